What follows belongs to an exercise in optimizing a design on an open flow for small area and a short achievable clock period; a production flow would make more cautious choices.
Function was checked by simulation only, so behaviour that the tests miss may differ from the original.
Order is by start time. A run may have started before the one above it ended, and the first run may already hold edits.
Some runs may be left out. An edit can pass the tests and still lose a function that they never use.

[flow/run.sh]
#!/bin/bash
# synth_recipe.tcl (not shown) runs the flow's synth.tcl, then flattens the netlist and writes it again
# the make line also repeats each setting of config.mk as NAME=value (left out here)
make -C /OpenROAD-flow-scripts/flow DESIGN_CONFIG=/design/flow/config.mk WORK_HOME=/design/flow/orfs CLKGATE_MAP_FILE= SYNTH_SCRIPT=/design/flow/synth_recipe.tcl finish
[flow/config.mk]
export PLATFORM = sky130hd
export DESIGN_NAME = armCPU_Pipelined
export DESIGN_NICKNAME = armCPU_Pipelined
export VERILOG_FILES = /design/flow/design.v
export SDC_FILE = /design/flow/constraint.sdc
export NUM_CORES = 8
export LEC_CHECK = 0
export CAP_MARGIN = 30
export CORE_MARGIN = 2
export CORE_UTILIZATION = 40
export SETUP_SLACK_MARGIN = 0.5
export SLEW_MARGIN = 40
[flow/constraint.sdc]
create_clock -name core_clock -period 30.0 [get_ports {clk}]
set_input_delay 6.0000 -clock core_clock [delete_from_list [all_inputs] [get_ports {clk}]]
set_output_delay 6.0000 -clock core_clock [all_outputs]
set_load 0.01 [all_outputs]
[flow/design.v]
package structures;
	typedef struct packed { 
		logic	ALU_src;
		logic [1:0] ALU_op;
		logic setFlags;
	}  struct_EX;
	typedef struct packed {
		logic branch;
		logic	mem_write;
		logic	pc_src;
		logic mem_read;
		logic unconbr;
	}	struct_MEM;
	typedef struct packed {
		logic reg_write;
		logic mem_to_reg;
	}	struct_WB;
	 typedef struct packed {
	  logic D_type;      
	  logic I_type;      
	  logic B_type;      
	  logic CB_type;     
	  logic cbz_op;
	  logic blt_op;
	} format_type;
endpackage : structures
`timescale 1ps/1ps
module mux2_1(out, i0, i1, sel);
	output logic out;
	input logic i0, i1, sel;
	logic temp1;
	logic temp2;
	logic notsel;
	not notselect (notsel, sel);
	and firstAnd  (temp1, i1, sel);
	and secondAnd  (temp2, i0, notsel);
	or outOr  (out, temp1, temp2);
	endmodule
module mux4_1(out, i00, i01, i10, i11, sel0, sel1);
	output logic out;
	input logic i00, i01, i10, i11, sel0, sel1;
	logic v0, v1;
	mux2_1 m0(.out(v0), .i0(i00), .i1(i01), .sel(sel0));
	mux2_1 m1(.out(v1), .i0(i10), .i1(i11), .sel(sel0));
	mux2_1 m (.out(out), .i0(v0), .i1(v1), .sel(sel1));
	endmodule
module mux32_1(registers, ReadRegister, out);
	input logic [31:0] registers;
	input logic [4:0] ReadRegister;
	output logic out;
	logic [7:0] muxOut1;
	logic [1:0] muxOut2;
	genvar i;
		generate
			for(i = 0; i < 32; i = i + 4) begin: firstMuxs
				mux4_1 mux4_1_8(.out(muxOut1[i/4]), .i00(registers[i]), .i01(registers[i + 1]), .i10(registers[i + 2]),
									 .i11(registers[i + 3]), .sel0(ReadRegister[0]), .sel1(ReadRegister[1]));
			end
		endgenerate
	mux4_1 mux4_1_21(.out(muxOut2[0]), .i00(muxOut1[0]), .i01(muxOut1[1]), 
						 .i10(muxOut1[2]), .i11(muxOut1[3]), .sel0(ReadRegister[2]), .sel1(ReadRegister[3]));
	mux4_1 mux4_1_22(.out(muxOut2[1]), .i00(muxOut1[4]), .i01(muxOut1[5]), 
						 .i10(muxOut1[6]), .i11(muxOut1[7]), .sel0(ReadRegister[2]), .sel1(ReadRegister[3]));
	mux2_1 muxout(.out(out), .i0(muxOut2[0]), .i1(muxOut2[1]), .sel(ReadRegister[4]));
endmodule
module mux8to1(cntrl, results, out);
	input logic [2:0] cntrl;
	input logic [7:0] results;
	logic [1:0] muxOut4_1;
	output logic out;
	mux4_1 mux4_1_1(.out(muxOut4_1[0]), .i00(results[0]), .i01(results[1]), 
						 .i10(results[2]), .i11(results[3]), .sel0(cntrl[0]), .sel1(cntrl[1]));
	mux4_1 mux4_1_2(.out(muxOut4_1[1]), .i00(results[4]), .i01(results[5]), 
						 .i10(results[6]), .i11(results[7]), .sel0(cntrl[0]), .sel1(cntrl[1]));
	mux2_1 muxout(.out(out), .i0(muxOut4_1[0]), .i1(muxOut4_1[1]), .sel(cntrl[2]));
endmodule
module D_FF (q, d, reset, clk);
output reg q;
input d, reset, clk;
always_ff @(posedge clk)
	if (reset)
		q <= 0;  
	else
		q <= d;  
endmodule
module singleReg (enable, writeData, out, reset, clk);
	input logic enable;
	input logic reset;
	input logic writeData;
	input logic clk;
	output logic out;
	logic  muxOutput;
			mux2_1 mux2_1loop(.out(muxOutput), .i0(out), .i1(writeData), .sel(enable));
			D_FF d_ff (.q(out), .d(muxOutput), .reset(reset), .clk(clk));
endmodule
`timescale 1ps/1ps
module enDecoder3_8(enable, in, out);
    input logic enable;
    input logic [2:0] in;
    output logic [7:0] out;
    and de3to8_1 (out[0], ~in[2], ~in[1], ~in[0], enable);
    and de3to8_2 (out[1], ~in[2], ~in[1], in[0], enable);
    and de3to8_3 (out[2], ~in[2], in[1], ~in[0], enable);
    and de3to8_4 (out[3], ~in[2], in[1], in[0], enable);
    and de3to8_5 (out[4], in[2], ~in[1], ~in[0], enable);
    and de3to8_6 (out[5], in[2], ~in[1], in[0], enable);
    and de3to8_7 (out[6], in[2], in[1], ~in[0], enable);
    and de3to8_8 (out[7], in[2], in[1], in[0], enable);
endmodule
`timescale 1ps/1ps
module regfile (ReadData1, ReadData2, WriteData, ReadRegister1, ReadRegister2, WriteRegister, 
					RegWrite, clk, reset);
		input logic	[4:0]		ReadRegister1, ReadRegister2, WriteRegister;
		input logic [63:0]	WriteData;
		input logic				RegWrite, clk, reset;
		output logic [63:0]	ReadData1, ReadData2;
		logic [31:0] writeEnable;
		logic [15:0] secondDecoderOut;
		logic [3:0] out2to4; 
		logic [31:0][63:0] registers;
		and de2to4_1   (out2to4[0], ~WriteRegister[3], ~WriteRegister[4], RegWrite);
		and de2to4_2   (out2to4[1], WriteRegister[3], ~WriteRegister[4], RegWrite);
		and de2to4_3   (out2to4[2], ~WriteRegister[3], WriteRegister[4], RegWrite);
		and de2to4_4   (out2to4[3], WriteRegister[3], WriteRegister[4], RegWrite);
		enDecoder3_8 dec3_8_1 (.enable(out2to4[0]), .in({WriteRegister[2], WriteRegister[1], WriteRegister[0]}), 
									.out(writeEnable[7:0]));
		enDecoder3_8 dec3_8_2 (.enable(out2to4[1]), .in({WriteRegister[2], WriteRegister[1], WriteRegister[0]}), 
									  .out(writeEnable[15:8]));
		enDecoder3_8 dec3_8_3 (.enable(out2to4[2]), .in({WriteRegister[2], WriteRegister[1], WriteRegister[0]}), 
									  .out(writeEnable[23:16]));
		enDecoder3_8 dec3_8_4 (.enable(out2to4[3]), .in({WriteRegister[2], WriteRegister[1], WriteRegister[0]}), 
									  .out(writeEnable[31:24]));
		genvar n;
		genvar m;
			generate 
				for(m = 0; m < 31; m++) begin : regs		
						for(n = 0; n < 64; n++) begin : DFFs
							singleReg writetoregister(.enable(writeEnable[m]), .writeData(WriteData[n]), .reset(reset),
												  .clk(clk), .out(registers[m][n]));
							end					  
				end
		endgenerate
		genvar c;
			generate
				for (c = 0; c < 64; c++) begin : reg31
					singleReg writetoregister(.enable(writeEnable[31]), .writeData(1'b0), .reset(reset),
						.clk(clk), .out(registers[31][c]));
				end
		endgenerate 
		logic [63:0] reg_data_1, reg_data_2;
		genvar i;
			generate
				for(i=0; i < 64; i++) begin : eachReg
					logic [31:0] temp_bits;
					genvar j;
					for(j=0; j<32; j++) begin: storetemp
						assign temp_bits[j] = registers[j][i];
					end
					mux32_1 mux32_1_1(.registers(temp_bits), .ReadRegister(ReadRegister1),
											.out(reg_data_1[i]));
					mux32_1 mux32_1_2(.registers(temp_bits), .ReadRegister(ReadRegister2),
											.out(reg_data_2[i]));
				end
		endgenerate
	logic [4:0] 			match_addr_1, match_addr_2;
	logic 					hold_1, hold_2;					
	logic 					match_1, match_2;
	genvar q;
		generate
			for(q = 0; q < 5; q++) begin: check_addr
				xnor xnor1(match_addr_1[q], WriteRegister[q], ReadRegister1[q]);
				xnor xnor2(match_addr_2[q], WriteRegister[q], ReadRegister2[q]);
		end
	endgenerate
	and  and_1			(hold_1, match_addr_1[0], match_addr_1[1], match_addr_1[2]);
	and  and_1_2		(match_1, hold_1, match_addr_1[3], match_addr_1[4], RegWrite);				
	and  and_2			(hold_2, match_addr_2[0], match_addr_2[1], match_addr_2[2]);
	and  and_2_2		(match_2, hold_2, match_addr_2[3], match_addr_2[4], RegWrite);
	genvar p;
		generate
			for (p = 0; p < 64; p++) begin: match_write_read_addr 
				mux2_1 addr_1(
				.out	(ReadData1[p]),
				.i0	(reg_data_1[p]), 
				.i1	(WriteData[p]),
				.sel	(match_1)
				);
				mux2_1 addr_2(
				.out	(ReadData2[p]),
				.i0	(reg_data_2[p]), 
				.i1	(WriteData[p]),
				.sel	(match_2)
				);
		end
	endgenerate
endmodule
`timescale 1ps/1ps
module fa1Bit (sum, carryOut, A, B, carryIn);
	input logic A, B, carryIn;
	output logic sum, carryOut;
	logic axb, ab, cxab;
	xor x1 (axb, A, B);
	xor x2 (sum, axb, carryIn);
	and a1 (ab, A, B);
	and a2 (cxab, axb, carryIn);
	or  o1 (carryOut, ab, cxab);
endmodule
`timescale 1ps/1ps
module Adder (A, B, result);
	input logic [63:0] A, B;
	output logic [63:0] result;
	logic [64:0] carry;
	assign carry[0] = 1'b0;
	genvar i;
		generate
			for (i = 0; i < 64; i++) begin: add
				fa1Bit fa(.sum(result[i]), .carryOut(carry[i + 1]), .A(A[i]), .B(B[i]), .carryIn(carry[i]));
			end
		endgenerate
endmodule
`timescale 1ps/1ps
module checkZero (result, out);
	input logic [63:0] result;
	output logic out;
	logic [31:0] firstStage;
	logic [15:0] secondStage;
	logic [7:0] thirdStage;
	logic [3:0] fourthStage;
	logic [2:0] fifthStage;
	genvar n;
		generate
			for(n = 0; n < 64; n = n + 2) begin: first
				or compareFirst(firstStage[n / 2], result[n], result[n + 1]);
			end
		endgenerate
	genvar m;
		generate 
			for(m = 0; m < 32; m = m + 2) begin: second
				or compareSecond(secondStage[m / 2], firstStage[m], firstStage[m + 1]);
			end
		endgenerate
	genvar z;
		generate 
			for(z = 0; z < 16; z = z + 2) begin: third
				or compareThird(thirdStage[z / 2], secondStage[z], secondStage[z + 1]);
			end
		endgenerate
	genvar y;
		generate
			for(y = 0; y < 8; y = y + 2)  begin: fourth
				or compareFourth(fourthStage[y / 2], thirdStage[y], thirdStage[y + 1]);
			end
		endgenerate
	logic [1:0] lastTwo;
	or compareLast_5(lastTwo[0], fourthStage[0], fourthStage[1]);
	or compareLast_6(lastTwo[1], fourthStage[2], fourthStage[3]);
	logic notOut;
	or compareLast_7(notOut, lastTwo[0], lastTwo[1]);
	not (out, notOut);
	endmodule
`timescale 1ps/1ps
module outputB(B, negative, zero, overflow, carry_out, result);
	input logic [63:0] B;
	output logic negative, zero, overflow, carry_out;
	output logic [63:0] result;
	genvar i;
		generate
			for(i = 0; i < 64; i++) begin: write
				buf writeToResult (result[i], B[i]);
			end
		endgenerate
	buf writeNegative(negative, B[63]);
	checkZero checkZeroB(result, zero);
	buf writeOverflow(overflow, 1'b0);  
	buf writeCarry(carry_out, 1'b0);
	endmodule
`timescale 1ps/1ps
module outputAdd (A, B, negative, zero, overflow, carry_out, result);
	input logic [63:0] A, B;
	output logic negative, zero, overflow, carry_out;
	output logic [63:0] result;
	logic [63:0] carryIn;
	fa1Bit fa_1(.sum(result[0]), .carryOut(carryIn[1]), .A(A[0]), .B(B[0]), .carryIn(1'b0));
	genvar i;
		generate
			for(i = 1; i < 63; i++) begin: add
				fa1Bit fa_2(.sum(result[i]), .carryOut(carryIn[i + 1]), .A(A[i]), .B(B[i]), .carryIn(carryIn[i]));
			end
		endgenerate
	logic lastCarry_Out;
	fa1Bit fa_3(.sum(result[63]), .carryOut(lastCarry_Out), .A(A[63]), .B(B[63]), .carryIn(carryIn[62]));
	buf negativeWrite(negative, result[63]); 
	xor overflowWrite(overflow, carryIn[63], lastCarry_Out);
	buf carrOutWrite(carry_out, lastCarry_Out);
	checkZero checkZeroAdd(result, zero);
	endmodule
`timescale 1ps/1ps
module outputSub (A, B, negative, zero, overflow, carry_out, result);
	input logic [63:0] A, B;
	output logic negative, zero, overflow, carry_out;
	output logic [63:0] result;
	logic [63:0] invertB;
	logic [64:0] carryIn;
	genvar n;
		generate
			for(n = 0; n < 64; n++) begin: invert
				not notb(invertB[n], B[n]);
			end
		endgenerate
	fa1Bit fa_1(.sum(result[0]), .carryOut(carryIn[1]), .A(A[0]), .B(invertB[0]), .carryIn(1'b1));
	genvar i;
		generate
			for(i = 1; i < 64; i++) begin: add
				fa1Bit fa_2(.sum(result[i]), .carryOut(carryIn[i + 1]), .A(A[i]), .B(invertB[i]), .carryIn(carryIn[i]));
			end
		endgenerate
	buf negativeWrite(negative, result[63]);  
	xor overflowWrite(overflow, carryIn[63], carryIn[64]);
	buf carryWrite(carry_out, carryIn[64]);
	checkZero checkZeroAdd(result, zero);
	endmodule
`timescale 1ps/1ps
module outputAnd(A, B, negative, zero, overflow, carry_out, result);
	input logic [63:0] A, B;
	output logic negative, zero, overflow, carry_out;
	output logic [63:0] result;
	genvar i;
		generate
			for(i = 0; i < 64; i++) begin: write
				and writeToResult (result[i], A[i], B[i]);
			end
		endgenerate
	buf writeNegative(negative, result[63]);
	checkZero checkZeroB(result, zero);
	buf writeOverflow(overflow, 1'b0);  
	buf writeCarry(carry_out, 1'b0);
	endmodule
`timescale 1ps/1ps
module outputOr(A, B, negative, zero, overflow, carry_out, result);
	input logic [63:0] A, B;
	output logic negative, zero, overflow, carry_out;
	output logic [63:0] result;
	genvar i;
		generate
			for(i = 0; i < 64; i++) begin: write
				or writeToResult (result[i], A[i], B[i]);
			end
		endgenerate
	buf writeNegative(negative, result[63]);
	checkZero checkZeroB(result, zero);
	buf writeOverflow(overflow, 1'b0);  
	buf writeCarry(carry_out, 1'b0);
	endmodule
`timescale 1ps/1ps
module outputXor(A, B, negative, zero, overflow, carry_out, result);
	input logic [63:0] A, B;
	output logic negative, zero, overflow, carry_out;
	output logic [63:0] result;
	genvar i;
		generate
			for(i = 0; i < 64; i++) begin: write
				xor writeToResult (result[i], A[i], B[i]);
			end
		endgenerate
	buf writeNegative(negative, result[63]);
	checkZero checkZeroB(result, zero);
	buf writeOverflow(overflow, 1'b0);  
	buf writeCarry(carry_out, 1'b0);
	endmodule
module alu (A, B, cntrl, result, negative, zero, overflow, carry_out);
	input logic [63:0]	A, B;
	input logic [2:0]		cntrl;
	output logic [63:0]	result;
	output logic negative, zero, overflow, carry_out;
	logic [7:0] negativeAll, zeroAll, overflowAll, carry_outAll;
	assign negativeAll[1] = 1'b0;  assign negativeAll[7] = 1'b0;
	assign zeroAll[1] = 1'b0;      assign zeroAll[7] = 1'b0;
	assign overflowAll[1] = 1'b0;  assign overflowAll[7] = 1'b0;
	assign carry_outAll[1] = 1'b0; assign carry_outAll[7] = 1'b0;
	logic [5:0][63:0] allResults;
	outputB outputB(.B(B), .negative(negativeAll[0]), .zero(zeroAll[0]), 
							.overflow(overflowAll[0]), .carry_out(carry_outAll[0]), .result(allResults[0]));
	outputAdd outputAdd(.A(A), .B(B), .negative(negativeAll[2]), .zero(zeroAll[2]), 
						.overflow(overflowAll[2]), .carry_out(carry_outAll[2]), .result(allResults[1]));
	outputSub outputSub(.A(A), .B(B), .negative(negativeAll[3]), .zero(zeroAll[3]), 
						.overflow(overflowAll[3]), .carry_out(carry_outAll[3]), .result(allResults[2]));
	outputAnd outputAnd(.A(A), .B(B), .negative(negativeAll[4]), .zero(zeroAll[4]), 
						.overflow(overflowAll[4]), .carry_out(carry_outAll[4]), .result(allResults[3]));
	outputOr outputOr(.A(A), .B(B), .negative(negativeAll[5]), .zero(zeroAll[5]), 
						.overflow(overflowAll[5]), .carry_out(carry_outAll[5]), .result(allResults[4]));
	outputXor outputXor(.A(A), .B(B), .negative(negativeAll[6]), .zero(zeroAll[6]), 
						.overflow(overflowAll[6]), .carry_out(carry_outAll[6]), .result(allResults[5]));
	genvar i;
		generate
			for(i=0; i<64; i++) begin : resultLoop
				logic [7:0] temp_results;        
				assign temp_results[0] = allResults[0][i];
				assign temp_results[1] = 1'b0;
				assign temp_results[2] = allResults[1][i];
				assign temp_results[3] = allResults[2][i];
				assign temp_results[4] = allResults[3][i];
				assign temp_results[5] = allResults[4][i];
				assign temp_results[6] = allResults[5][i];
				assign temp_results[7] = 1'b0;
				mux8to1 mux8_1_1(.results(temp_results), .cntrl(cntrl),
											.out(result[i]));
			end
		endgenerate
		mux8to1 mux8_1_2(.results(negativeAll), .cntrl(cntrl),
							.out(negative));
		mux8to1 mux8_1_3(.results(zeroAll), .cntrl(cntrl),
							.out(zero));
		mux8to1 mux8_1_4(.results(overflowAll), .cntrl(cntrl),
							.out(overflow));
		mux8to1 mux8_1_5(.results(carry_outAll), .cntrl(cntrl),
							.out(carry_out));
	endmodule
module ALU_ctrl(
	ALU_ctrl,
	ALU_op,
	instruction_ALU_ctrl
	);
	input logic [1:0]  	 ALU_op;
	input logic [10:0]	 instruction_ALU_ctrl;
	output logic [2:0]	 ALU_ctrl;
    always_comb begin
        ALU_ctrl = 3'b111;              
        case (ALU_op)
				2'b00 : begin
					 ALU_ctrl = 3'b000;        
				end
				2'b01 : begin
					 ALU_ctrl = 3'b010;        
				end
				2'b10 : begin
					 ALU_ctrl = 3'b011;       
				end
				2'b11 : begin
					 ALU_ctrl = 3'b000;       
				end
			endcase
		end
endmodule
`timescale 1ps/1ps
import structures::*; 
module Control(
					clk,
					rst,
					instruction, 
					bubble_ctrl,
					Rd,
					EX, 
					MEM, 
					WB, 
					sel_se,
					linked_br,
					reg_br
				);
	input logic 			clk;
	input logic 			rst;
	input logic 			[10:0] instruction;
	input logic 			bubble_ctrl;
	input logic 			[4:0] Rd;
	output structures::format_type 	sel_se;					
	output structures::struct_EX 	EX; 	 
	output structures::struct_MEM	MEM; 	 
	output structures::struct_WB	WB; 	 
	output logic		linked_br;	
	output logic		reg_br;	
	always_comb begin
		EX  			= '0;
		MEM 			= '0;
		WB	 			= '0;
		sel_se		= '0;
		linked_br	= '0;
		reg_br		= '0;
		if (bubble_ctrl == '1) begin
			EX  			= '0;
			MEM 			= '0;
			WB	 			= '0;
			sel_se		= '0;
			linked_br	= '0;
			reg_br		= '0;
			end
		else if 		(instruction[10:1] == 11'b1001000100) begin		 
			EX.ALU_src 		= 1'b1;
			EX.ALU_op		= 2'b01;
			WB.reg_write 	= 1'b1;
			sel_se.I_type 	= 1'b1;
			end
		else if 	(instruction[10:0] == 11'b10101011000) begin		 
			EX.ALU_op		= 2'b01;
			WB.reg_write 	= 1'b1;
			EX.setFlags = 1'b1;
			end
		else if 	(instruction[10:0] == 11'b11101011000) begin		 
			EX.ALU_op		= 2'b10;
			WB.reg_write = 1'b1;
			EX.setFlags = 1'b1;
			end
		else if 	(instruction[10:5] == 6'b000101) begin				 
			EX.ALU_op		= 2'b00;
			MEM.branch 		= 1'b1;
			sel_se.B_type 	= 1'b1;
			end
		else if 	(instruction[10:5] == 6'b100101) begin				 
			EX.ALU_op		= 2'b00;
			EX.ALU_src 		= 1'b1;
			WB.reg_write 	= 1'b1;
			MEM.branch 		= 1'b1;
			sel_se.B_type 	= 1'b1;
			linked_br		= 1'b1;
			end
		else if 	(instruction[10:0] == 11'b11010110000) begin		 
			EX.ALU_op		= 2'b00;
			sel_se.B_type 	= 1'b1;
			reg_br		= 1'b1;
			MEM.branch = 1'b1;
			end
		else if 	(instruction[10:3] == 8'b10110100) begin			 
			EX.ALU_op		= 2'b00;
			MEM.branch = 1'b1;
			sel_se.CB_type 	= 1'b1;
			sel_se.cbz_op		= 1'b1;
			end
		else if 	(instruction[10:3] == 8'b01010100) begin			 
			EX.ALU_src 			= 1'b1;
			EX.ALU_op			= 2'b10;
			MEM.branch 			= 1'b1;
			sel_se.CB_type 	= 1'b1;
			sel_se.blt_op		= 1'b1;
			end
		else if 	(instruction[10:0] == 11'b11111000010) begin		 
			EX.ALU_op		= 2'b01;
			WB.reg_write  		= 1'b1;
			WB.mem_to_reg 		= 1'b1;
			MEM.mem_read  		= 1'b1;
			sel_se.D_type 		= 1'b1;
			EX.ALU_src 			= 1'b1;
			end
		else if 	(instruction[10:0] == 11'b11111000000) begin		 
			EX.ALU_op		= 2'b01;
			MEM.mem_write	= 1'b1;
			sel_se.D_type 	= 1'b1;
			EX.ALU_src 			= 1'b1;
		end
		if (Rd == 5'b11111) begin
			WB.reg_write  		= 1'b0;
		end
	end
endmodule
import structures::*;
`timescale 1ps/1ps 
module Sign_Extender(sel_se, se_data, instruction);
	input  logic 			[31:0] instruction;
	input  structures::format_type 	sel_se;
	output logic 			[63:0] se_data;
	logic [63:0] seImmData;
	logic [63:0] seLoadStore;
	logic [63:0] seBrAddr;
	logic [63:0] seCondBrAddr;	
	genvar i;
		generate 
			for (i = 0; i < 12; i++) begin: firstbits
				buf se (seImmData[i], instruction[i+10]);
			end
		endgenerate
	genvar j;
		generate 
			for (j = 12; j < 64; j++) begin: extendedbits
				buf se2 (seImmData[j], instruction[21]);
			end
		endgenerate
	genvar k;
		generate 
			for (k = 0; k < 9; k++) begin : seLS1
				buf se (seLoadStore[k], instruction[12+k]);
			end
	genvar p;
			for (p = 9; p < 64; p++) begin : seLS2
				buf se2 (seLoadStore[p], instruction[20]);   
			end
		endgenerate
	genvar a;
		generate 
			for (a = 0; a < 26; a++) begin: seBr1
				buf se (seBrAddr[a], instruction[a]);
			end
		endgenerate
	genvar b;
		generate 
			for (b = 26; b < 64; b++) begin: seBr2
				buf se2 (seBrAddr[b], instruction[25]);
			end
		endgenerate
	genvar c;
		generate 
			for (c = 0; c < 18; c++) begin: seCondBr1
				buf se (seCondBrAddr[c], instruction[c + 5]);
			end
		endgenerate
	genvar d;
		generate 
			for (d = 18; d < 64; d++) begin: seCondBr2
				buf se2 (seCondBrAddr[d], instruction[23]);
			end
		endgenerate
	logic sel0, sel1;
   or de4to2_1 (sel0, sel_se.D_type, sel_se.CB_type);
   or de4to2_2 (sel1, sel_se.B_type, sel_se.CB_type);
	genvar e;
		generate
			for (e = 0; e < 64; e++) begin: se_data_muxs
			mux4_1 se_muxs(
				.out(se_data[e]), 
				.i00(seImmData[e]), .i01(seLoadStore[e]), .i10(seBrAddr[e]), .i11(seCondBrAddr[e]), 
				.sel0(sel0), .sel1(sel1));
		end
	endgenerate
endmodule 
`timescale 1ps/1ps
import structures::*; 
module Conditonal_Branch_Check (
		read_data_1,
		read_data_2,
		instruction,
		branch,
		cbz_op,
		blt_op,
		flags,
		b_type,
		br_taken
	);
	input logic 	[63:0]		read_data_1, read_data_2;
	input logic 	[31:0]		instruction;
	input logic 					branch;
	input logic 					cbz_op;
	input logic 					blt_op;
	input logic 	[3:0]			flags;
	input logic						b_type;
	output logic					br_taken;
	logic 			neg_xor_overflow;
	logic 			not_zero_flag;
	logic 			pass_blt;
	xor (neg_xor_overflow, flags[0], flags[2]);
	not (not_zero_flag, flags[1]);
	and (pass_blt, not_zero_flag, neg_xor_overflow, blt_op);
	logic 			rd_not_zero;
	logic [63:0]	or_bits;
	logic 			pass_cbz;
	logic 			cbz_con_met;
	or (or_bits[0], 1'b0, read_data_2[0]);
	genvar x;
		generate
			for(x = 1; x < 64; x++) begin: cbz_or_loop
				or (or_bits[x], or_bits[x-1], read_data_2[x]);
		end
	endgenerate
	not (cbz_con_met, or_bits[63]);
	and (pass_cbz, cbz_con_met, cbz_op);
	or	 (br_taken, pass_cbz, pass_blt, b_type);
endmodule 
`timescale 1ps/1ps
import structures::*; 
module Hazard_Detection_Unit(
		id_reg_Rn,
		id_reg_Rm,
		ex_reg_Rm,
		ex_mem_read,
		clk,
		rst,
		if_flush,
		br_taken,
		bubble_ctrl,
		IF_ID_write,
		pc_write
	);
	input logic [4:0]			id_reg_Rn;
	input logic [4:0]			id_reg_Rm;
	input logic [4:0]			ex_reg_Rm;
	input logic 				ex_mem_read;
	input logic					br_taken;
	input logic					clk, rst;
	output logic				if_flush;
	output logic 				bubble_ctrl;
	output logic				IF_ID_write;
	output logic				pc_write;
	logic							br_taken_dff;
	logic							br_taken_dff_2;
	D_FF br_d_ff 	(.q(br_taken_dff), .d(br_taken), .reset(rst), .clk(clk));
	D_FF br_d_ff_2 (.q(br_taken_dff_2), .d(br_taken_dff), .reset(rst), .clk(clk));
	always_comb begin
		if_flush 	= 1'b0;
		bubble_ctrl = 1'b0;
		IF_ID_write = 1'b1;
		pc_write    = 1'b1;
		if (br_taken_dff) begin
			if_flush    = 1'b1;   
			bubble_ctrl = 1'b0;  
			IF_ID_write = 1'b0;  
			pc_write    = 1'b0;   
		end
		else if (br_taken_dff_2) begin
			if_flush    = 1'b0;   
			bubble_ctrl = 1'b1;  
			IF_ID_write = 1'b1;  
			pc_write    = 1'b1;   
		end
		else if (ex_mem_read &&
			(ex_reg_Rm == id_reg_Rn || 
			 ex_reg_Rm == id_reg_Rm)) begin
			if_flush 	= 1'b0;
			bubble_ctrl = 1'b1;
			IF_ID_write = 1'b0;
			pc_write		= 1'b0;
		end
	end
endmodule 
module Forwarding_Unit (
		clk,
		rst,
		ex_Rn,
		ex_Rm,
		mem_Rd,
		wb_Rd,
		ex_mem_reg_write,
		mem_wb_reg_write,
		instruction_ex,
		forward_A,
		forward_B,
		ALU_result,
		mem_ALU_result,
		wb_write_data,
		cbz_or_br,
		id_ex_reg_write,
		ex_Rd,
		forward_id_BR_data,
		forward_idB,
		id_Rd
	);
	input logic					clk, rst;
	input logic [4:0]	 		ex_Rn, ex_Rm;
	input logic [4:0] 		mem_Rd;
	input logic	[4:0]			wb_Rd;
	input logic 				ex_mem_reg_write;
	input logic 				mem_wb_reg_write;
	input logic	[31:0]		instruction_ex;
	output logic [1:0] 		forward_A;
	output logic [1:0] 		forward_B;
	input logic [63:0]		ALU_result;
	input logic [63:0]		mem_ALU_result;
	input logic [63:0]		wb_write_data;
	input logic 				cbz_or_br;
	input logic 				id_ex_reg_write;
	input logic [4:0]			ex_Rd;
	input logic	[4:0]			id_Rd;
	output logic [63:0]		forward_id_BR_data;
	output logic				forward_idB;
	logic [5:0] 				forward_rm;
	always_comb begin
		forward_A = '0;
		forward_B = '0;
		forward_idB = '0;
		forward_id_BR_data = '0;
		if (instruction_ex[31:21] == 11'b11111000000) begin  
			forward_rm = instruction_ex[4:0];   
		end
		else begin
			forward_rm = ex_Rm;
		end
		if ( cbz_or_br & id_ex_reg_write & (ex_Rd == id_Rd)) begin
				forward_idB = 1'b1;      				 
				forward_id_BR_data =	 ALU_result;
			end
		if ( cbz_or_br & ex_mem_reg_write & (mem_Rd == id_Rd)) begin
				forward_idB = 1'b1;      					 
				forward_id_BR_data = mem_ALU_result;
			end
		if ( cbz_or_br & mem_wb_reg_write & (wb_Rd == id_Rd)) begin
				forward_idB = 1'b1;      					 
				forward_id_BR_data = wb_write_data;
			end
		if (ex_mem_reg_write & (mem_Rd != 5'd31)) begin
			if  (mem_Rd == ex_Rn) begin
				forward_A = 2'b10;			
			end
			if (mem_Rd == forward_rm) begin
				forward_B = 2'b10;   
			end
		end
		if (mem_wb_reg_write & (wb_Rd != 5'd31)) begin
			if  (wb_Rd == ex_Rn) begin
				forward_A = 2'b01;
			end
			if (wb_Rd == ex_Rm) begin
				forward_B = 2'b01;
			end
		end
		end
endmodule 
`timescale 1ps/1ps 
import structures::*;
module IF_Stage (
			pc_src, 
			instruction, 
			pc_write, 
			pc_br,
			clk, 
			rst,
			pc,
			imem_rdata
		);
	input logic 					rst, clk;
	input logic 					pc_src;
	input logic 					pc_write;
	input logic 	[63:0] 		pc_br;	
	output logic 	[31:0] 		instruction;
	logic 			[63:0] 		pc_next;
	logic 			[63:0] 		pc_add4;
	output logic 	[63:0] 		pc;
	input logic 	[31:0] 		imem_rdata;
	genvar i;
		generate
			for(i = 0; i < 64; i++) begin: pc_src_muxs
				mux2_1 pc_src_mux(.out(pc_next[i]), .i0(pc_add4[i]), .i1(pc_br[i]), .sel(pc_src));
			end
		endgenerate
	genvar z;
		generate			
			for(z = 0; z < 64; z++) begin : pc_regs
				singleReg writetoregister(.enable(pc_write), .writeData(pc_next[z]), .reset(rst),
												  .clk(clk), .out(pc[z]));
			end	
	endgenerate	
	Adder PC_Add4(.A(pc), .B(64'h0000000000000004), .result(pc_add4));
	assign instruction = imem_rdata;
endmodule 
`timescale 1ps/1ps
import structures::*; 
module IF_ID_reg(	clk, rst, IF_ID_write, if_flush,
						instruction_in, pc_in, instruction_out, pc_out);
	input logic				 clk, rst;
	input logic				 IF_ID_write;
	input logic 	[31:0] instruction_in;
	input logic 	[63:0] pc_in;
	input logic				 if_flush;
	output logic 	[31:0] instruction_out;
	output logic 	[63:0] pc_out;
	logic						 rst_or_flush;
	or (rst_or_flush, rst, if_flush);
	genvar y;
		generate			
			for(y = 0; y < 64; y++) begin : pc_reg_loop
				singleReg pc_reg(.enable(IF_ID_write), .writeData(pc_in[y]), .reset(rst_or_flush),
												  .clk(clk), .out(pc_out[y]));
			end	
	endgenerate	
	genvar z;
		generate			
			for(z = 0; z < 32; z++) begin : instruct_reg_loop
				singleReg instruct_reg(.enable(IF_ID_write), .writeData(instruction_in[z]), .reset(rst_or_flush),
												  .clk(clk), .out(instruction_out[z]));
			end	
	endgenerate	
endmodule
`timescale 1ps/1ps
import structures::*; 
module ID_Stage (
			ex_reg_Rm,
			ex_mem_read,
			bubble_ctrl,
			IF_ID_write,
			pc_write,
			pc_id,
			instruction_id, 
			clk, 
			rst, 
			reg_to_loc, 
			write_data, 
			reg_write,  
			wr_reg_addr,
			flags,
			tempFlags,
			ex_setFlags,
			read_data_1,
			read_data_2, 
			se_data,
			id_EX, 
			id_MEM, 
			id_WB,
			if_flush,
			linked_or_Rd,
			pc_out,
			br_taken,
			cbz_or_br,
			forward_id_BR_data,
			forward_idB
			);
	input logic [4:0]			ex_reg_Rm;
	input logic 				ex_mem_read;
	output logic 				bubble_ctrl;	 
	output logic 				IF_ID_write;
	output logic				pc_write;
	input logic 				clk, rst;
	input logic [31:0] 		instruction_id;
	input logic [63:0] 		write_data;
	input logic [4:0] 		wr_reg_addr;
	input logic 				reg_to_loc;
	input logic					reg_write;
	input logic	[63:0]		pc_id;
	input logic [3:0]			flags, tempFlags;
	input logic 				ex_setFlags;
	output structures::struct_EX 			id_EX; 	
	output structures::struct_MEM			id_MEM; 	
	output structures::struct_WB			id_WB; 	
	output logic [63:0] 		se_data; 
	output logic [63:0] 		read_data_1, read_data_2;
	output logic [4:0]		linked_or_Rd;
	output logic [63:0]		pc_out;
	logic  [4:0] 				read_reg_2;	
	structures::format_type					sel_se;
	logic							linked_br;
	output logic				br_taken;
	logic 						reg_br;
	output logic				cbz_or_br;
	input  logic [63:0]		forward_id_BR_data;
	input  logic				forward_idB;
	output logic if_flush;
	Hazard_Detection_Unit hazard_detect(
			.id_reg_Rn					(instruction_id[9:5]),
			.id_reg_Rm					(instruction_id[4:0]),
			.ex_reg_Rm					(ex_reg_Rm),
			.ex_mem_read				(ex_mem_read),
			.if_flush					(if_flush),
			.br_taken					(br_taken),
			.clk							(clk),
			.rst							(rst),
			.bubble_ctrl				(bubble_ctrl),
			.IF_ID_write				(IF_ID_write),
			.pc_write					(pc_write)
		);
	logic	r2l_or_BR;
	or (r2l_or_BR, reg_to_loc, reg_br);
	genvar i;
		generate
			for (i = 0; i < 5; i++) begin: sel_reg2_loc  
				mux2_1 reg2logic(
				.out	(read_reg_2[i]),
				.i0	(instruction_id[i+16]), 
				.i1	(instruction_id[i]),
				.sel	(r2l_or_BR)
				);
		end
	endgenerate
	regfile regfilerun(
				.ReadData1			(read_data_1),
				.ReadData2			(read_data_2),
				.WriteData			(write_data),
				.ReadRegister1		(instruction_id[9:5]),
				.ReadRegister2		(read_reg_2),
				.WriteRegister		(wr_reg_addr),
				.RegWrite			(reg_write),
				.clk					(clk),
				.reset				(rst)
			);
	Control ctrl_unit(
					.clk				(clk),
					.rst				(rst),
					.instruction	(instruction_id[31:21]),	
					.bubble_ctrl	(bubble_ctrl),
					.Rd				(instruction_id[4:0]),
					.EX				(id_EX),
					.MEM				(id_MEM),
					.WB				(id_WB),
					.sel_se			(sel_se),
					.linked_br		(linked_br),
					.reg_br			(reg_br)
				); 
	logic [63:0] 					se_data_temp;
	Sign_Extender se (
			.sel_se					(sel_se),
			.se_data					(se_data_temp),
			.instruction			(instruction_id)
			);
	logic [63:0] 					br_shifted;
	logic [63:0]					br_link_data;
	buf (br_shifted[0], 1'b0);
	buf (br_shifted[1], 1'b0);
	genvar o;
		generate
			for (o = 2; o < 64; o++) begin: branchShift  
					buf (br_shifted[o], se_data_temp[o-2]);
		end
	endgenerate	
	Adder PC_Add4(.A(pc_id), .B(64'h0000000000000004), .result(br_link_data));
	genvar f;
		generate
			for (f = 0; f < 64; f++) begin: se_data_shift_mux
			mux2_1 se_shift_muxs(
				.out(se_data[f]), 
				.i0(se_data_temp[f]), .i1(br_link_data[f]),
				.sel(linked_br));
			end
		endgenerate
	logic [63:0]		br_add_pc;
	Adder addPCandBr(.A(pc_id), .B(br_shifted), .result(br_add_pc));
	logic [63:0] 					reg_br_data;
	genvar j;
		generate
			for (j = 0; j < 64; j++) begin: fwd_br_loop
			mux2_1 fwd_br_muxs(
				.out(reg_br_data[j]), 
				.i0(read_data_2[j]), .i1(forward_id_BR_data[j]),
				.sel(forward_idB));
			end
		endgenerate
	genvar h;
		generate
			for (h = 0; h < 64; h++) begin: reg_br_or_addPCandBr
			mux2_1 reg_br_or_addPCandBr_muxs(
				.out(pc_out[h]), 
				.i0(br_add_pc[h]), .i1(reg_br_data[h]),
				.sel(reg_br));
			end
		endgenerate
	logic [3:0]			flags_for_check;
	or (cbz_or_br, sel_se.cbz_op, reg_br);
	genvar k;
		generate
			for (k = 0; k < 4; k++) begin: flag_mux_loop
				mux2_1 flagMux (
					.out (flags_for_check[k]),
					.i0  (flags[k]),
					.i1  (tempFlags[k]),
					.sel (ex_setFlags)
					);
			end
		endgenerate
	 Conditonal_Branch_Check conBrCheck(
			.read_data_1					(read_data_1),
			.read_data_2					(reg_br_data),
			.instruction					(instruction_id),
			.branch							(id_MEM.branch),
			.cbz_op							(sel_se.cbz_op),
			.blt_op							(sel_se.blt_op),
			.b_type							(sel_se.B_type),
			.flags							(flags_for_check),
			.br_taken						(br_taken)
		);
	genvar t;
		generate
			for (t = 0; t < 4; t++) begin: wrRegMux 
				mux2_1 reg2logic_2(
				.out	(linked_or_Rd[t + 1]),
				.i0	(instruction_id[t + 1]),
				.i1	(1'b1),
				.sel	(linked_br)
				);	
		end
	endgenerate
	mux2_1 reg2logic(
				.out					(linked_or_Rd[0]),
				.i0					(instruction_id[0]),
				.i1					(1'b0),
				.sel					(linked_br)
			);	
endmodule 
import structures::*; 
module ID_EX_reg(
			read_data_1,						
			read_data_2,			
			pc_id,						
			instruction_id,			
			id_EX,						
			id_MEM,					
			id_WB,						
			se_data,					
			Rm_if_id,					
			Rn_if_id,					
			clk,
			rst,
			linked_or_Rd,
			pc_ex,						
			instruction_ALU_ctrl,		
			read_data_1_ex,			
			read_data_2_ex,			
			ex_Rm, ex_Rn,
			ex_Rd,
			ex_EX,						
			ex_MEM,						
			ex_WB,
			instruction_ex,
			se_data_ex
		);
	input logic [63:0] 	read_data_1, read_data_2, pc_id;
	input logic [31:0] 	instruction_id;
	input structures::struct_EX	 	id_EX;	
	input structures::struct_MEM	 	id_MEM;		
	input structures::struct_WB		id_WB;
	input logic [63:0]	se_data;
	input logic [4:0]		Rm_if_id;
	input logic [4:0]		Rn_if_id;
	input logic [4:0]		linked_or_Rd;
	input logic 			clk,rst;
	output logic [63:0] 	read_data_1_ex, read_data_2_ex, pc_ex, se_data_ex;
	output logic [10:0]	instruction_ALU_ctrl;
	output logic [31:0] 	instruction_ex;
	output structures::struct_EX	 	ex_EX;	
	output structures::struct_MEM	 	ex_MEM;		
	output structures::struct_WB		ex_WB;
	output logic [4:0]  ex_Rm, ex_Rn;
	output logic [4:0]  ex_Rd;
	genvar s;
		generate			
			for(s = 0; s < 11; s++) begin : alu_ctrl_loop
				singleReg alu_ctrl_reg(.enable(1'b1), .writeData(instruction_id[s+21]), .reset(rst),
												  .clk(clk), .out(instruction_ALU_ctrl[s]));
			end	
	endgenerate		
	genvar h;
		generate			
			for(h = 0; h < 5; h++) begin : rd_reg_loop
				singleReg rd_reg(.enable(1'b1), .writeData(linked_or_Rd[h]), .reset(rst),
												  .clk(clk), .out(ex_Rd[h]));
			end	
	endgenerate		
	genvar g;
		generate			
			for(g = 0; g < 5; g++) begin : rn_reg_loop
				singleReg rn_reg(.enable(1'b1), .writeData(Rn_if_id[g]), .reset(rst),
												  .clk(clk), .out(ex_Rn[g]));
			end	
	endgenerate		
	genvar f;
		generate			
			for(f = 0; f < 5; f++) begin : Rm_reg_loop
				singleReg Rm_reg(.enable(1'b1), .writeData(Rm_if_id[f]), .reset(rst),
												  .clk(clk), .out(ex_Rm[f]));
			end	
	endgenerate		
	genvar e;
		generate			
			for(e = 0; e < 32; e++) begin : instruction_reg_loop
				singleReg instruction_reg(.enable(1'b1), .writeData(instruction_id[e]), .reset(rst),
												  .clk(clk), .out(instruction_ex[e]));
			end	
	endgenerate	
	genvar d;
		generate			
			for(d = 0; d < 64; d++) begin : se_data_reg_loop
				singleReg read_data_1_reg(.enable(1'b1), .writeData(se_data[d]), .reset(rst),
												  .clk(clk), .out(se_data_ex[d]));
			end	
	endgenerate	
	genvar c;
		generate			
			for(c = 0; c < 2; c++) begin : wb_reg_loop
				singleReg wb_reg(.enable(1'b1), .writeData(id_WB[c]), .reset(rst),
												  .clk(clk), .out(ex_WB[c]));
			end	
	endgenerate	
	genvar b;
		generate			
			for(b = 0; b < 5; b++) begin : mem_reg_loop
				singleReg mem_reg(.enable(1'b1), .writeData(id_MEM[b]), .reset(rst),
												  .clk(clk), .out(ex_MEM[b]));
			end	
	endgenerate	
	genvar a;
		generate			
			for(a = 0; a < 4; a++) begin : ex_reg_loop
				singleReg ex_reg(.enable(1'b1), .writeData(id_EX[a]), .reset(rst),
												  .clk(clk), .out(ex_EX[a]));
			end	
	endgenerate	
	genvar y;
		generate			
			for(y = 0; y < 64; y++) begin : read_data_1_reg
				singleReg read_data_1_reg(.enable(1'b1), .writeData(read_data_1[y]), .reset(rst),
												  .clk(clk), .out(read_data_1_ex[y]));
			end	
	endgenerate	
	genvar x;
		generate			
			for(x = 0; x < 64; x++) begin : read_data_2_reg
				singleReg read_data_2_reg(.enable(1'b1), .writeData(read_data_2[x]), .reset(rst),
												  .clk(clk), .out(read_data_2_ex[x]));
			end	
	endgenerate	
	genvar u;
		generate			
			for(u = 0; u < 64; u++) begin : pc_reg_loop
				singleReg pc_reg(.enable(1'b1), .writeData(pc_id[u]), .reset(rst),
												  .clk(clk), .out(pc_ex[u]));
			end	
	endgenerate	
endmodule
import structures::*; 
`timescale 1ps/1ps 
module EX_Stage(
		instruction_ALU_ctrl,		
		read_data_1_ex,			
		read_data_2_ex,			
		ex_Rm,
		ex_Rn,
		ex_EX,						
		ex_MEM,						
		ex_WB,
		instruction_ex,
		se_data_ex,
		clk,
		rst,
		mem_Rd,
		wb_Rd,
		ex_mem_reg_write,
		mem_wb_reg_write,
		id_write_data,				
		mem_ALU_result,	
		ALU_result,
		ALU_B,
		flags,
		tempFlags,
		cbz_or_br,				
		forward_id_BR_data,	
		forward_idB,			
		id_Rd,					
		ex_Rd					
	);
	input logic [63:0] 		se_data_ex;
	input logic [63:0] 		read_data_1_ex, read_data_2_ex;
	input logic [10:0] 		instruction_ALU_ctrl;	
	input logic					clk, rst;
	input structures::struct_EX	 		ex_EX;	
	input structures::struct_MEM	 		ex_MEM;		
	input structures::struct_WB	 		ex_WB;
	input logic [63:0] 		id_write_data;
	input logic [63:0] 		mem_ALU_result;			
	output logic [3:0]		flags;
	output logic [63:0] 		ALU_result;
	input logic [4:0]	 		ex_Rn, ex_Rm, ex_Rd;
	input logic [4:0] 		mem_Rd;
	input logic	[4:0]			wb_Rd;
	input logic 				ex_mem_reg_write;
	input logic 				mem_wb_reg_write;
	logic [1:0] 				forward_A;
	logic [1:0] 				forward_B;
	input logic 				cbz_or_br;
	input logic	 [4:0]		id_Rd;
	output logic [63:0]		forward_id_BR_data;
	output logic				forward_idB;
	input logic [31:0]		instruction_ex;
	Forwarding_Unit ForwardUnit (
		.clk						(clk),
		.rst						(rst),
		.ex_Rn					(ex_Rn),
		.ex_Rm					(ex_Rm),
		.mem_Rd					(mem_Rd),
		.wb_Rd					(wb_Rd),
		.ex_mem_reg_write		(ex_mem_reg_write),			 
		.mem_wb_reg_write		(mem_wb_reg_write),
		.instruction_ex		(instruction_ex),
		.forward_A				(forward_A),
		.forward_B				(forward_B),
		.forward_id_BR_data	(forward_id_BR_data),
		.forward_idB			(forward_idB),
		.ALU_result				(ALU_result),
		.mem_ALU_result		(mem_ALU_result),
		.wb_write_data			(id_write_data),
		.cbz_or_br				(cbz_or_br),
		.id_ex_reg_write		(ex_WB.reg_write),
		.ex_Rd					(ex_Rd),
		.id_Rd					(id_Rd)
	);
	logic [2:0]	 ALU_ctrl;
	ALU_ctrl alu_control_unit(
		.instruction_ALU_ctrl			(instruction_ALU_ctrl), 
		.ALU_op								(ex_EX.ALU_op),
		.ALU_ctrl							(ALU_ctrl)
		);
	logic [63:0] 				ALU_A;
	output logic [63:0]		ALU_B;	 
	genvar z;
		generate 
			for (z = 0; z < 64; z++) begin: ALU_A_loop
				mux4_1 ALU_A_mux(
				.out(ALU_A[z]), 
				.i00(read_data_1_ex[z]), 
				.i01(id_write_data[z]),
				.i10(mem_ALU_result[z]),
				.i11(1'b0),
				.sel0(forward_A[0]),
				.sel1(forward_A[1])
				);
		end
	endgenerate
	genvar y;
		generate 
			for (y = 0; y < 64; y++) begin: ALU_B_loop
				mux4_1 ALU_B_mux(
				.out(ALU_B[y]), 
				.i00(read_data_2_ex[y]), 
				.i01(id_write_data[y]),
				.i10(mem_ALU_result[y]),
				.i11(1'b0),
				.sel0(forward_B[0]),
				.sel1(forward_B[1])
				);
		end
	endgenerate
	logic [63:0] se_or_B;
	genvar n;
		generate 
			for (n = 0; n < 64; n++) begin: SignE_readData2_muxs 
				mux2_1 se_or_read2_mux(
				.out(se_or_B[n]), 
				.i0(ALU_B[n]), 
				.i1(se_data_ex[n]), 
				.sel(ex_EX.ALU_src)
				);
		end
	endgenerate
	output logic  [3:0] tempFlags;				
	alu runALU(.A(ALU_A), .B(se_or_B), .cntrl(ALU_ctrl), .result(ALU_result),
			  .negative(tempFlags[0]), .zero(tempFlags[1]),
			  .overflow(tempFlags[2]), .carry_out(tempFlags[3]));
	singleReg negativeReg(.enable(ex_EX.setFlags), .writeData(tempFlags[0]), .reset(rst),
									.clk(clk), .out(flags[0]));
	singleReg zeroReg(.enable(ex_EX.setFlags), .writeData(tempFlags[1]), .reset(rst),
									.clk(clk), .out(flags[1]));
	singleReg overflowReg(.enable(ex_EX.setFlags), .writeData(tempFlags[2]), .reset(rst),
									.clk(clk), .out(flags[2]));
	singleReg carryReg(.enable(ex_EX.setFlags), .writeData(tempFlags[3]), .reset(rst),
									.clk(clk), .out(flags[3]));
endmodule 
import structures::*;
`timescale 1ps/1ps 
module EX_MEM_reg(
		ALU_result,
		flags,
		ex_MEM,
		ex_WB,
		ex_Rd,
		ALU_B,
		clk, rst,
		mem_MEM,
		mem_WB,
		mem_flags,
		mem_ALU_result,
		mem_ALU_B,
		mem_Rd
	);
	input logic [63:0] 		ALU_result; 
	input logic [3:0] 		flags; 
	input structures::struct_MEM			ex_MEM; 
	input structures::struct_WB			ex_WB;
	input logic [4:0]			ex_Rd; 
	input logic [63:0]		ALU_B; 
	input logic 				clk, rst;
	output logic [3:0]		mem_flags;
	output logic [63:0]		mem_ALU_result;
	output logic [63:0]		mem_ALU_B;
	output logic [4:0]		mem_Rd;
	output structures::struct_MEM			mem_MEM;
	output structures::struct_WB			mem_WB;
	genvar a;
		generate			
			for(a = 0; a < 5; a++) begin : mem_MEM_reg_loop
				singleReg ex_reg(.enable(1'b1), .writeData(ex_MEM[a]), .reset(rst),
												  .clk(clk), .out(mem_MEM[a]));
			end	
	endgenerate	
	genvar c;
		generate			
			for(c = 0; c < 2; c++) begin : mem_WB_reg_loop
				singleReg wb_reg(.enable(1'b1), .writeData(ex_WB[c]), .reset(rst),
												  .clk(clk), .out(mem_WB[c]));
			end	
	endgenerate	
	genvar y;
		generate			
			for(y = 0; y < 64; y++) begin : ALU_result_reg_loop
				singleReg ALU_result_reg(.enable(1'b1), .writeData(ALU_result[y]), .reset(rst),
												  .clk(clk), .out(mem_ALU_result[y]));
			end	
	endgenerate	
	genvar x;
		generate			
			for(x = 0; x < 64; x++) begin : mem_read_data_2_reg
				singleReg mem_read_data_2_reg(.enable(1'b1), .writeData(ALU_B[x]), .reset(rst),
												  .clk(clk), .out(mem_ALU_B[x]));
			end	
	endgenerate	
	genvar h;
		generate			
			for(h = 0; h < 5; h++) begin : mem_Rd_reg_loop
				singleReg mem_Rd_reg(.enable(1'b1), .writeData(ex_Rd[h]), .reset(rst),
												  .clk(clk), .out(mem_Rd[h]));
			end	
	endgenerate		
	genvar b;
		generate			
			for(b = 0; b < 4; b++) begin : flags_reg_loop
				singleReg flags_reg(.enable(1'b1), .writeData(flags[b]), .reset(rst),
												  .clk(clk), .out(mem_flags[b]));
			end	
	endgenerate	
endmodule 
import structures::*;
`timescale 1ps/1ps 
module MEM_Stage(
		mem_MEM,					
		mem_WB,					
		mem_flags,				
		mem_ALU_result,	
		mem_ALU_B,		
		mem_Rd,	
		clk,
		rst,
		mem_read_data,
		dmem_addr, dmem_we, dmem_re, dmem_wdata, dmem_rdata
	);
	input logic [3:0]			mem_flags;
	input logic [63:0]		mem_ALU_result;
	input logic [63:0]		mem_ALU_B;
	input logic [4:0]			mem_Rd;
	input logic 				clk, rst;
	input structures::struct_MEM			mem_MEM;
	input structures::struct_WB			mem_WB;
	output logic [63:0]		mem_read_data;
	output logic [63:0]		dmem_addr, dmem_wdata;
	output logic 				dmem_we, dmem_re;
	input logic [63:0]		dmem_rdata;
	assign dmem_addr      = mem_ALU_result;
	assign dmem_we        = mem_MEM.mem_write;
	assign dmem_re        = mem_MEM.mem_read;
	assign dmem_wdata     = mem_ALU_B;
	assign mem_read_data  = dmem_rdata;
endmodule 
import structures::*;
`timescale 1ps/1ps 
module MEM_WB_reg	(
		mem_read_data,		
		mem_ALU_result,		
		mem_WB,				
		mem_Rd,
		clk,
		rst,
		wb_read_data,			
		wb_ALU_result,		
		wb_Rd,					
		wb_WB					
	);
	input logic [63:0]		mem_read_data;
	input logic [63:0]		mem_ALU_result;
	input logic [4:0]			mem_Rd;
	input logic 				clk, rst;
	input structures::struct_WB 			mem_WB;
	output logic [63:0]		wb_read_data;
	output logic [63:0]		wb_ALU_result;
	output logic [4:0]		wb_Rd;
	output structures::struct_WB 			wb_WB;
	genvar x;
		generate			
			for(x = 0; x < 5; x++) begin : wb_mem_Rd_reg_loop
				singleReg wb_mem_Rd_reg(.enable(1'b1), .writeData(mem_Rd[x]), .reset(rst),
												  .clk(clk), .out(wb_Rd[x]));
			end	
	endgenerate	
	genvar a;
		generate			
			for(a = 0; a < 2; a++) begin : wb_WB_reg_loop
				singleReg wb_WB_reg(.enable(1'b1), .writeData(mem_WB[a]), .reset(rst),
												  .clk(clk), .out(wb_WB[a]));
			end	
	endgenerate	
	genvar c;
		generate			
			for(c = 0; c < 64; c++) begin : wb_read_data_reg_loop
				singleReg wb_read_data_reg_(.enable(1'b1), .writeData(mem_read_data[c]), .reset(rst),
												  .clk(clk), .out(wb_read_data[c]));
			end	
	endgenerate	
	genvar y;
		generate			
			for(y = 0; y < 64; y++) begin : wb_ALU_result_reg_loop
				singleReg wb_ALU_result_reg(.enable(1'b1), .writeData(mem_ALU_result[y]), .reset(rst),
												  .clk(clk), .out(wb_ALU_result[y]));
			end	
	endgenerate	
endmodule 
import structures::*;
`timescale 1ps/1ps 
module WB_Stage (
		wb_read_data,			
		wb_ALU_result,		
		wb_WB,
		wb_Rd,
		clk,
		rst,
		id_write_data,	 
		id_write_reg,			
		id_reg_write			
	);
	input logic [63:0]		wb_read_data;
	input logic [63:0]		wb_ALU_result;
	input logic [4:0]			wb_Rd;
	input logic 				clk, rst;
	input structures::struct_WB			wb_WB;
	output logic [63:0]		id_write_data;
	output logic [4:0]		id_write_reg;
	output logic 				id_reg_write;
	genvar n;
		generate 
			for (n = 0; n < 64; n++) begin: ALU_read_data_mux 
				mux2_1 ALU_B_mux(
				.out(id_write_data[n]), 
				.i0(wb_ALU_result[n]), 
				.i1(wb_read_data[n]), 
				.sel(wb_WB.mem_to_reg)
				);
		end
	endgenerate
	genvar x;
		generate 
			for (x = 0; x < 5; x++) begin: write_reg_addr
				buf write_reg_addr(id_write_reg[x], wb_Rd[x]);
		end
	endgenerate
	buf reg_write_set(id_reg_write, wb_WB.reg_write);
endmodule 
`timescale 1ps/1ps
import structures::*;
module armCPU_Pipelined (clk, rst, imem_addr, imem_rdata, dmem_addr, dmem_wdata, dmem_we, dmem_re, dmem_rdata);
	input logic clk, rst;
	output logic [63:0]	imem_addr;
	input  logic [31:0]	imem_rdata;
	output logic [63:0]	dmem_addr;
	output logic [63:0]	dmem_wdata;
	output logic 			dmem_we;
	output logic 			dmem_re;
	input  logic [63:0]	dmem_rdata;
	logic 		 			if_pc_src;
	logic [63:0]			pc_br;
	logic [63:0]			IF_ID_pc; 
	logic						pc_write;
	logic 					if_flush;
	logic [31:0] 			instruction_if; 		 
	logic [31:0] 			instruction_id; 		 
	logic 					bubble_ctrl;
	logic						IF_ID_write;			 
	logic						PC_write;
	logic						br_taken;
	logic [63:0] 			read_data_1, read_data_2;
	logic [63:0] 			id_write_data;
	logic [63:0] 			se_data;
	logic [4:0] 			id_write_reg;
	logic						id_reg_wr;	
	logic [4:0]				linked_or_Rd;
	logic [63:0]			pc_out;
	logic [63:0]			pc_id;
	structures::struct_EX 	 			id_EX;  
	structures::struct_MEM 	 			id_MEM; 
	structures::struct_WB	 			id_WB; 	
	logic [63:0]			pc_ex;
	logic [10:0] 			instruction_ALU_ctrl;
	logic [63:0] 			read_data_1_ex, read_data_2_ex;
	logic [63:0]			se_data_ex;
	logic [31:0]			instruction_ex;
	logic [4:0]	 			ex_Rd, ex_Rn, ex_Rm;
	structures::struct_EX 				ex_EX;  						 
	structures::struct_MEM 				ex_MEM; 						 
	structures::struct_WB				ex_WB;  						 
	logic [3:0]				flags;
	logic [63:0] 			ALU_result;
	logic [63:0]			ALU_B;
	logic [3:0]				tempFlags;
	logic [3:0] 			mem_flags;	
	logic	[63:0]			mem_ALU_result;
	logic [4:0]				mem_Rd;
	logic [63:0]			mem_ALU_B;
	structures::struct_MEM 				mem_MEM; 
	structures::struct_WB				mem_WB; 	
	logic	[63:0]			mem_read_data;
	logic	[63:0]			wb_read_data;
	logic	[63:0]			wb_ALU_result;
	logic [4:0]				wb_Rd;
	structures::struct_WB				wb_WB;
	IF_Stage  if_Stage(
					 .pc_src							(br_taken), 
					 .pc_br							(pc_br),
					 .pc_write						(pc_write), 
					 .clk								(clk), 
					 .rst								(rst), 
					 .pc								(IF_ID_pc),
					 .instruction					(instruction_if),
					 .imem_rdata					(imem_rdata)
			); 
	assign imem_addr = IF_ID_pc;
	IF_ID_reg if_id_register (
					 .instruction_in			(instruction_if), 
					 .pc_in						(IF_ID_pc),
					 .IF_ID_write				(IF_ID_write), 
					 .if_flush					(if_flush),
					 .clk							(clk),
					 .rst							(rst),
					 .pc_out						(pc_id),
					 .instruction_out			(instruction_id) 
			); 
	logic 				cbz_or_br;
	logic [63:0]		forward_id_BR_data;
	logic					forward_idB;
	ID_Stage  id_stage (
					.ex_reg_Rm					(ex_Rm),
					.ex_mem_read				(ex_MEM.mem_read),
					.bubble_ctrl				(bubble_ctrl),
					.IF_ID_write				(IF_ID_write),
					.pc_write					(pc_write),
					.clk							(clk), 
					.rst							(rst),
					.instruction_id			(instruction_id), 
					.reg_to_loc					(instruction_id[28]),
					.write_data					(id_write_data),
					.wr_reg_addr				(id_write_reg),
					.reg_write					(id_reg_wr),
					.pc_id						(pc_id),
					.flags						(flags),
					.tempFlags					(tempFlags),
					.ex_setFlags				(ex_EX.setFlags),
					.se_data						(se_data),
					.read_data_1				(read_data_1), 
					.read_data_2				(read_data_2),
					.id_EX						(id_EX), 
					.id_MEM						(id_MEM), 
					.id_WB						(id_WB),
					.linked_or_Rd				(linked_or_Rd),
					.pc_out						(pc_br),
					.br_taken					(br_taken),
					.if_flush					(if_flush),
					.cbz_or_br					(cbz_or_br), 
					.forward_id_BR_data		(forward_id_BR_data),  
					.forward_idB				(forward_idB)			  
			 );
	ID_EX_reg id_ex_reg (
				.read_data_1				(read_data_1), 		
				.read_data_2				(read_data_2), 
				.pc_id						(pc_id), 										 
				.instruction_id			(instruction_id),
				.id_EX						(id_EX), 
				.id_MEM						(id_MEM), 
				.id_WB						(id_WB), 
				.se_data						(se_data),
				.Rm_if_id					(instruction_id[20:16]), 		
				.Rn_if_id					(instruction_id[9:5]), 		
				.linked_or_Rd				(linked_or_Rd), 
				.clk							(clk),
				.rst							(rst),
				.pc_ex						(pc_ex), 							 
				.instruction_ALU_ctrl	(instruction_ALU_ctrl), 				
				.read_data_1_ex			(read_data_1_ex), 
				.read_data_2_ex			(read_data_2_ex),
				.se_data_ex					(se_data_ex),	
				.ex_Rm						(ex_Rm),
				.ex_Rn						(ex_Rn),
				.ex_Rd						(ex_Rd),
				.ex_EX						(ex_EX), 
				.ex_MEM						(ex_MEM), 
				.ex_WB						(ex_WB),
				.instruction_ex			(instruction_ex)
			);
	EX_Stage ex_stage(
				.ex_EX						(ex_EX),
				.ex_MEM						(ex_MEM),
				.ex_WB						(ex_WB),
				.read_data_1_ex			(read_data_1_ex),
				.read_data_2_ex			(read_data_2_ex),
				.se_data_ex					(se_data_ex),
				.instruction_ALU_ctrl	(instruction_ALU_ctrl),
				.clk							(clk),
				.rst							(rst),
				.ex_Rm						(ex_Rm),
				.ex_Rn						(ex_Rn),
				.mem_Rd						(mem_Rd),
				.wb_Rd						(wb_Rd),
				.ex_mem_reg_write			(mem_WB.reg_write),
				.mem_wb_reg_write			(wb_WB.reg_write),
				.id_write_data				(id_write_data),
				.mem_ALU_result			(mem_ALU_result),
				.instruction_ex			(instruction_ex),
				.flags						(flags),
				.tempFlags					(tempFlags),
				.ALU_B						(ALU_B),
				.ALU_result					(ALU_result),
				.cbz_or_br					(cbz_or_br),
				.forward_id_BR_data		(forward_id_BR_data),
				.forward_idB				(forward_idB),
				.id_Rd						(instruction_id[4:0]),
				.ex_Rd						(ex_Rd)
	); 
	EX_MEM_reg ex_mem_reg(
			.ALU_result				(ALU_result),
			.flags					(flags),
			.ex_MEM					(ex_MEM),
			.ex_WB					(ex_WB),
			.ex_Rd					(ex_Rd),
			.ALU_B					(ALU_B),
			.clk						(clk),
			.rst						(rst),
			.mem_MEM					(mem_MEM),
			.mem_WB					(mem_WB),
			.mem_flags				(mem_flags),
			.mem_ALU_result		(mem_ALU_result),
			.mem_ALU_B				(mem_ALU_B),
			.mem_Rd					(mem_Rd)
		);
	MEM_Stage mem_stage(
			.mem_MEM					(mem_MEM),
			.mem_WB					(mem_WB),
			.mem_flags				(mem_flags),
			.mem_ALU_result		(mem_ALU_result),
			.mem_ALU_B				(mem_ALU_B),
			.mem_Rd					(mem_Rd),
			.clk						(clk),
			.rst						(rst),
			.mem_read_data			(mem_read_data),
			.dmem_addr				(dmem_addr),
			.dmem_we					(dmem_we),
			.dmem_re					(dmem_re),
			.dmem_wdata				(dmem_wdata),
			.dmem_rdata				(dmem_rdata)
	);
	MEM_WB_reg mem_wb_register(
			.mem_read_data			(mem_read_data),
			.mem_ALU_result		(mem_ALU_result),
			.mem_WB					(mem_WB),
			.mem_Rd					(mem_Rd),
			.clk						(clk),
			.rst						(rst),
			.wb_read_data			(wb_read_data),
			.wb_ALU_result			(wb_ALU_result),
			.wb_Rd					(wb_Rd),					 
			.wb_WB					(wb_WB)
	);
	WB_Stage write_back_stage(
			.wb_read_data			(wb_read_data),
			.wb_ALU_result			(wb_ALU_result),
			.wb_Rd					(wb_Rd),
			.wb_WB					(wb_WB),
			.clk						(clk),
			.rst						(rst),			
			.id_write_data			(id_write_data),			 
			.id_write_reg			(id_write_reg),			
			.id_reg_write			(id_reg_wr)
		);
endmodule
==> flow_summary.json, run 1 <==
{
  "worst_reg2reg_setup_slack_ps": 1110,
  "vias": 129325,
  "async_flop_share": 0,
  "synth_seq_cells": 2714,
  "boundary_pins": 292,
  "tritoncts_sinks": 2714,
  "first_pass_grt_wire_length_mm": 968,
  "first_iter_violations": 18585,
  "nets": 15400,
  "synthCells": 15732,
  "timing_hold_violations_final": 0,
  "syn_area_um2": 142000,
  "first_pass_iters": 12,
  "detail_route.wl_per_cell_um": 35.0,
  "worst_setup_path_start_kind": "flip-flop",
  "grt_pass1_vias": 118301,
  "synth_most_common_cell": "dfxtp_1",
  "globalplace.congestion": 1.09,
  "synth_enable_flop_cells": 0,
  "route.met2.wl_mm": 293,
  "met3RoutedLength_mm": 82.3,
  "outcome": "timing/DRC/antenna clean",
  "routedLengthMet1_mm": 270,
  "place.detailed.hpwl_mm": 466,
  "synth_top_cells_by_area": "dfxtp_1, mux4_2, a211oi_1",
  "worst_path_largest_cell_delay_ps": 510,
  "holdPathEnd": "ex_mem_reg.mem_MEM_reg_loop[3].ex_reg.d_ff.q",
  "max-clock-path-buffers": 4,
  "rsz0062_at_grt": "false",
  "report.final.setup_viol": 0,
  "synth-warning-count": 5,
  "starting_density": 0.402,
  "die_area_um2": 360000,
  "finalClockSkew_ps": 58.0,
  "io_buffers": 291,
  "drt.antenna.violating_nets": 0,
  "final_max_slew_viol_count": 0,
  "critPathRequiredTime_ps": 30830,
  "avgSynthCellArea_um2": 9.02,
  "grt_max_degree": 193,
  "cts_made_buffers": 310,
  "die_h_um": 600,
  "layout.area.seq_um2": 54400,
  "path_common_cell": "fa_1",
  "min_period_over_period": 0.963,
  "max_capacitance_violation_count": 0,
  "antenna_found_initial": 77,
  "drc": 0,
  "filler_cell_count": 33743,
  "clk_pin_slew_ps": 60,
  "final_core_util": 0.455,
  "std_cell_rows": 218,
  "placement.cell_area_um2": 149000,
  "whs_path_depth": 1,
  "grt_overflow": 0,
  "path_buf_inv": 9,
  "drt_wl_total_mm": 702,
  "setup-tns-final_ps": 0,
  "grt_util_all_layers": 0.378,
  "post-route-min-period_ps": 28890,
  "cts_post_setup_buffers_inserted": 0,
  "maxSlewHeadroom": 0.244,
  "hold_buffers": 0,
  "avgViaCountPerCell": 6.45,
  "highest_layer": "met5",
  "timing_worst_slew_pin_value_ps": 1130,
  "drive_gt1_frac": 0.144,
  "synth_area_leader_cell": "dfxtp_1",
  "coreArea_um2": 353000,
  "worst_skew_pair.late_latency_ps": 960,
  "multi_input_area_um2": 80800,
  "worstHoldStart": "id_ex_reg.mem_reg_loop[3].mem_reg.d_ff.q",
  "clockRootBuffer": "clkbuf_16",
  "cts.htree.levels": 5,
  "post_route_cell_area_um2": 161000,
  "yosys.area.top_type_share": 0.383,
  "synth_top_flop_cell": "dfxtp_1",
  "fp.dieW_um": 600,
  "critical_path_s_top_delay_family": "adder cells",
  "critical_path_arrival_ps": 29720,
  "reg2regPathDepth": 94,
  "share_of_the_yosys_chip_area_belonging_to_registers": 0.383,
  "critical_path.slowest_cell": "fa_1",
  "max_freq_ghz": 0.0346,
  "end_kind": "flip-flop",
  "timing_worst_setup_path_type": "reg2reg",
  "synth.lib_cells_used.distinct": 102,
  "synth_common_cells": "dfxtp_1, nor2_1, a211oi_1, nand2_1, clkbuf_1",
  "holdCritPathClass": "reg2reg",
  "cts_tree": "yes",
  "synthToLayoutAreaGrowth_pct": 13.2,
  "critical_path.max_fanout": 38
}
==> metal layers <==
metal | GRT usage | up-vias
li1 | - | 55596
met3 | 0.103 | 1914
met2 | 0.551 | 8421
met1 | 0.489 | 63350
met5 | 0.00174 | -
met4 | 0.254 | 44
==> worst max-delay path by stage <==
stage / slack (ps) / depth (start not counted) / endpoint / startpoint
final: 1110 / 94 / flip-flop / flip-flop
after global routing: 510 / 94 / flip-flop / flip-flop
after CTS: 580 / 92 / flip-flop / flip-flop
after detailed placement: 270 / 92 / flip-flop / flip-flop
after global placement: 330 / 92 / flip-flop / flip-flop
after floorplan: 4620 / 89 / flip-flop / flip-flop
==> cell type report <==
| cell class | count | share of cell area |
|---|---|---|
| tap | 4730 | 0.0368 |
| clock buffer | 447 | 0.0567 |
| antenna | 88 | 0.00137 |
| multi-input combinational | 10978 | 0.503 |
| clock inverter | 105 | 0.00935 |
| timing repair buffer | 836 | 0.0505 |
| sequential | 2714 | 0.339 |
| inverter | 151 | 0.00354 |
==> worst register-to-register path: cells and delay by family, from the launching register on <==
kind	cells	cell delay (ps)
and+or+nand+nor	11	2480
muxes	1	230
adders and majority gates	64	22570
buffers and inverters	9	1330
DFF	1	300
AOI/OAI and AO/OA	9	1920
==> what timing repair did <==
item | CTS | global route
resized for setup | 2 | 16
gates cloned | 0 | 0
endpoints found under the setup margin | 53 | 65
pin swaps | 0 | 3
==> per-stage QoR <==
step | hold slack, ps | worst slack, ps | cells
floorplan | 414 | 4620 | 15732
CTS | 458 | 578 | 19948
detailed placement | 444 | 272 | 19396
global route | 472 | 506 | 20001
finish | 460 | 1110 | 20049
global placement | 452 | 328 | 19352
==> kinds of logic after synthesis <==
group,Yosys count,synth area share
AO/OA/AOI/OAI,3856,0.192
XOR/XNOR,59,0.00364
adder cells (fa/ha/maj),311,0.0372
buffers and inverters,2040,0.0621
flip-flops,2714,0.383
multiplexers,1390,0.163
AND/OR/NAND/NOR,5362,0.160
==> cell usage in the layout, fill, tap and decap left out, types with 289 or more instances in the layout <==
cell,synthesis,layout
buf_4,225,430
nand3_1,471,468
mux4_2,721,721
a21oi_1,606,591
clkdlybuf4s50_1,0,289
a211oi_1,2147,2143
nor2_1,2582,2531
dfxtp_1,2714,2694
mux2i_1,563,482
nand2_1,1550,1545
clkbuf_16,0,315
Power of run 1 is not shown: the default activity estimate is doubtful for this run.
==> run 2, diff against run 1 <==
==> flow/design.v (replaced) <==
`timescale 1ps/1ps
module armCPU_Pipelined (clk, rst, imem_addr, imem_rdata, dmem_addr, dmem_wdata, dmem_we, dmem_re, dmem_rdata);
	input  logic        clk, rst;
	output logic [63:0] imem_addr;
	input  logic [31:0] imem_rdata;
	output logic [63:0] dmem_addr;
	output logic [63:0] dmem_wdata;
	output logic        dmem_we;
	output logic        dmem_re;
	input  logic [63:0] dmem_rdata;
	logic [63:0] pc;
	logic [31:0] id_ins;
	logic        id_valid;           
	logic [30:0] id_s1, id_s2;       
	logic [63:0] id_pc;              
	logic        br_d1, br_d2;
	logic [63:0] ex_a;               
	logic [63:0] ex_b;               
	logic [11:0] ex_imm;             
	logic [4:0]  ex_rd, ex_rm;
	logic        ex_a_reg, ex_a_wb, ex_a_mem, ex_bl;
	logic        ex_b_reg, ex_b_wb, ex_b_mem;
	logic        ex_imm_sel;
	logic        ex_rw, ex_m2r, ex_mr, ex_mw, ex_sf, ex_sub;
	logic        fl_lt;
	logic [63:0] mem_res, mem_sd;
	logic [4:0]  mem_rd;
	logic        mem_rw, mem_m2r, mem_mr, mem_mw, mem_z;
	logic [63:0] wb_data;
	logic [4:0]  wb_rd;
	logic        wb_rw;
	logic [30:0][63:0] X;
	logic        rst_q;
	wire [10:0] op = id_ins[31:21];
	wire [4:0]  f_rd = id_ins[4:0];
	wire [4:0]  f_rn = id_ins[9:5];
	wire [4:0]  f_rm = id_ins[20:16];
	wire d_addi = (op[10:1] == 10'b1001000100);
	wire d_adds = (op == 11'b10101011000);
	wire d_subs = (op == 11'b11101011000);
	wire d_b    = (op[10:5] == 6'b000101);
	wire d_bl   = (op[10:5] == 6'b100101);
	wire d_br   = (op == 11'b11010110000);
	wire d_cbz  = (op[10:3] == 8'b10110100);
	wire d_blt  = (op[10:3] == 8'b01010100);
	wire d_ldur = (op == 11'b11111000010);
	wire d_stur = (op == 11'b11111000000);
	wire lu_hit = ex_mr & ((ex_rm == f_rn) | (ex_rm == f_rd));
	wire bubble = ~br_d1 & (br_d2 | lu_hit);
	wire kill   = bubble | ~id_valid;      
	wire ifid_we = ~br_d1 & (br_d2 | ~lu_hit);
	wire pc_we   = ~br_d1 & (br_d2 | ~lu_hit);
	wire flush   = br_d1;
	wire rd_ok = (f_rd != 5'd31);
	wire c_rw  = ~kill & rd_ok & (d_addi | d_adds | d_subs | d_bl | d_ldur);
	wire c_mr  = ~kill & d_ldur;
	wire c_mw  = ~kill & d_stur;
	wire c_sf  = ~kill & (d_adds | d_subs);
	wire [4:0] ra2 = id_ins[28] ? f_rd : f_rm;
	wire byp1 = wb_rw & (wb_rd == f_rn);
	wire byp2 = wb_rw & (wb_rd == ra2);
	wire [30:0] s1 = id_s1 & {31{~byp1}};
	wire [30:0] s2 = id_s2 & {31{~byp2 & ~d_bl}};
	logic [63:0] rd1, rd2;
	always_comb begin
		rd1 = wb_data & {64{byp1}};
		rd2 = (wb_data & {64{byp2 & ~d_bl}}) | (id_pc & {64{d_bl}});
		for (int r = 0; r < 31; r++) begin
			rd1 = rd1 | (X[r] & {64{s1[r]}});
			rd2 = rd2 | (X[r] & {64{s2[r]}});
		end
	end
	wire [4:0] nra1 = ifid_we ? imem_rdata[9:5] : f_rn;
	wire [4:0] nra2 = ifid_we ? (imem_rdata[28] ? imem_rdata[4:0] : imem_rdata[20:16]) : ra2;
	logic [30:0] ns1, ns2;
	always_comb
		for (int r = 0; r < 31; r++) begin
			ns1[r] = (nra1 == r);
			ns2[r] = (nra2 == r);
		end
	wire [63:0] opa = ({64{ex_a_reg}} & ex_a) | ({64{ex_a_wb}} & wb_data) | ({64{ex_a_mem}} & mem_res)
	                | {61'd0, ex_bl, 2'd0};
	wire [63:0] fwdb = ({64{ex_b_reg}} & ex_b) | ({64{ex_b_wb}} & wb_data) | ({64{ex_b_mem}} & mem_res);
	wire [63:0] opb = ex_imm_sel ? {{52{ex_imm[11]}}, ex_imm} : fwdb;
	wire [63:0] bb  = opb ^ {64{ex_sub}};
	logic [63:0] sum, sum_lo;
	logic        c62, c63, cq, cout, n_t, z_t, v_t, lt_t;
	always_comb begin
		sum_lo = {1'b0, opa[62:0]} + {1'b0, bb[62:0]} + {63'b0, ex_sub};
		c63 = sum_lo[63];
		c62 = sum_lo[62] ^ opa[62] ^ bb[62];
		cq = (ex_sub | ex_bl) ? c63 : c62;
		sum = {opa[63] ^ bb[63] ^ cq, sum_lo[62:0]};
		cout = (opa[63] & bb[63]) | (cq & (opa[63] ^ bb[63]));
		n_t = sum[63];
		v_t = c63 ^ cout;
	end
	logic [63:0] zk;
	always_comb begin
		zk[0] = ex_sub;
		for (int i = 1; i < 63; i++) zk[i] = opa[i-1] | bb[i-1];
		zk[63] = (ex_sub | ex_bl) ? (opa[62] | bb[62]) : (opa[61] | bb[61]);
	end
	assign z_t = &(~(opa ^ bb ^ zk));
	assign lt_t = ~z_t & (n_t ^ v_t);
	wire m_wb  = wb_rw & (wb_rd == f_rd);
	wire m_mem = mem_rw & (mem_rd == f_rd);
	wire m_ex  = ex_rw & (ex_rd == f_rd);
	wire s_mem = ~m_wb & m_mem;
	wire s_ex  = ~m_wb & ~m_mem & m_ex;
	wire s_rd2 = ~s_mem & ~s_ex;
	wire rt_zero = s_mem ? mem_z : (s_ex ? z_t : ~|rd2);
	wire blt_ok  = ex_sf ? lt_t : fl_lt;
	wire cond    = (d_cbz & rt_zero) | (d_blt & blt_ok);
	wire br_taken = ~kill & (d_b | d_bl | d_br | cond);
	wire [25:0] off  = (id_ins[30] | id_ins[29]) ? {{7{id_ins[23]}}, id_ins[23:5]} : id_ins[25:0];
	wire [63:0] target = id_pc + {{36{off[25]}}, off, 2'b00};
	wire [63:0] pc4 = pc + 64'd4;
	wire pc_go   = ~rst & pc_we;
	wire go      = pc_go & ~kill;
	wire p_hold  = ~rst & ~pc_we;
	wire p_sum   = go & d_br & s_ex;
	wire p_mem   = go & d_br & s_mem;
	wire p_rd2   = go & d_br & s_rd2;
	wire p_tgt   = go & (d_b | d_bl | cond);
	wire p_pc4   = pc_go & ~(~kill & (d_b | d_bl | d_br | cond));
	wire [63:0] pc_next = ({64{p_sum}} & sum) | ({64{p_mem}} & mem_res) | ({64{p_rd2}} & rd2)
	                    | ({64{p_tgt}} & target) | ({64{p_pc4}} & pc4) | ({64{p_hold}} & pc);
	wire [4:0] rm_f = d_stur ? f_rd : f_rm;
	wire na_wb  = mem_rw & (mem_rd == f_rn);
	wire na_mem = ex_rw & (ex_rd == f_rn);
	wire nb_wb  = mem_rw & (mem_rd == f_rm);
	wire nb_mem = ex_rw & (ex_rd == rm_f);
	always_ff @(posedge clk) begin
		pc <= pc_next;
		if (ifid_we) begin
			id_ins <= imem_rdata;
			id_pc  <= pc;
		end
		if (rst | flush)  id_valid <= 1'b0;
		else if (ifid_we) id_valid <= 1'b1;
		rst_q <= rst;
		id_s1 <= ns1;
		id_s2 <= ns2;
		if (rst) begin
			br_d1 <= 1'b0;
			br_d2 <= 1'b0;
		end else begin
			br_d1 <= br_taken;
			br_d2 <= br_d1;
		end
		ex_a     <= rd1;
		ex_b     <= rd2;
		ex_bl    <= d_bl;
		ex_imm   <= id_ins[30] ? {{3{id_ins[20]}}, id_ins[20:12]} : id_ins[21:10];
		ex_rd    <= d_bl ? 5'd30 : f_rd;
		ex_rm    <= f_rm;
		ex_a_wb  <= ~d_bl & na_wb;
		ex_a_mem <= ~d_bl & ~na_wb & na_mem;
		ex_a_reg <= ~d_bl & ~na_wb & ~na_mem;
		ex_b_wb  <= ~d_bl & nb_wb;
		ex_b_mem <= ~d_bl & ~nb_wb & nb_mem;
		ex_b_reg <= d_bl | (~nb_wb & ~nb_mem);
		ex_m2r   <= d_ldur;
		ex_sub   <= d_subs;
		ex_imm_sel <= d_addi | d_ldur | d_stur;
		if (rst) begin
			ex_rw <= 1'b0;
			ex_mr <= 1'b0;
			ex_mw <= 1'b0;
			ex_sf <= 1'b0;
		end else begin
			ex_rw <= c_rw;
			ex_mr <= c_mr;
			ex_mw <= c_mw;
			ex_sf <= c_sf;
		end
		if (rst)        fl_lt <= 1'b0;
		else if (ex_sf) fl_lt <= lt_t;
		mem_res <= sum;
		mem_sd  <= fwdb;
		mem_rd  <= ex_rd;
		mem_m2r <= ex_m2r;
		mem_z   <= z_t;
		if (rst) begin
			mem_rw <= 1'b0;
			mem_mr <= 1'b0;
			mem_mw <= 1'b0;
		end else begin
			mem_rw <= ex_rw;
			mem_mr <= ex_mr;
			mem_mw <= ex_mw;
		end
		wb_data <= rst ? 64'd0 : (mem_m2r ? dmem_rdata : mem_res);
		wb_rd   <= mem_rd;
		wb_rw   <= mem_rw;
	end
	wire [63:0] wr_data = wb_data;
	genvar r;
	generate
		for (r = 0; r < 31; r++) begin : rf
			wire wen = rst_q | (wb_rw & (wb_rd == r));
			always_ff @(posedge clk)
				if (wen) X[r] <= wr_data;
		end
	endgenerate
	assign imem_addr  = pc;
	assign dmem_addr  = mem_res;
	assign dmem_wdata = mem_sd;
	assign dmem_we    = mem_mw;
	assign dmem_re    = mem_mr;
endmodule
==> flow/flow/run.sh (new file) <==
#!/bin/bash
# Layout flow: the standard ORFS flow (standard.sh, synthesis unchanged) with
#  - input/output port buffers of sky130_fd_sc_hd__buf_4,
#  - timing repair aiming at a setup slack of 22.7 ns instead of 0.5 ns (the clock
#    period and the constraints are unchanged),
#  - clock-tree sink clusters of up to 25 sinks within 80 um,
#  - one site of padding around cells in placement, for easier detailed routing.
# make's output goes to flow.log; ORFS keeps each step's log under orfs/logs/.
set -uo pipefail
bash standard.sh \
  SETUP_SLACK_MARGIN=22.7 \
  "BUFFER_PORTS_ARGS=-buffer_cell sky130_fd_sc_hd__buf_4" \
  CTS_CLUSTER_SIZE=25 CTS_CLUSTER_DIAMETER=80 \
  CELL_PAD_IN_SITES_GLOBAL_PLACEMENT=1 CELL_PAD_IN_SITES_DETAIL_PLACEMENT=1 \
  finish > flow.log 2>&1
==> flow/standard.sh (new file) <==
#!/bin/bash
# synth_recipe.tcl (not shown) runs the flow's synth.tcl, then flattens the netlist and writes it again
# the make line also repeats each setting of config.mk as NAME=value (left out here)
make -C /OpenROAD-flow-scripts/flow DESIGN_CONFIG=/design/flow/config.mk WORK_HOME=/design/flow/orfs CLKGATE_MAP_FILE= SYNTH_SCRIPT=/design/flow/synth_recipe.tcl "${@:-finish}"
removed: flow/run.sh
==> run 2 against run 1 <==
Against the previous run: still clean on timing, DRC and antenna; fmax rose to 3.9 times the previous value; clock-buffer cell count shrank 259; area after synthesis down 19%; sequential share of layout area rose by 21 points; highest routed layer unchanged.
==> flow_summary.json, run 2 <==
{
  "outcome": "timing/DRC/antenna clean",
  "grt_overflow": 0,
  "grt_util_all_layers": 0.464,
  "share_of_the_yosys_chip_area_belonging_to_registers": 0.631,
  "starting_density": 0.402,
  "synth.lib_cells_used.distinct": 87,
  "std_cell_rows": 196,
  "synth_common_cells": "edfxtp_1, a22oi_1, dfxtp_1, clkbuf_1, nand2_1",
  "post-route-min-period_ps": 7490,
  "layout.cells.most_common": "edfxtp_1",
  "die_h_um": 540,
  "finalClockSkew_ps": 96.2,
  "max_freq_ghz": 0.134,
  "grt_pass1_vias": 95380,
  "rsz0062_at_grt": "true",
  "max_capacitance_violation_count": 0,
  "synth_top_flop_cell": "edfxtp_1",
  "synthCells": 8884,
  "avgViaCountPerCell": 7.87,
  "first_iter_violations": 23458,
  "critical_path.max_fanout": 2,
  "maxSlewHeadroom": 0.311,
  "drive_gt1_frac": 0.179,
  "max-clock-path-buffers": 4,
  "synth_area_leader_cell": "edfxtp_1",
  "io_buffers": 291,
  "boundary_pins": 292,
  "synth-warning-count": 1,
  "tritoncts_sinks": 2582,
  "timing_worst_slew_pin_value_ps": 1030,
  "syn_area_um2": 115000,
  "worst_setup_path_start_kind": "flip-flop",
  "setup-tns-final_ps": 0,
  "place_worst_setup_slack_ps": 20330,
  "avgSynthCellArea_um2": 12.9,
  "vias": 104068,
  "timing_worst_setup_path_type": "reg2out",
  "coreArea_um2": 285000,
  "synth_top_cells_by_area": "edfxtp_1, dfxtp_1, a22oi_1",
  "globalplace.congestion": 0.973,
  "drc": 0,
  "first_pass_grt_wire_length_mm": 910,
  "antenna_found_initial": 92,
  "synth_seq_cells": 2582,
  "yosys.area.top_type_share": 0.544,
  "hold_buffers": 0,
  "min_period_over_period": 0.250,
  "final_cell_mix": "edfxtp_1, a22oi_1, buf_4",
  "nets": 9530,
  "place.detailed.hpwl_mm": 434,
  "detail_route.wl_per_cell_um": 53.5,
  "drt_wl_total_mm": 707,
  "die_area_um2": 291000,
  "holdCritPathClass": "reg2reg",
  "synth_enable_flop_cells": 2080,
  "max_ffs_per_register": 1984,
  "report.final.setup_viol": 0,
  "async_flop_share": 0,
  "end_kind": "output pin",
  "worst_skew_pair.late_latency_ps": 930,
  "critical_path_arrival_ps": 1490,
  "filler_cell_count": 28588,
  "final_max_slew_viol_count": 0,
  "synth_most_common_cell": "edfxtp_1",
  "synthToLayoutAreaGrowth_pct": 15.9,
  "cts_tree": "yes",
  "clk_pin_slew_ps": 90,
  "clockRootBuffer": "clkbuf_16",
  "grt_max_degree": 65,
  "critPathRequiredTime_ps": 24000,
  "layout_setup_ws_ps": 22510,
  "drt.antenna.violating_nets": 0,
  "cts_made_buffers": 160,
  "fp.dieW_um": 540,
  "timing_hold_violations_final": 0,
  "cts.htree.levels": 4,
  "first_pass_iters": 13
}
[run 2: changes by cell type after synthesis, sizes merged, moves of 262 or more]
cell and change:
a211oi -2095, a21oi -262, a221oi +352, a22o +350
a22oi +1049, buf -432, clkbuf -772, dfxtp -2212
edfxtp +2080, mux2i -431, mux4 -721, nand2 -1113
nor2 -2235
[run 2: metrics by stage]
stage | cells | utilization | hold slack [ps] | area [µm²]
floorplan | 8884 | - | 310 | 115000
global placement | 12614 | 0.430 | 311 | 123000
detailed placement | 12623 | 0.432 | 313 | 123000
CTS | 13061 | 0.461 | 330 | 132000
global route | 13130 | 0.466 | 338 | 133000
finish | 13222 | 0.466 | 328 | 133000
[run 2: worst paths after layout]
| path | start | end | slack (ps) | cells past startpoint |
|---|---|---|---|---|
| setup / recovery | mem_res[29] | dmem_addr[29] | 22510 | 2 |
| hold / removal | ex_m2r | mem_m2r | 330 | 0 |
| setup reg to reg | wb_data[1] | pc[53] | 22650 | 34 |
| hold reg to reg | ex_m2r | mem_m2r | 330 | 0 |
[run 2: logic make-up (layout without fill, tap and decap cells)]
logic type	count (synthesis)	in the layout	share of synthesized area
other	0	104	0
DFF	2582	2582	0.631
xor gates and xnor gates	359	359	0.0274
adders and majority gates	191	191	0.0210
muxes	174	174	0.0157
and+or+nand+nor	1716	1716	0.0749
buffers and inverters	866	1338	0.0293
AOI/OAI and AO/OA	2996	2996	0.201
[run 2: repair_timing]
action / in CTS / in global routing
setup endpoints to repair: 260 / 249
pin swaps: 14 / 51
buffers inserted: 154 / 44
gates resized for setup: 612 / 95
gates cloned: 7 / 12
[run 2: layout make-up]
class / instances / area [µm²] / share of cell area
Sequential cell: 2582 / 73300 / 0.551
Multi-Input combinational cell: 5436 / 40200 / 0.302
Timing Repair Buffer: 879 / 8550 / 0.0642
Tap cell: 3762 / 4710 / 0.0354
Clock buffer: 188 / 4250 / 0.0319
Clock inverter: 89 / 1110 / 0.00836
Inverter: 181 / 693 / 0.00521
Antenna cell: 104 / 260 / 0.00195
Timing Repair inverter: 1 / 8.76 / 0.0000658
[run 2: critical path: stages (launching register included)]
cell,delay [ps]
dfxtp_2,320
buf_6,130
buf_6,120
[run 2: routing by layer]
layer	GRT usage	wire length (µm)	up-vias
li1	-	-	36863
met1	0.583	244000	52438
met2	0.642	282000	11604
met3	0.191	116000	3100
met4	0.326	64600	63
met5	0.00690	715	-
Power of run 2 is not shown: the default activity estimate is doubtful for this run.
==> run 3, diff against run 2 <==
--- a/flow/flow/run.sh
+++ b/flow/flow/run.sh
@@ -6,3 +6,5 @@
 #  - clock-tree sink clusters of up to 25 sinks within 80 um,
-#  - one site of padding around cells in placement, for easier detailed routing.
+#  - one site of padding around cells in placement, for easier detailed routing,
+#  - 55% core utilization, synthesis buffers removed before placement, and
+#    15% slew and capacitance margins for repair.
 # make's output goes to flow.log; ORFS keeps each step's log under orfs/logs/.
@@ -14,2 +16,3 @@
   CELL_PAD_IN_SITES_GLOBAL_PLACEMENT=1 CELL_PAD_IN_SITES_DETAIL_PLACEMENT=1 \
+  CORE_UTILIZATION=55 REMOVE_ABC_BUFFERS=1 SLEW_MARGIN=15 CAP_MARGIN=15 \
   finish > flow.log 2>&1
==> run 3 against run 2 <==
Against the previous run: global-route usage is 13 points higher; area after synthesis stayed put; wire length is 7.3% lower; still clean on timing, DRC and antenna; cell count is 7.4% lower; first-iteration DRC count is 16% higher; non-clock buffer count is 41 lower.
==> flow_summary.json, run 3 <==
{
  "synth_area_leader_cell": "edfxtp_1",
  "die_area_um2": 213000,
  "cts_tree": "yes",
  "grt_pass1_vias": 98493,
  "parity_gate_share_of_the_synthesized_area_counting_xor_and_xnor_cells": 0.0274,
  "end_kind": "flip-flop",
  "cts_made_buffers": 140,
  "route.met2.wl_mm": 248,
  "yosys.area.top_type_share": 0.544,
  "finalClockSkew_ps": 66.9,
  "first_pass_grt_wire_length_mm": 854,
  "max-clock-path-buffers": 3,
  "outcome": "timing/DRC/antenna clean",
  "tritoncts_sinks": 2582,
  "drc": 0,
  "globalplace.congestion": 1.02,
  "die_h_um": 461,
  "worst_skew_pair.late_latency_ps": 900,
  "path_common_cell": "buf_6",
  "critPathRequiredTime_ps": 30780,
  "post-route-min-period_ps": 7540,
  "clk_pin_slew_ps": 100,
  "layout.cells.most_common": "edfxtp_1",
  "synth_seq_cells": 2582,
  "max_ffs_per_register": 1984,
  "filler_cell_count": 19604,
  "place.detailed.hpwl_mm": 385,
  "timing_hold_violations_final": 0,
  "synth_top_family_by_area": "compound AO/OA/AOI/OAI gates",
  "synth.lib_cells_used.distinct": 87,
  "met3RoutedLength_mm": 130,
  "synth_top_cells_by_area": "edfxtp_1, dfxtp_1, a22oi_1",
  "async_flop_share": 0,
  "critical_path.slowest_cell": "fa_2",
  "drt_wl_total_mm": 656,
  "vias": 109052,
  "share_of_synthesized_cell_area_in_and_or_nand_and_nor_gates": 0.0749,
  "synth_top_flop_cell": "edfxtp_1",
  "detail_route.wl_per_cell_um": 53.5,
  "synthToLayoutAreaGrowth_pct": 13.8,
  "first_pass_iters": 13,
  "final_max_slew_viol_count": 0,
  "starting_density": 0.554,
  "timing_worst_slew_pin_value_ps": 1450,
  "std_cell_rows": 167,
  "fp.dieW_um": 461,
  "first_iter_violations": 27140,
  "drive_gt1_frac": 0.169,
  "max_freq_ghz": 0.133,
  "coreArea_um2": 207000,
  "critical_path_arrival_ps": 8320,
  "share_of_synthesized_cell_area_in_full_adder_half_adder_and_majority_cells": 0.0210,
  "grt_overflow": 0,
  "cts.htree.levels": 4,
  "highest_layer": "met5",
  "io_buffers": 291,
  "post_synth_mux_area_share": 0.0157,
  "min_period_over_period": 0.251,
  "worst_setup_path_start_kind": "flip-flop",
  "final_cell_mix": "edfxtp_1, a22oi_1, buf_4",
  "grt_util_all_layers": 0.594,
  "rsz0062_at_grt": "true",
  "antenna_found_initial": 93,
  "synthCells": 8884,
  "report.final.setup_viol": 0,
  "boundary_pins": 292,
  "synth_most_common_cell": "edfxtp_1",
  "avgSynthCellArea_um2": 12.9,
  "synth-warning-count": 1,
  "timing_worst_setup_path_type": "reg2reg",
  "maxSlewHeadroom": 0.0343,
  "share_of_the_yosys_chip_area_belonging_to_registers": 0.631,
  "nets": 9469,
  "avgViaCountPerCell": 8.91,
  "worst_path_largest_cell_delay_ps": 550,
  "compound_cell_area_share_of_the_yosys_netlist": 0.201,
  "critical_path.max_fanout": 16,
  "synth_enable_flop_cells": 2080,
  "holdCritPathClass": "reg2reg",
  "grt_max_degree": 77,
  "synth_common_cells": "edfxtp_1, a22oi_1, dfxtp_1, clkbuf_1, nand2_1",
  "syn_area_um2": 115000,
  "max_capacitance_violation_count": 0,
  "clockRootBuffer": "clkbuf_16",
  "routedLengthMet1_mm": 200,
  "setup-tns-final_ps": 0,
  "drt.antenna.violating_nets": 0
}
[run 3: cell counts after synthesis]
Identical to the previous run, type by type.
[run 3: metrics by stage]
step | std cells | worst slack (ps) | cell area (µm²) | util | hold slack, ps
2_1_floorplan | 8199 | 17270 | 112000 | - | 310
3_3_place_gp | 11591 | 20110 | 121000 | 0.584 | 312
3_5_place_dp | 11591 | 20020 | 121000 | 0.584 | 320
4_1_cts | 12024 | 22600 | 129000 | 0.623 | 330
5_1_grt | 12108 | 22360 | 130000 | 0.629 | 345
6_report | 12243 | 22460 | 131000 | 0.630 | 330
[run 3: kinds of logic (layout without fill, tap and decap cells)]
group	after synthesis	count (layout)
simple gates	1716	1717
buf+inv	866	1264
compound gates	2996	2996
flops	2582	2582
mux	174	174
fa+ha+maj	191	191
xor+xnor	359	359
other cells	0	172
[run 3: path summary, 6_finish.rpt]
| check | slack, ps | to | start | cells past startpoint |
|---|---|---|---|---|
| min reg2reg | 330 | mem_m2r | ex_m2r | 0 |
| min | 330 | mem_m2r | ex_m2r | 0 |
| max reg2reg | 22460 | pc[12] | ex_a_wb | 34 |
| max | 22460 | pc[12] | ex_a_wb | 34 |
[run 3: timing repair]
item / 4_1_cts / 5_1_grt
cloned: 15 / 10
pin swaps: 28 / 69
resized for setup: 587 / 141
setup endpoints to repair: 242 / 251
hold buffers: 0 / 0
buffers inserted: 173 / 36
[run 3: cell type report]
type	instances	area [µm²]	share of cell area
Sequential cell	2582	73300	0.561
Multi-Input combinational cell	5437	40200	0.308
Timing Repair Buffer	838	7990	0.0612
Clock buffer	186	3770	0.0288
Tap cell	2788	3490	0.0267
Clock inverter	59	836	0.00640
Inverter	181	683	0.00523
Antenna cell	172	430	0.00329
[run 3: worst max-delay path: cells and delay by family (launching register included)]
kind            cells  cell delay [ps]
compound gates     15             3170
buf+inv             9             1490
fa+ha+maj           2              960
xor+xnor            3              600
simple gates        4              590
flops               1              380
mux                 1              200
[run 3: metal layers]
metal	GRT usage	up-vias
met4	0.491	54
met2	0.773	14863
li1	-	36807
met3	0.343	4931
met1	0.695	52397
met5	0.0627	-
Power of run 3 is not shown: the default activity estimate is doubtful for this run.
==> run 4, diff against run 3 <==
==> flow/flow/run.sh (replaced) <==
#!/bin/bash
# Layout flow: the standard ORFS flow (standard.sh, synthesis unchanged) with
#  - input/output port buffers of sky130_fd_sc_hd__buf_4,
#  - timing repair aiming at a setup slack of 22.8 ns instead of 0.5 ns (the clock
#    period and the constraints are unchanged),
#  - clock-tree sink clusters of up to 25 sinks within 80 um,
#  - one site of padding around cells in placement, for easier detailed routing,
#  - synthesis buffers removed before placement, and 15% slew and capacitance
#    margins for repair.
# make's output goes to flow.log; ORFS keeps each step's log under orfs/logs/.
set -uo pipefail
bash standard.sh \
  SETUP_SLACK_MARGIN=22.8 \
  "BUFFER_PORTS_ARGS=-buffer_cell sky130_fd_sc_hd__buf_4" \
  CTS_CLUSTER_SIZE=25 CTS_CLUSTER_DIAMETER=80 \
  CELL_PAD_IN_SITES_GLOBAL_PLACEMENT=1 CELL_PAD_IN_SITES_DETAIL_PLACEMENT=1 \
  REMOVE_ABC_BUFFERS=1 SLEW_MARGIN=15 CAP_MARGIN=15 \
  finish > flow.log 2>&1
==> run 4 against run 3 <==
Against the previous run: sequential share of layout area shrank 0.71 points; flip-flop and latch count is the same; clock-buffer cell count grew 11; critical path type unchanged; critical endpoint is now pc[57].
==> flow_summary.json, run 4 <==
{
  "avgSynthCellArea_um2": 12.9,
  "io_buffers": 291,
  "antenna_found_initial": 73,
  "die_h_um": 540,
  "critical_path_arrival_ps": 8260,
  "globalplace.congestion": 0.991,
  "final_max_slew_viol_count": 0,
  "grt_pass1_vias": 95988,
  "place.detailed.hpwl_mm": 412,
  "yosys.area.top_type_share": 0.544,
  "report.final.setup_viol": 0,
  "starting_density": 0.402,
  "post-route-min-period_ps": 7460,
  "filler_cell_count": 28715,
  "timing_hold_violations_final": 0,
  "clockRootBuffer": "clkbuf_16",
  "rsz0062_at_grt": "true",
  "fp.dieW_um": 540,
  "grt_overflow": 0,
  "synthCells": 8884,
  "hold_buffers": 0,
  "tritoncts_sinks": 2582,
  "cts_made_buffers": 151,
  "cts_tree": "yes",
  "grt_max_degree": 124,
  "worst_skew_pair.late_latency_ps": 950,
  "synth_common_cells": "edfxtp_1, a22oi_1, dfxtp_1, clkbuf_1, nand2_1",
  "grt_util_all_layers": 0.459,
  "max_freq_ghz": 0.134,
  "async_flop_share": 0,
  "synth.lib_cells_used.distinct": 87,
  "synth_top_flop_cell": "edfxtp_1",
  "min_period_over_period": 0.249,
  "finalClockSkew_ps": 74.0,
  "synth_area_leader_cell": "edfxtp_1",
  "synth_most_common_cell": "edfxtp_1",
  "final_cell_mix": "edfxtp_1, a22oi_1, buf_4",
  "share_of_the_yosys_chip_area_belonging_to_registers": 0.631,
  "synthToLayoutAreaGrowth_pct": 15.3,
  "setup-tns-final_ps": 0,
  "timing_worst_slew_pin_value_ps": 1440,
  "synth-warning-count": 1,
  "outcome": "timing/DRC/antenna clean",
  "detail_route.wl_per_cell_um": 53.2,
  "drive_gt1_frac": 0.174,
  "drt_wl_total_mm": 700,
  "max-clock-path-buffers": 4,
  "synth_enable_flop_cells": 2080,
  "max_capacitance_violation_count": 0,
  "end_kind": "flip-flop",
  "maxSlewHeadroom": 0.0351,
  "std_cell_rows": 196,
  "timing_worst_setup_path_type": "reg2reg",
  "die_area_um2": 291000,
  "synth_seq_cells": 2582,
  "critical_path.max_fanout": 21,
  "drc": 0,
  "layout.cells.most_common": "edfxtp_1",
  "first_iter_violations": 22904,
  "avgViaCountPerCell": 7.89,
  "worst_setup_path_start_kind": "flip-flop",
  "critPathRequiredTime_ps": 30800,
  "clk_pin_slew_ps": 100,
  "vias": 103861,
  "max_ffs_per_register": 1984,
  "drt.antenna.violating_nets": 0,
  "nets": 9493,
  "coreArea_um2": 285000,
  "holdCritPathClass": "reg2reg",
  "first_pass_grt_wire_length_mm": 905,
  "first_pass_iters": 19,
  "boundary_pins": 292,
  "syn_area_um2": 115000,
  "synth_top_cells_by_area": "edfxtp_1, dfxtp_1, a22oi_1",
  "cts.htree.levels": 4
}
run 4: critical path, cell delays in order, from the launching register on:
cell	delay, ps
dfxtp_4	550
buf_4	440
buf_4	420
a221oi_1	370
nand3_1	120
or4_1	890
mux2i_1	780
o21ai_0	640
o21ai_0	930
o2111ai_1	650
nor4_2	650
o21ai_4	150
buf_6	160
buf_12	150
buf_6	130
a21oi_2	100
o211ai_1	80
run 4: worst paths after layout:
kind / start / endpoint / slack, ps / cells after the start
worst max-delay path: id_s2[11] / pc[57] / 22540 / 16
worst min-delay path: ex_m2r / mem_m2r / 340 / 0
worst max register to register: id_s2[11] / pc[57] / 22540 / 16
worst min register to register: ex_m2r / mem_m2r / 340 / 0
run 4: routing by layer:
metal	track usage	routed length [µm]
met1	0.576	238000
met2	0.646	282000
met3	0.170	114000
met4	0.341	65700
met5	0	196
run 4: logic make-up after synthesis:
logic type / after synthesis / share of synthesized area
AO/OA/AOI/OAI: 2996 / 0.201
XOR/XNOR: 359 / 0.0274
adder cells (fa/ha/maj): 191 / 0.0210
buffers and inverters: 866 / 0.0293
flip-flops: 2582 / 0.631
multiplexers: 174 / 0.0157
AND/OR/NAND/NOR: 1716 / 0.0749
run 4: final cells by class:
type                            instances  area [µm²]  area share
Sequential cell                      2582       73300       0.554
Clock inverter                         60         748     0.00565
Clock buffer                          197        4010      0.0303
Timing Repair Buffer                  845        8330      0.0629
Antenna cell                           95         238     0.00180
Multi-Input combinational cell       5443       40300       0.305
Tap cell                             3762        4710      0.0355
Inverter                              181         708     0.00535
run 4: repair_timing:
action / 4_1_cts / 5_1_grt
pin swaps: 37 / 45
setup buffers: 183 / 30
cloned: 21 / 8
endpoints found under the setup margin: 261 / 258
gates resized for setup: 682 / 103
run 4: per-stage QoR:
step / cells / cell area (µm²) / worst slack, ps / util / hold slack, ps
6_report: 13165 / 132000 / 22540 / 0.464 / 341
5_1_grt: 13072 / 132000 / 22550 / 0.463 / 348
4_1_cts: 13032 / 131000 / 22540 / 0.460 / 336
3_5_place_dp: 12571 / 123000 / 18580 / 0.429 / 313
3_3_place_gp: 12571 / 122000 / 18620 / 0.429 / 324
2_1_floorplan: 8199 / 112000 / 17270 / - / 310
Power of run 4 is not shown: the default activity estimate is doubtful for this run.
==> run 5, diff against run 4 <==
--- a/flow/flow/run.sh
+++ b/flow/flow/run.sh
@@ -3,3 +3,3 @@
 #  - input/output port buffers of sky130_fd_sc_hd__buf_4,
-#  - timing repair aiming at a setup slack of 22.8 ns instead of 0.5 ns (the clock
+#  - timing repair aiming at a setup slack of 23.0 ns instead of 0.5 ns (the clock
 #    period and the constraints are unchanged),
@@ -12,3 +12,3 @@
 bash standard.sh \
-  SETUP_SLACK_MARGIN=22.8 \
+  SETUP_SLACK_MARGIN=23.0 \
   "BUFFER_PORTS_ARGS=-buffer_cell sky130_fd_sc_hd__buf_4" \
==> run 5 against run 4 <==
Against the previous run: area after synthesis stayed put; flip-flop and latch count stayed put; critical path depth is 15 lower; setup slack better by 32 ps; register-to-register slack better by 110 ps; die area stayed put; via count is 0.54% higher; global-route usage is 0.51 points higher; sequential share of layout area is 0.63 points lower; critical path type is now reg2out.
==> flow_summary.json, run 5 <==
{
  "outcome": "timing/DRC/antenna clean",
  "max_ffs_per_register": 1984,
  "clockRootBuffer": "clkbuf_16",
  "synthCells": 8884,
  "synth.lib_cells_used.distinct": 87,
  "post-route-min-period_ps": 7430,
  "layout.area.seq_um2": 73300,
  "first_pass_iters": 13,
  "timing_worst_slew_pin_value_ps": 1420,
  "finalClockSkew_ps": 68.0,
  "async_flop_share": 0,
  "report.final.setup_viol": 0,
  "setup-tns-final_ps": 0,
  "critical_path.slowest_cell": "dfxtp_4",
  "critical_path_arrival_ps": 1430,
  "boundary_pins": 292,
  "path_buf_inv": 1,
  "max-clock-path-buffers": 4,
  "grt_pass1_vias": 96603,
  "critical_path.max_fanout": 2,
  "grt_util_all_layers": 0.465,
  "synthToLayoutAreaGrowth_pct": 16.6,
  "starting_density": 0.402,
  "drive_gt1_frac": 0.192,
  "max_capacitance_violation_count": 0,
  "grt_max_degree": 124,
  "maxSlewHeadroom": 0.0476,
  "timing_worst_setup_path_type": "reg2out",
  "clk_pin_slew_ps": 100,
  "coreArea_um2": 285000,
  "end_kind": "output pin",
  "synth-warning-count": 1,
  "synth_most_common_cell": "edfxtp_1",
  "grt_overflow": 0,
  "avgViaCountPerCell": 7.91,
  "tritoncts_sinks": 2582,
  "share_of_the_yosys_chip_area_belonging_to_registers": 0.631,
  "rsz0062_at_grt": "true",
  "vias": 104424,
  "avgSynthCellArea_um2": 12.9,
  "synth_enable_flop_cells": 2080,
  "std_cell_rows": 196,
  "first_pass_grt_wire_length_mm": 914,
  "synth_common_cells": "edfxtp_1, a22oi_1, dfxtp_1, clkbuf_1, nand2_1",
  "cts_tree": "yes",
  "drt_wl_total_mm": 706,
  "drc": 0,
  "layout.cells.most_common": "edfxtp_1",
  "fp.dieW_um": 540,
  "nets": 9551,
  "max_freq_ghz": 0.135,
  "synth_top_flop_cell": "edfxtp_1",
  "final_max_slew_viol_count": 0,
  "globalplace.congestion": 0.991,
  "place.detailed.hpwl_mm": 412,
  "met1_routing_resource_usage_after_global_routing": 0.576,
  "critical_path_s_top_delay_family": "flip-flops",
  "worst_setup_path_start_kind": "flip-flop",
  "drt.antenna.violating_nets": 0,
  "filler_cell_count": 28588,
  "critPathRequiredTime_ps": 24000,
  "final_cell_mix": "edfxtp_1, a22oi_1, buf_4",
  "multi_input_area_um2": 41000,
  "detail_route.wl_per_cell_um": 53.4,
  "synth_top_cells_by_area": "edfxtp_1, dfxtp_1, a22oi_1",
  "met3_routing_resource_usage_after_global_routing": 0.173,
  "first_iter_violations": 22635,
  "yosys.area.top_type_share": 0.544,
  "synth_area_leader_cell": "edfxtp_1",
  "antenna_found_initial": 65,
  "worst_path_largest_cell_delay_ps": 410,
  "syn_area_um2": 115000,
  "min_period_over_period": 0.248,
  "holdCritPathClass": "reg2reg",
  "cts.htree.levels": 4,
  "die_h_um": 540,
  "worst_path_cell_chain": "buf_6",
  "synth_seq_cells": 2582,
  "worst_skew_pair.late_latency_ps": 930,
  "groute.layer.met2.usage": 0.655,
  "die_area_um2": 291000,
  "cts_made_buffers": 151,
  "gr-max-usage-layer": "met2",
  "timing_hold_violations_final": 0,
  "io_buffers": 291
}
[run 5: cell type report]
| cell class | instances | share of cell area |
|---|---|---|
| Clock inverter | 60 | 0.00559 |
| Multi-Input combinational cell | 5443 | 0.306 |
| Tap cell | 3762 | 0.0351 |
| Inverter | 181 | 0.00529 |
| Timing Repair Buffer | 903 | 0.0688 |
| Clock buffer | 197 | 0.0300 |
| Antenna cell | 79 | 0.00148 |
| Sequential cell | 2582 | 0.547 |
[run 5: kinds of logic after synthesis]
group,after synthesis,share of synthesized area
AO/OA/AOI/OAI,2996,0.201
XOR/XNOR,359,0.0274
buffers and inverters,866,0.0293
adder cells (fa/ha/maj),191,0.0210
multiplexers,174,0.0157
flip-flops,2582,0.631
AND/OR/NAND/NOR,1716,0.0749
[run 5: layer usage]
metal,share of wire,vias to the layer above
li1,-,36868
met4,0.097,26
met3,0.16,3199
met1,0.34,52567
met5,0.00050,-
met2,0.40,11764
[run 5: timing repair]
action | CTS | global route
buffers inserted | 222 | 36
hold buffers | 0 | 0
resized for setup | 861 | 126
pin swaps | 89 | 59
setup endpoints to repair | 264 | 258
gates cloned | 34 | 6
[run 5: worst paths after layout]
| path | startpoint | to | slack (ps) | cells after the start |
|---|---|---|---|---|
| worst max register to register | id_s2[11] | pc[15] | 22650 | 14 |
| worst min-delay path | ex_m2r | mem_m2r | 340 | 0 |
| worst min register to register | ex_m2r | mem_m2r | 340 | 0 |
| worst max-delay path | mem_res[61] | dmem_addr[61] | 22570 | 1 |
[run 5: metrics by stage]
stage                     utilization  setup WS (ps)  cell area, µm²  hold WS [ps]  cells
after global routing            0.469          22560          134000           348  13130
after floorplan                     -          17270          112000           310   8199
after global placement          0.429          18620          122000           324  12571
after detailed placement        0.429          18580          123000           313  12571
after CTS                       0.465          22540          133000           336  13084
final                           0.469          22570          134000           341  13207
Power of run 5 is not shown: the default activity estimate is doubtful for this run.

re-timing with driven ports:
No port has a modelled driver above. Below, the same layouts with a new extraction and two added sets of constraints. Step 1 assumes that a clkbuf_16 drives the clock port and a buf_2 every other input. Step 2 moves the port delays by t, midway between the first and last clock arrival at a register: inputs arrive t later, outputs are due t later. That takes back most of the time a late clock gives input paths. a / b / c = no drivers / after step 1 / after step 2; a / b = the first two.
run	t (ns)	setup slack, ns	clock arrival spread, ns
run 1	1.059	1.109 / 1.109 / 1.109	0.069 / 0.069
run 2	0.985	22.513 / 22.412 / 21.605	0.098 / 0.099
run 3	0.974	22.461 / 22.461 / 21.589	0.067 / 0.067
run 4	1.020	22.539 / 22.440 / 21.658	0.074 / 0.075
run 5	1.009	22.571 / 22.458 / 21.657	0.069 / 0.070
After both steps setup and hold are still met in every run listed. The setup slack of run 5, which loses most, moves by -0.113 ns with the drivers and by -0.914 ns with both steps.
